From an optimization exercise on the open Yosys and OpenROAD flow, aimed at small area; shortcuts taken in it are not production practice.
Function was checked by simulation only, so behaviour that the tests miss may differ from the original.
Order is by start time. A run may have started before the one above it ended, and the first run may already hold edits.
Some runs may be left out. An edit can pass the tests and still lose a function that they never use.
The clock cells of runs 7 to 12 come from the design's own scripts or RTL, not from TritonCTS.
The clock port is modelled as an ideal driver, which makes a skipped or thinned clock tree look cheaper than it is; a real chip needs a root buffer or a tree.
No activity file was given, so power comes from the tool's default toggle rates.

### flow/run.sh
#!/bin/bash
# synth_recipe.tcl (not shown) runs the flow's synth.tcl, then flattens the netlist and writes it again
# the make line also repeats each setting of config.mk as NAME=value (left out here)
make -C /OpenROAD-flow-scripts/flow DESIGN_CONFIG=/design/flow/config.mk WORK_HOME=/design/flow/orfs CLKGATE_MAP_FILE= SYNTH_SCRIPT=/design/flow/synth_recipe.tcl finish
### flow/config.mk
export PLATFORM = sky130hd
export DESIGN_NAME = ir_gun
export DESIGN_NICKNAME = ir_gun
export VERILOG_FILES = /design/flow/design.v
export SDC_FILE = /design/flow/constraint.sdc
export NUM_CORES = 4
export LEC_CHECK = 0
export CAP_MARGIN = 20
export CORE_MARGIN = 2
export CORE_UTILIZATION = 40
export SLEW_MARGIN = 20
### flow/constraint.sdc
create_clock -name core_clock -period 10.0 [get_ports {PCLK}]
set_input_delay 2.0000 -clock core_clock [delete_from_list [all_inputs] [get_ports {PCLK}]]
set_output_delay 2.0000 -clock core_clock [all_outputs]
set_load 0.01 [all_outputs]
### flow/design.v
module ir_gun(PCLK,ir_send,
                    PENABLE,
					PSEL,
					PRESETN,
					PWRITE,
					PREADY,
					PSLVERR,
					PADDR,
					PWDATA,
					PRDATA);
input PENABLE, PSEL, PRESETN, PWRITE;
input  [31:0] PWDATA;
input  [7:0] PADDR;
output reg [31:0] PRDATA;
output PREADY, PSLVERR;
wire BUS_WRITE_EN, BUS_READ_EN;
assign BUS_WRITE_EN = (PENABLE && PWRITE && PSEL);
assign BUS_READ_EN = (!PWRITE && PSEL);  
assign PREADY = 1'b1;
assign PSLVERR = 1'b0;
input PCLK;
output reg ir_send;
reg [10:0] DATA_TO_SEND;
reg [10:0] count1;    
reg [20:0] count2;    
reg [3:0] count3;     
always @(posedge PCLK) begin
  if (!PRESETN) begin
    DATA_TO_SEND <= 0;
    count1 <= 0;
    count2 <= 0;
    count3 <= 0;
    ir_send <= 0;
    PRDATA <= 0;
  end
  else begin
    if (BUS_READ_EN)
        PRDATA <= {count2[20:0], DATA_TO_SEND[10:0]};
    if (BUS_WRITE_EN) begin
        DATA_TO_SEND[10:0] <= PWDATA[10:0];
        count3 <= 0;
    end
    if (count3 == 10)
        DATA_TO_SEND[10:0] <= 0;
    else if (count3 > 10)
        count3 <= 0;
    if (count1 > 596*3)
        count1 <= 0;
    else
        count1 <= count1 + 1;
    if (count2 > 30*70*596) begin
        count2 <= 0;
        if (count3 < 10)
            count3 <= count3 + 1;
    end
    else
        count2 <= count2 + 1;
    if (count2 < 30*6*596) begin 
        if (count1 < 596)
            ir_send <= 1;
        else
            ir_send <= 0;
    end
    else if (count2 < 30*8*596) begin
        ir_send <= 0;
    end
    else if (count2 < 30*13*596) begin
        if (DATA_TO_SEND[10] == 0) begin
            if (count2 < 30*10*596) begin 
                if (count1 < 596)
                    ir_send <= 1;
                else
                    ir_send <= 0;
            end
            else begin
                 ir_send <= 0;
            end
        end
        else begin
            if (count2 < 30*11*596) begin 
                if (count1 < 596)
                    ir_send <= 1;
                else
                    ir_send <= 0;
            end
            else begin
                 ir_send <= 0;
            end
        end
    end
    else if (count2 < 30*18*596) begin
        if (DATA_TO_SEND[9] == 0) begin
            if (count2 < 30*15*596) begin 
                if (count1 < 596)
                    ir_send <= 1;
                else
                    ir_send <= 0;
            end
            else begin
                 ir_send <= 0;
            end
        end
        else begin
            if (count2 < 30*16*596) begin 
                if (count1 < 596)
                    ir_send <= 1;
                else
                    ir_send <= 0;
            end
            else begin
                 ir_send <= 0;
            end
        end
    end
    else if (count2 < 30*23*596) begin
        if (DATA_TO_SEND[8] == 0) begin
            if (count2 < 30*20*596) begin 
                if (count1 < 596)
                    ir_send <= 1;
                else
                    ir_send <= 0;
            end
            else begin
                 ir_send <= 0;
            end
        end
        else begin
            if (count2 < 30*21*596) begin 
                if (count1 < 596)
                    ir_send <= 1;
                else
                    ir_send <= 0;
            end
            else begin
                 ir_send <= 0;
            end
        end
    end
    else if (count2 < 30*28*596) begin
        if (DATA_TO_SEND[7] == 0) begin
            if (count2 < 30*25*596) begin 
                if (count1 < 596)
                    ir_send <= 1;
                else
                    ir_send <= 0;
            end
            else begin
                 ir_send <= 0;
            end
        end
        else begin
            if (count2 < 30*26*596) begin 
                if (count1 < 596)
                    ir_send <= 1;
                else
                    ir_send <= 0;
            end
            else begin
                 ir_send <= 0;
            end
        end
    end
    else if (count2 < 30*33*596) begin
        if (DATA_TO_SEND[6] == 0) begin
            if (count2 < 30*30*596) begin 
                if (count1 < 596)
                    ir_send <= 1;
                else
                    ir_send <= 0;
            end
            else begin
                 ir_send <= 0;
            end
        end
        else begin
            if (count2 < 30*31*596) begin 
                if (count1 < 596)
                    ir_send <= 1;
                else
                    ir_send <= 0;
            end
            else begin
                 ir_send <= 0;
            end
        end
    end
    else if (count2 < 30*38*596) begin
        if (DATA_TO_SEND[5] == 0) begin
            if (count2 < 30*35*596) begin 
                if (count1 < 596)
                    ir_send <= 1;
                else
                    ir_send <= 0;
            end
            else begin
                 ir_send <= 0;
            end
        end
        else begin
            if (count2 < 30*36*596) begin 
                if (count1 < 596)
                    ir_send <= 1;
                else
                    ir_send <= 0;
            end
            else begin
                 ir_send <= 0;
            end
        end
    end
    else if (count2 < 30*43*596) begin
        if (DATA_TO_SEND[4] == 0) begin
            if (count2 < 30*40*596) begin 
                if (count1 < 596)
                    ir_send <= 1;
                else
                    ir_send <= 0;
            end
            else begin
                 ir_send <= 0;
            end
        end
        else begin
            if (count2 < 30*41*596) begin 
                if (count1 < 596)
                    ir_send <= 1;
                else
                    ir_send <= 0;
            end
            else begin
                 ir_send <= 0;
            end
        end
    end
    else if (count2 < 30*48*596) begin
        if (DATA_TO_SEND[3] == 0) begin
            if (count2 < 30*45*596) begin 
                if (count1 < 596)
                    ir_send <= 1;
                else
                    ir_send <= 0;
            end
            else begin
                 ir_send <= 0;
            end
        end
        else begin
            if (count2 < 30*46*596) begin 
                if (count1 < 596)
                    ir_send <= 1;
                else
                    ir_send <= 0;
            end
            else begin
                 ir_send <= 0;
            end
        end
    end
    else if (count2 < 30*53*596) begin
        if (DATA_TO_SEND[2] == 0) begin
            if (count2 < 30*50*596) begin 
                if (count1 < 596)
                    ir_send <= 1;
                else
                    ir_send <= 0;
            end
            else begin
                 ir_send <= 0;
            end
        end
        else begin
            if (count2 < 30*51*596) begin 
                if (count1 < 596)
                    ir_send <= 1;
                else
                    ir_send <= 0;
            end
            else begin
                 ir_send <= 0;
            end
        end
    end
    else if (count2 < 30*58*596) begin
        if (DATA_TO_SEND[1] == 0) begin
            if (count2 < 30*55*596) begin 
                if (count1 < 596)
                    ir_send <= 1;
                else
                    ir_send <= 0;
            end
            else begin
                 ir_send <= 0;
            end
        end
        else begin
            if (count2 < 30*56*596) begin 
                if (count1 < 596)
                    ir_send <= 1;
                else
                    ir_send <= 0;
            end
            else begin
                 ir_send <= 0;
            end
        end
    end
    else if (count2 < 30*63*596) begin
        if (DATA_TO_SEND[0] == 0) begin
            if (count2 < 30*60*596) begin 
                if (count1 < 596)
                    ir_send <= 1;
                else
                    ir_send <= 0;
            end
            else begin
                 ir_send <= 0;
            end
        end
        else begin
            if (count2 < 30*61*596) begin 
                if (count1 < 596)
                    ir_send <= 1;
                else
                    ir_send <= 0;
            end
            else begin
                 ir_send <= 0;
            end
        end
    end
    else begin
        ir_send <= 0;
    end 
end
  end
endmodule
==> reports/results.ini, run 1 <==
[worst_setup_path]
worst-setup-path-type=in -> reg
r2r_start=count2[5]
reg2reg_to=count2[8]
ff2ff_path_depth=6
cp-end-kind=flop
rrSetupSlack_ns=7.08
critPathLaunchType=primary input
cp.required_ns=10.27
worstPathArrival_ns=3.59
worstPathMaxFanout=42

[placement]
dpl.hpwl_um=9910
gp_congestion=0.946
placed_cells=791
port-buffer-count=48

[synthesis]
synth_commonest_cells=nand2_1 (126), dfxtp_1 (80), nor2_1 (64), a21oi_1 (40), clkbuf_1 (36)
syn_avg_cell_area_um2=7.36
synth-edff-count=0
ys_types=67
synth_area_leaders=dfxtp_1 (33%), nand2_1 (9.9%), a21boi_0 (5.0%), nor2_1 (5.0%), a21oi_1 (4.2%)
synth_top_area_cell=dfxtp_1
async_reset_ff_share_pct=0
ys_ff_latch=80
synthCells=651
synth_area_um2=4790
synth.yosys.seq_area_share_pct=33.4
synth_most_common_cell=nand2_1
ys.warnings.count=1
synthFlopType=dfxtp_1
syn_nets=702
yosys.area.top_type_share_pct=33.4

[floorplan]
core_area_um2=11600
initial_core_util_pct=41.4
io_pins=80
rows=39
die-area_um2=12900
die_h_um=113
die_w_um=113

[detailed_routing]
vias_per_cell=5.95
first_pass_iters=5
dr.first_iter.drc_count=493
dr_total_vias=4802
routed_wl_um=14300
wl_per_cell_um=17.7
drt.antenna.violating_nets=0
drc_errors=0

[pwr]
power-per-cell-area_nw_per_um2=128
ir_drop_mv=0.102
total_power_mw=0.715
leakage_nw=1.84

[sta]
hold_violations=0
fin_crit_sh_pct=33.1
finalSetupTns_ns=0
finClkSkew_ns=0.0103
relSlewSlack_pct=30.3
rsz0062_at_grt=no
slew_viol_final=0
fin_crit_ns=3.31
tightest_slew_ns=1.04
max_freq_mhz=302
setup_violations=0

[grt]
grt_pass1_wl_um=23800
grt_usage_pct=23.2
grt_pass1_vias=4516
antenna_found_initial=0
grt-ovfl-total=0
grt_max_degree=43

[worst_hold_path]
hold_depth=2
hold_start=PRDATA[13]
hp-class=reg -> reg
hold_path_end=PRDATA[13]

[final_layout]
syn_to_final_growth_pct=16.4
num_antenna_cells=0
nNetsFinal=710
fillers=1184
post-route-util_pct=48.2
instances_no_fill=807
drive_above_1_share_pct=5.27

[clock_tree]
cts_hold_buf=0
h-tree-depth=3
ctsResizeCount=0
clk_latency_ns=0.35
cts_max_path_buffers=2
cts_tree=built
clk_pin_slew_ns=0.06
cts.sink_count=80
cts_root_buf=clkbuf_16
cts_buffers=9
post_cts_buffers=0

[run_status]
status=complete, no violations

[run]
cap_violations=0

## metal layers
| layer | vias up | part of all wire, % | GRT usage (%) |
|---|---|---|---|
| met2 | 195 | 43 | 33.7 |
| met1 | 2245 | 46 | 31.6 |
| met4 | 0 | 3.8 | 9.92 |
| met3 | 44 | 7.4 | 7.44 |
| li1 | 2318 | - | - |
| met5 | - | 0 | 0 |
## how the worst max path moves through the flow
stage	start	endpoint	cells past startpoint
6_report	PRESETN	count2[8]	4
2_1_floorplan	PSEL	PRDATA[21]	5
4_1_cts	PRESETN	count2[17]	4
3_3_place_gp	PWRITE	PRDATA[14]	4
5_1_grt	PRESETN	count2[16]	4
3_5_place_dp	PRESETN	count2[8]	4
## critical path: stages
cell and delay [ns]:
clkdlybuf4s50_1 0.45, buf_4 0.35, nand2_1 0.52, nor2_1 0.24
## layout by cell type, fill, tap and decap left out, types with 7 or more instances in the layout
| cell type | n |
|---|---|
| dfxtp_1 | 80 |
| buf_4 | 8 |
| and3_1 | 8 |
| inv_1 | 11 |
| xor2_1 | 11 |
| nand3_1 | 27 |
| o21ai_0 | 17 |
| a21boi_0 | 32 |
| nor2_1 | 64 |
| a21oi_1 | 40 |
| o211ai_1 | 8 |
| clkdlybuf4s50_1 | 48 |
| nand2_1 | 126 |
| xnor2_1 | 15 |
| nor3_1 | 19 |
| a311oi_1 | 7 |
| clkbuf_16 | 9 |
| nand4_1 | 9 |
## through the flow
| stage | setup slack, ns | hold WS [ns] | cell area, um^2 |
|---|---|---|---|
| global placement | 6.18 | 0.456 | 5250 |
| floorplan | 7.19 | 0.441 | 4790 |
| detailed placement | 6.31 | 0.460 | 5260 |
| global route | 6.48 | 0.496 | 5580 |
| CTS | 6.67 | 0.469 | 5580 |
| finish | 6.69 | 0.464 | 5580 |
## flip-flops by register name, indices dropped and copies added, names as in the netlist
signal	cells
DATA_TO_SEND	11
ir_send	1
count3	4
PRDATA	32
count2	21
count1	11
## cell families after synthesis
group / after synthesis / synth area share, %
compound gates: 167 / 24.4
xor+xnor: 26 / 4.75
fa+ha+maj: 6 / 1.57
buf+inv: 70 / 6.24
flops: 80 / 33.4
mux: 2 / 0.418
other cells: 2 / 0.157
simple gates: 298 / 29.0
## power by group
group	total, mW	internal [mW]	switching, mW
logic	0.0305	0.0140	0.0165
registers	0.328	0.323	0.00497
clock network	0.357	0.220	0.137
## cell type report
cell class	count	area (um^2)	area share, %
inverter	11	41.3	0.740
multi-input combinational	501	2890	51.9
tap	143	179	3.21
timing repair buffer	56	541	9.69
clock inverter	6	91.3	1.64
sequential	80	1600	28.7
clock buffer	10	229	4.11
==> run 2, diff against run 1 <==
==> flow/design.v (replaced) <==
module ir_gun(PCLK,ir_send,
                    PENABLE,
					PSEL,
					PRESETN,
					PWRITE,
					PREADY,
					PSLVERR,
					PADDR,
					PWDATA,
					PRDATA);
input PENABLE, PSEL, PRESETN, PWRITE;
input  [31:0] PWDATA;
input  [7:0] PADDR;
output reg [31:0] PRDATA;
output PREADY, PSLVERR;
input PCLK;
output reg ir_send;
wire wr = PENABLE & PWRITE & PSEL;
wire rd = PSEL & ~PWRITE;
assign PREADY = 1'b1;
assign PSLVERR = 1'b0;
reg [10:0] DATA_TO_SEND;
reg [20:0] count2;    
reg [9:0]  count1h;   
reg [3:0]  count3;    
reg [11:0] ru;        
reg [2:0]  uj;        
reg [3:0]  ui;        
wire c2wrap = (count2 == 21'd1251601);
wire carrier = (count1h < 10'd298);
wire c7 = (count2[2:0] == 3'd7);
wire utick = c7 & (ru == 12'd2234);
reg bitv;
always @* begin
  case (ui)
    4'd2: bitv = DATA_TO_SEND[10];
    4'd3: bitv = DATA_TO_SEND[9];
    4'd4: bitv = DATA_TO_SEND[8];
    4'd5: bitv = DATA_TO_SEND[7];
    4'd6: bitv = DATA_TO_SEND[6];
    4'd7: bitv = DATA_TO_SEND[5];
    4'd8: bitv = DATA_TO_SEND[4];
    4'd9: bitv = DATA_TO_SEND[3];
    4'd10: bitv = DATA_TO_SEND[2];
    4'd11: bitv = DATA_TO_SEND[1];
    4'd12: bitv = DATA_TO_SEND[0];
    default: bitv = 1'b0;
  endcase
end
reg env;
always @* begin
  if (ui == 4'd0) env = 1'b1;
  else if (ui == 4'd1) env = (uj < 3'd3);
  else env = (uj < 3'd2) ? (ui < 4'd13) : (uj == 3'd2) & bitv;
end
always @(posedge PCLK) begin
  if (!PRESETN || c2wrap) begin
    count2 <= 0;
    ru <= 0;
    ui <= 0;
    uj <= 3'd2;
  end else begin
    count2 <= count2 + 1'b1;
    if (c7)
      ru <= (ru == 12'd2234) ? 12'd0 : ru + 1'b1;
    if (utick) begin
      if (uj == 3'd4) begin
        uj <= 0;
        ui <= ui + 1'b1;
      end else
        uj <= uj + 1'b1;
    end
  end
  if (!PRESETN) begin
    DATA_TO_SEND <= 0;
    count1h <= 0;
    count3 <= 0;
    ir_send <= 0;
    PRDATA <= 0;
  end else begin
    if (rd)
      PRDATA <= {count2, DATA_TO_SEND};
    if (count3 == 4'd10)
      DATA_TO_SEND <= 0;
    else if (wr)
      DATA_TO_SEND <= PWDATA[10:0];
    if (c2wrap && count3 != 4'd10)
      count3 <= count3 + 1'b1;
    else if (wr)
      count3 <= 0;
    if (count2[0])
      count1h <= (count1h == 10'd894) ? 10'd0 : count1h + 1'b1;
    ir_send <= env & carrier;
  end
end
endmodule
--- a/flow/config.mk
+++ b/flow/config.mk
@@ -6,6 +6,9 @@
 export NUM_CORES = 4
 export LEC_CHECK = 0
+export ABC_AREA = 1
 export CAP_MARGIN = 20
 export CORE_MARGIN = 2
-export CORE_UTILIZATION = 40
+export CORE_UTILIZATION = 70
+export CTS_BUF_LIST = sky130_fd_sc_hd__clkbuf_4 sky130_fd_sc_hd__clkbuf_8
+export PLACE_DENSITY = 0.8
 export SLEW_MARGIN = 20
==> run 2 against run 1 <==
Cell count is 15% lower. Maximum frequency decreased by 5.1%. Wire length fell by 30%. Count of clock-buffer cells in the layout rose by 1. Critical endpoint is now ru[4].
==> reports/results.ini, run 2 <==
[synthesis]
synth.yosys.seq_area_share_pct=44.6  ; +11 points
ys.warnings.count=1  ; unchanged
synth-edff-count=0  ; unchanged
synth_area_leaders=dfxtp_1 (45%), a21oi_1 (6.6%), nand2_1 (5.8%), inv_1 (5.7%), nor2_1 (5.4%)
synthCells=562  ; -14%
syn_nets=624  ; -11%
yosys.area.top_type_share_pct=44.6  ; +11 points
synth_commonest_cells=dfxtp_1 (98), nand2_1 (68), inv_1 (67), nor2_1 (63), a21oi_1 (58)
ys_types=37  ; -45%
synth_area_um2=4400  ; -8.2%
async_reset_ff_share_pct=0  ; unchanged
synthFlopType=dfxtp_1
synth_top_area_cell=dfxtp_1
syn_avg_cell_area_um2=7.82  ; +6.3%
ys_ff_latch=98  ; +23%
synth_most_common_cell=dfxtp_1

[worst_setup_path]
ff2ff_path_depth=8  ; +2
worstPathMaxFanout=38  ; -9.5%
critPathLaunchType=primary input
reg2reg_to=ru[4]
rrSetupSlack_ns=7.66  ; +0.58 ns
r2r_start=count2[0]
cp.required_ns=10.28  ; about the same
worstPathArrival_ns=3.78  ; +0.19 ns
cp-end-kind=flop
worst-setup-path-type=in -> reg

[final_layout]
nNetsFinal=666  ; -6.2%
num_antenna_cells=0  ; unchanged
post-route-util_pct=86.0  ; +38 points
largest_registers=PRDATA x32, count2 x21, ru x12
syn_to_final_growth_pct=17.1
final_cell_mix=dfxtp_1 (98), nand2_1 (68), inv_1 (67)
largest_register_ffs=32  ; unchanged
final_common_cell=dfxtp_1
drive_above_1_share_pct=7.22  ; +2.0 points
top_register=PRDATA

[clock_tree]
cts_hold_buf=0  ; unchanged
post_cts_buffers=0  ; unchanged
cts_buffers=9  ; unchanged
clk_pin_slew_ns=0.09  ; +0.03 ns
cts_tree=built
cts_max_path_buffers=2  ; unchanged
h-tree-depth=3  ; unchanged
cts.sink_count=98  ; +23%
clk_latency_ns=0.36  ; about the same
ctsResizeCount=0  ; unchanged
cts_root_buf=clkbuf_8

[floorplan]
die_w_um=83.3  ; -27%
core_area_um2=5990  ; -48%
die-area_um2=6930  ; -46%
io_pins=80  ; unchanged
die_h_um=83.3  ; -27%
initial_core_util_pct=73.4  ; +32 points
rows=28  ; -28%

[detailed_routing]
dr.first_iter.drc_count=214  ; -57%
routed_wl_um=9960  ; -30%
vias_per_cell=5.73  ; -3.6%
dr_total_vias=3922  ; -18%
drt.antenna.violating_nets=0  ; unchanged
drc_errors=0  ; unchanged
wl_per_cell_um=14.6  ; -18%
first_pass_iters=5  ; unchanged

[sta]
max_freq_mhz=286  ; -5.1%
finClkSkew_ns=0.0116  ; +0.00126 ns
setup_slack_ns=6.51  ; -0.179 ns
fin_crit_ns=3.49  ; +0.179 ns
finalSetupTns_ns=0  ; unchanged
relSlewSlack_pct=34.5  ; +4.3 points
slew_viol_final=0  ; unchanged
rsz0062_at_grt=no
fin_crit_sh_pct=34.9  ; +1.8 points
hold_ws_ns=0.482  ; +0.0183 ns
hold_violations=0  ; unchanged
tightest_slew_ns=0.979  ; -0.0651 ns
setup_violations=0  ; unchanged

[grt]
grt_usage_pct=29.2  ; +6.0 points
grt_pass1_wl_um=16800  ; -29%
grt-ovfl-total=0  ; unchanged
antenna_found_initial=0  ; unchanged
grt_pass1_vias=3811  ; -16%
grt_max_degree=64  ; +49%

[run]
cap_violations=0  ; unchanged

[placement]
dpl.hpwl_um=6820  ; -31%
gp_congestion=0.923  ; -2.5%
port-buffer-count=48  ; unchanged
pre_cts_slack_ns=6.14  ; -0.170 ns

[pwr]
power-per-cell-area_nw_per_um2=146  ; +13%
leakage_nw=1.91  ; +4.2%
ir_drop_mv=0.112  ; +9.9%
total_power_mw=0.750  ; +4.8%

[worst_hold_path]
hold_depth=2  ; unchanged
hold_path_end=PRDATA[7]
hold_start=DATA_TO_SEND[7]
hp-class=reg -> reg

[run_status]
status=complete, no violations

[run 2: cell types whose count changed in the layout (fill, tap and decap cells not counted), sizes merged, moves of 8 or more]
cell / delta
nor2: +8
dfxtp: +18
xnor2: -13
nand2: -52
inv: +58
a21oi: +18
and3: -8
o21ai: +19
a21boi: -32
nand4: +11
ha: +11
[run 2: through the flow]
stage          cell area (um^2)  instances
4_1_cts                    5120        683
3_5_place_dp               4900        667
2_1_floorplan              4400        562
5_1_grt                    5150        684
6_report                   5150        684
3_3_place_gp               4900        667
[run 2: layout make-up]
cell class,count,area [um^2]
Fill cell,330,841
Clock buffer,11,145
Sequential cell,98,1960
Clock inverter,5,77.6
Inverter,70,263
Multi-Input combinational cell,375,2090
Tap cell,75,93.8
Timing Repair Buffer,50,515
[run 2: kinds of logic (layout without fill, tap and decap cells)]
family,Yosys count,count (layout),share of synthesized area (%)
adder cells (fa/ha/maj),17,17,4.84
AND/OR/NAND/NOR,221,221,24.3
flip-flops,98,98,44.6
XOR/XNOR,18,18,3.59
buffers and inverters,89,136,7.94
other,2,2,0.171
AO/OA/AOI/OAI,117,117,14.5
[run 2: worst max-delay path by stage]
stage | startpoint | endpoint | slack [ns] | depth (start not counted)
final | PRESETN | ru[4] | 6.51 | 6
after CTS | PSEL | PRDATA[15] | 6.51 | 6
after detailed placement | PSEL | PRDATA[15] | 6.14 | 6
after global placement | PRESETN | ru[2] | 6.21 | 6
after global routing | PRESETN | ru[4] | 6.36 | 6
after floorplan | PSEL | PRDATA[0] | 7.18 | 4
[run 2: report_power, final]
group          internal, mW  leakage [nW]  switching (mW)
sequential            0.402         0.798         0.00803
clock                 0.150         0.113           0.133
combinational        0.0272          1.00          0.0298
total                 0.579          1.91           0.171
[run 2: routing by layer]
layer  track usage [%]  vias to the layer above  part of all wire (%)
met5                 0                        -                     0
met4              12.7                        0                   2.5
met3              7.46                       27                   5.7
met2              50.8                      137                    50
met1              33.9                     1821                    42
li1                  -                     1937                     -
[run 2: worst max-delay path: stages]
cell and delay [ns]:
clkdlybuf4s50_1 0.45, buf_4 0.34, nand2_2 0.40, inv_2 0.28, nand2_2 0.14, nor3_1 0.14
==> run 3, diff against run 2 <==
==> flow/flow/run.sh (new file) <==
#!/bin/bash
# Own layout flow: the standard synthesis, then an area-oriented re-mapping of the
# combinational logic (registers untouched), then the standard layout steps with
# small port buffers and small clock buffers.
set -euo pipefail
W=$(pwd)
R=$W/orfs/results/$FLOW_PLATFORM/ir_gun/base
LIB=$FLOW_HOME/platforms/$FLOW_PLATFORM/lib/sky130_fd_sc_hd__tt_025C_1v80.lib
YOSYS=$FLOW_HOME/../tools/install/yosys/bin/yosys
[[ -x $YOSYS ]] || YOSYS=yosys

# 1. standard synthesis (unchanged)
bash standard.sh synth > $W/flow_synth.log 2>&1
cp $R/1_2_yosys.v $W/std_synth.v

# 2. re-map the combinational logic for area; flip-flop instances are kept as they are
sed -e "s|@LIB@|$LIB|g" -e "s|@IN@|$W/std_synth.v|g" -e "s|@OUT@|$W/reopt.v|g" \
    -e "s|@SCR@|$W/flow/abc_area.scr|g" flow/reopt.ys > $W/reopt.ys
(cd $W && $YOSYS -s $W/reopt.ys > $W/reopt_yosys.log 2>&1)
cp $W/reopt.v $R/1_2_yosys.v
rm -f $R/1_synth.odb $R/1_synth.sdc

# 3. standard layout steps
bash standard.sh \
  "BUFFER_PORTS_ARGS=-buffer_cell sky130_fd_sc_hd__buf_1" \
  "CTS_ARGS=-sink_clustering_enable -repair_clock_nets -dont_use_dummy_load -sink_clustering_size 30 -sink_clustering_max_diameter 100 -buf_list {sky130_fd_sc_hd__clkbuf_4 sky130_fd_sc_hd__clkbuf_8}" \
  finish > $W/flow_layout.log 2>&1
==> flow/flow/abc_area.scr (new file) <==
strash
&get -n
&deepsyn -T 60
&put
dch -f
amap
topo
==> flow/flow/reopt.ys (new file) <==
read_liberty -ignore_miss_func @LIB@
read_verilog @IN@
hierarchy -top ir_gun
setattr -mod -set keep_hierarchy 1 sky130_fd_sc_hd__df* sky130_fd_sc_hd__edf* sky130_fd_sc_hd__sdf* sky130_fd_sc_hd__sedf*
flatten
opt_clean
tee -o reopt_stat_in.txt stat -liberty @LIB@
abc -liberty @LIB@ -dont_use sky130_fd_sc_hd__lpflow_bleeder_1 -dont_use sky130_fd_sc_hd__lpflow_clkbufkapwr_1 -dont_use sky130_fd_sc_hd__lpflow_clkbufkapwr_16 -dont_use sky130_fd_sc_hd__lpflow_clkbufkapwr_2 -dont_use sky130_fd_sc_hd__lpflow_clkbufkapwr_4 -dont_use sky130_fd_sc_hd__lpflow_clkbufkapwr_8 -dont_use sky130_fd_sc_hd__lpflow_clkinvkapwr_1 -dont_use sky130_fd_sc_hd__lpflow_clkinvkapwr_16 -dont_use sky130_fd_sc_hd__lpflow_clkinvkapwr_2 -dont_use sky130_fd_sc_hd__lpflow_clkinvkapwr_4 -dont_use sky130_fd_sc_hd__lpflow_clkinvkapwr_8 -dont_use sky130_fd_sc_hd__lpflow_decapkapwr_12 -dont_use sky130_fd_sc_hd__lpflow_decapkapwr_3 -dont_use sky130_fd_sc_hd__lpflow_decapkapwr_4 -dont_use sky130_fd_sc_hd__lpflow_decapkapwr_6 -dont_use sky130_fd_sc_hd__lpflow_decapkapwr_8 -dont_use sky130_fd_sc_hd__lpflow_inputiso0n_1 -dont_use sky130_fd_sc_hd__lpflow_inputiso0p_1 -dont_use sky130_fd_sc_hd__lpflow_inputiso1n_1 -dont_use sky130_fd_sc_hd__lpflow_inputiso1p_1 -dont_use sky130_fd_sc_hd__lpflow_inputisolatch_1 -dont_use sky130_fd_sc_hd__lpflow_isobufsrc_1 -dont_use sky130_fd_sc_hd__lpflow_isobufsrc_16 -dont_use sky130_fd_sc_hd__lpflow_isobufsrc_2 -dont_use sky130_fd_sc_hd__lpflow_isobufsrc_4 -dont_use sky130_fd_sc_hd__lpflow_isobufsrc_8 -dont_use sky130_fd_sc_hd__lpflow_isobufsrckapwr_16 -dont_use sky130_fd_sc_hd__lpflow_lsbuf_lh_hl_isowell_tap_1 -dont_use sky130_fd_sc_hd__lpflow_lsbuf_lh_hl_isowell_tap_2 -dont_use sky130_fd_sc_hd__lpflow_lsbuf_lh_hl_isowell_tap_4 -dont_use sky130_fd_sc_hd__lpflow_lsbuf_lh_isowell_4 -dont_use sky130_fd_sc_hd__lpflow_lsbuf_lh_isowell_tap_1 -dont_use sky130_fd_sc_hd__lpflow_lsbuf_lh_isowell_tap_2 -dont_use sky130_fd_sc_hd__lpflow_lsbuf_lh_isowell_tap_4 -dont_use sky130_fd_sc_hd__probe_p_8 -dont_use sky130_fd_sc_hd__probec_p_8  -script @SCR@
opt_clean -purge
hilomap -singleton -hicell sky130_fd_sc_hd__conb_1 HI -locell sky130_fd_sc_hd__conb_1 LO
tee -o reopt_stat_out.txt stat -liberty @LIB@
blackbox sky130_fd_sc_hd__df* sky130_fd_sc_hd__edf* sky130_fd_sc_hd__sdf* sky130_fd_sc_hd__sedf*
write_verilog -noattr -nohex -nodec @OUT@
==> flow/standard.sh (new file) <==
#!/bin/bash
# synth_recipe.tcl (not shown) runs the flow's synth.tcl, then flattens the netlist and writes it again
# the make line also repeats each setting of config.mk as NAME=value (left out here)
make -C /OpenROAD-flow-scripts/flow DESIGN_CONFIG=/design/flow/config.mk WORK_HOME=/design/flow/orfs CLKGATE_MAP_FILE= SYNTH_SCRIPT=/design/flow/synth_recipe.tcl "${@:-finish}"
--- a/flow/config.mk
+++ b/flow/config.mk
@@ -6,9 +6,8 @@
 export NUM_CORES = 4
 export LEC_CHECK = 0
-export ABC_AREA = 1
 export CAP_MARGIN = 20
 export CORE_MARGIN = 2
 export CORE_UTILIZATION = 70
-export CTS_BUF_LIST = sky130_fd_sc_hd__clkbuf_4 sky130_fd_sc_hd__clkbuf_8
+export CTS_BUF_LIST = sky130_fd_sc_hd__clkbuf_2 sky130_fd_sc_hd__clkbuf_4 sky130_fd_sc_hd__clkbuf_8
 export PLACE_DENSITY = 0.8
 export SLEW_MARGIN = 20
removed: flow/run.sh
==> run 3 against run 2 <==
Critical path type is now reg -> reg. Via count fell by 22%. Non-clock buffer count down 1. Highest routed layer unchanged. Critical endpoint is now count2[20]. Global-route usage is 2.2 points lower. Register-to-register slack got worse by 1.8 ns. Total power decreased by 18%.
==> reports/results.ini, run 3 <==
[floorplan]
die-area_um2=5670  ; -18%
core_area_um2=4820  ; -20%
rows=25  ; -11%
initial_core_util_pct=73.9  ; +0.50 points
die_w_um=75.3  ; -9.5%
die_h_um=75.3  ; -9.5%
io_pins=80  ; unchanged

[sta]
rsz0062_at_grt=no
fin_crit_ns=4.17  ; +0.671 ns
finalSetupTns_ns=0  ; unchanged
tightest_slew_ns=0.764  ; -0.216 ns
max_freq_mhz=240  ; -16%
finClkSkew_ns=0.0253  ; +0.0137 ns
slew_viol_final=0  ; unchanged
relSlewSlack_pct=49.0  ; +14 points
hold_violations=0  ; unchanged
setup_violations=0  ; unchanged
fin_crit_sh_pct=41.7  ; +6.7 points

[clock_tree]
clk_pin_slew_ns=0.10  ; about the same
post_cts_buffers=0  ; unchanged
h-tree-depth=3  ; unchanged
clk_latency_ns=0.36  ; about the same
cts_hold_buf=0  ; unchanged
cts.sink_count=98  ; unchanged
cts_tree=built
cts_max_path_buffers=2  ; unchanged
ctsResizeCount=0  ; unchanged
cts_root_buf=clkbuf_8
cts_buffers=9  ; unchanged

[final_layout]
nNetsFinal=530  ; -20%
multi_input_area_um2=1230  ; -41%
num_antenna_cells=0  ; unchanged
top_register=PRDATA
fillers=342  ; +3.6%
largest_register_ffs=32  ; unchanged
largest_registers=PRDATA x32, count2 x21, ru x12
syn_to_final_growth_pct=11.2
final_cell_mix=dfxtp_1 (98), clkinv_1 (98), nor2_1 (51)
area.sequential_um2=1960  ; unchanged
final_cell_area_um2=3960  ; -23%
drive_above_1_share_pct=2.48  ; -4.7 points

[worst_setup_path]
reg2reg_to=count2[20]
cpMostUsedCell=nor2_1
ff2ff_path_depth=22  ; +14
cpMaxStageDelayCell=dfxtp_1
worstPathMaxFanout=6  ; -84%
worstPathArrival_ns=4.42  ; +0.64 ns
cp.required_ns=10.25  ; -0.03 ns
r2r_start=count2[0]
critPathLaunch=count2[0]
worst-setup-path-type=reg -> reg
max_stage_delay_ns=0.40  ; -0.05 ns
critPathLaunchType=flop
cp-endpoint=count2[20]
cp-end-kind=flop
rrSetupSlack_ns=5.84  ; -1.83 ns
path_cells=clkinv_1 -> nor2_1 -> nand2_1 -> nor2_1 -> nand2_1 -> nor2_1 -> nand2_1 -> nor2_1 -> nand2_1 -> nor2_1 -> nand2_1 -> nor2_1 -> nand2_1 -> nor2_1 -> nand2_1 -> nor2_1 -> clkinv_1 -> nor3_1 -> nand2_1 -> nor2_1 -> nor2_1 -> a211oi_1

[grt]
grt_usage_pct=27.0  ; -2.2 points
grt_pass1_vias=2767  ; -27%
antenna_found_initial=0  ; unchanged
grt_max_degree=33  ; -48%
grt-ovfl-total=0  ; unchanged
grt_pass1_wl_um=11800  ; -30%

[run_status]
status=complete, no violations

[detailed_routing]
wl_per_cell_um=13.1  ; -10%
routed_wl_um=7190  ; -28%
first_pass_iters=4  ; -1
drt.antenna.violating_nets=0  ; unchanged
drc_errors=0  ; unchanged
dr.first_iter.drc_count=153  ; -29%
vias_per_cell=5.56  ; -3.1%
dr_total_vias=3057  ; -22%

[synthesis]
syn_avg_cell_area_um2=8.38  ; +7.1%
synthCells=425  ; -24%
syn_nets=470  ; -25%
ys.warnings.count=1  ; unchanged
synth_area_um2=3560  ; -19%

[run]
cap_violations=0  ; unchanged

[pwr]
leakage_nw=1.21  ; -37%
ir_drop_mv=0.0929  ; -17%
power-per-cell-area_nw_per_um2=156  ; +7.2%

[placement]
dpl.hpwl_um=5150  ; -25%
dpl_cell_area_um2=3830  ; -22%
port-buffer-count=48  ; unchanged
gp_congestion=0.802  ; -13%

[worst_hold_path]
hp-class=reg -> reg

==> run 3: worst max-delay path, delay by kind of cell, from the launching register on <==
kind | cells | cell delay (ns)
buffers and inverters | 2 | 0.30
AND/OR/NAND/NOR | 19 | 3.12
AO/OA/AOI/OAI | 1 | 0.21
flip-flops | 1 | 0.40
==> run 3: final cells by class <==
class | instances | share of cell area (%)
clock buffers | 9 | 3.13
multi-input cells | 229 | 31.2
well taps | 67 | 2.12
inverters | 98 | 9.29
flip-flops and latches | 98 | 49.5
repair buffers | 49 | 4.74
==> run 3: routing by layer <==
metal	track usage, %	vias to the layer above	part of all wire (%)
li1	-	1566	-
met1	34.5	1391	47
met2	44.2	86	47
met3	5.69	14	5.1
met4	12.7	0	1.4
met5	0	-	0
==> run 3: where the power goes <==
group	internal, mW	leakage, nW	total, mW	switching, mW
Sequential	0.394	0.792	0.396	0.00240
Clock	0.0809	0.0647	0.196	0.115
Combinational	0.00739	0.356	0.0249	0.0175
==> run 3: stage by stage <==
| step | hold WS [ns] | cells | utilization (%) | total power [mW] | setup WS, ns |
|---|---|---|---|---|---|
| after floorplan | 0.418 | 425 | - | 0.420 | 5.91 |
| after global placement | 0.435 | 541 | 79.6 | 0.429 | 6.05 |
| after detailed placement | 0.449 | 541 | 79.6 | 0.430 | 5.89 |
| after CTS | 0.460 | 550 | 82.2 | 0.617 | 5.87 |
| after global routing | 0.477 | 550 | 82.2 | 0.636 | 5.10 |
| final | 0.459 | 550 | 82.2 | 0.618 | 5.84 |
==> run 3: how the worst min path moves through the flow <==
stage                          start         end  slack (ns)  depth (start not counted)
after floorplan           count1h[9]     ir_send        0.42                          1
after global placement        ru[11]      ru[11]        0.44                          1
after detailed placement   PRDATA[4]   PRDATA[4]        0.45                          2
after global routing      PRDATA[14]  PRDATA[14]        0.48                          2
after CTS                  PRDATA[4]   PRDATA[4]        0.46                          2
final                      PRDATA[5]   PRDATA[5]        0.46                          2
==> run 4, diff against run 3 <==
--- a/flow/flow/run.sh
+++ b/flow/flow/run.sh
@@ -24,4 +24,3 @@
 bash standard.sh \
   "BUFFER_PORTS_ARGS=-buffer_cell sky130_fd_sc_hd__buf_1" \
-  "CTS_ARGS=-sink_clustering_enable -repair_clock_nets -dont_use_dummy_load -sink_clustering_size 30 -sink_clustering_max_diameter 100 -buf_list {sky130_fd_sc_hd__clkbuf_4 sky130_fd_sc_hd__clkbuf_8}" \
   finish > $W/flow_layout.log 2>&1
==> run 4 against run 3 <==
Utilization increased by 2.0 points. Clock power up 42%. Critical path type unchanged. Combinational power hardly changed. Largest cell class unchanged. Synthesized cell count unchanged. Still clean. Global-route usage is 0.92 points higher. Count of clock-buffer cells in the layout rose by 1. Highest routed layer unchanged. Flip-flop and latch count is the same. Setup slack worse by 0.10 ns.
==> reports/results.ini, run 4 <==
[placement]
port-buffer-count=48  ; unchanged
dpl_cell_area_um2=3830  ; unchanged
placed_cells=541  ; unchanged
dpl.hpwl_um=5150  ; unchanged
gp_congestion=0.802  ; unchanged

[worst_setup_path]
worstPathArrival_ns=4.53  ; +0.11 ns
ff2ff_path_depth=22  ; unchanged
cpMostUsedCell=nor2_1
worstPathMaxFanout=6  ; unchanged
reg2reg_to=count2[20]
worst-path-buf-inv=2  ; unchanged
path_cells=clkinv_1 -> nor2_1 -> nand2_1 -> nor2_1 -> nand2_1 -> nor2_1 -> nand2_1 -> nor2_1 -> nand2_1 -> nor2_1 -> nand2_1 -> nor2_1 -> nand2_1 -> nor2_1 -> nand2_1 -> nor2_1 -> clkinv_1 -> nor3_1 -> nand2_1 -> nor2_1 -> nor2_1 -> a211oi_1
worst-setup-path-type=reg -> reg
cp-end-kind=flop
cp-endpoint=count2[20]
cp.required_ns=10.26  ; about the same
critPathLaunchType=flop
max_stage_delay_ns=0.40  ; about the same
cp.depth=22  ; unchanged
r2r_start=count2[0]
cpMaxStageDelayCell=dfxtp_1
cp_top_family=simple AND/OR/NAND/NOR gates
rrSetupSlack_ns=5.73  ; -0.10 ns
critPathLaunch=count2[0]

[floorplan]
die_h_um=75.3  ; unchanged
die_w_um=75.3  ; unchanged
rows=25  ; unchanged
die-area_um2=5670  ; unchanged
io_pins=80  ; unchanged
initial_core_util_pct=73.9  ; unchanged
core_area_um2=4820  ; unchanged

[final_layout]
instances_no_fill=557  ; +1.3%
multi_input_area_um2=1230  ; unchanged
drive_above_1_share_pct=3.88  ; +1.4 points
largest_registers=PRDATA x32, count2 x21, ru x12
syn_to_final_growth_pct=14.0
area.sequential_um2=1960  ; unchanged
top_register=PRDATA
fillers=310  ; -9.4%
nNetsFinal=530  ; unchanged
num_antenna_cells=0  ; unchanged
largest_register_ffs=32  ; unchanged
final_cell_mix=dfxtp_1 (98), clkinv_1 (98), nor2_1 (51)
final_cell_area_um2=4060  ; +2.5%

[detailed_routing]
vias_per_cell=5.54  ; -0.32%
drt.antenna.violating_nets=0  ; unchanged
routed_wl_um=7480  ; +4.1%
dr.first_iter.drc_count=150  ; -2.0%
dr_total_vias=3086  ; +0.95%
drc_errors=0  ; unchanged
first_pass_iters=4  ; unchanged
wl_per_cell_um=13.4  ; +2.8%

[sta]
tightest_slew_ns=0.752  ; -0.0115 ns
max_freq_mhz=234  ; -2.4%
relSlewSlack_pct=49.7  ; +0.77 points
fin_crit_ns=4.27  ; +0.103 ns
slew_viol_final=0  ; unchanged
rsz0062_at_grt=no
hold_violations=0  ; unchanged
finClkSkew_ns=0.0119  ; -0.0133 ns
finalSetupTns_ns=0  ; unchanged
fin_crit_sh_pct=42.7  ; +1.0 points
setup_violations=0  ; unchanged

[clock_tree]
h-tree-depth=3  ; unchanged
cts_root_buf=clkbuf_8
clk_pin_slew_ns=0.09  ; about the same
cts_hold_buf=0  ; unchanged
ctsResizeCount=0  ; unchanged
cts_buffers=9  ; unchanged
clk_latency_ns=0.36  ; about the same
cts_max_path_buffers=2  ; unchanged
cts.sink_count=98  ; unchanged
cts_tree=built
post_cts_buffers=0  ; unchanged

[worst_hold_path]
hp-class=reg -> reg

[pwr]
leakage_nw=1.26  ; +3.8%
ir_drop_mv=0.149  ; +61%
power-per-cell-area_nw_per_um2=173  ; +11%

[synthesis]
ys.warnings.count=1  ; unchanged
syn_nets=470  ; unchanged
syn_avg_cell_area_um2=8.38  ; unchanged
synth_area_um2=3560  ; unchanged
synthCells=425  ; unchanged

[grt]
grt_pass1_wl_um=12200  ; +3.9%
grt_pass1_vias=2866  ; +3.6%
grt-ovfl-total=0  ; unchanged
grt_max_degree=33  ; unchanged
grt_usage_pct=28.0  ; +0.92 points
antenna_found_initial=0  ; unchanged

[run]
cap_violations=0  ; unchanged

[run_status]
status=complete, no violations

[run 4: cell count changes in the layout (fill, tap and decap cells not counted), sizes merged]
cell,change
clkinv,+2
clkbuf,+1
inv,+1
clkinvlp,+1
bufinv,+2
[run 4: worst register-to-register path, delay by kind of cell (launching register included)]
| family | cells | cell delay [ns] |
|---|---|---|
| compound gates | 1 | 0.20 |
| simple gates | 19 | 3.27 |
| flops | 1 | 0.40 |
| buf+inv | 2 | 0.31 |
[run 4: area by class of cell]
type                            instances  share of cell area, %
Clock inverter                          6                   2.22
Multi-Input combinational cell        229                   30.4
Inverter                               98                   9.07
Clock buffer                           10                   3.24
Timing Repair Buffer                   49                   4.63
Sequential cell                        98                   48.4
Tap cell                               67                   2.07
[run 4: worst min-delay path by stage]
stage	from	endpoint	cells after the start
finish	PRDATA[14]	PRDATA[14]	2
global route	PRDATA[24]	PRDATA[24]	2
CTS	count3[3]	count3[3]	1
detailed placement	PRDATA[4]	PRDATA[4]	2
global placement	ru[11]	ru[11]	1
floorplan	count1h[9]	ir_send	1
[run 4: where the power goes]
group	switching [mW]	total, mW	internal, mW
logic	0.0177	0.0251	0.00739
clock network	0.135	0.279	0.145
registers	0.00251	0.397	0.394
[run 4: metal layers]
| metal | part of all wire (%) | vias to the layer above | track usage, % |
|---|---|---|---|
| li1 | - | 1574 | - |
| met4 | 2.2 | 0 | 14.4 |
| met3 | 4.9 | 18 | 5.82 |
| met5 | 0 | - | 0 |
| met2 | 47 | 90 | 45.7 |
| met1 | 46 | 1404 | 35.1 |
[run 4: stage by stage]
step	power [mW]	hold slack (ns)	setup slack, ns	utilization, %
2_1_floorplan	0.420	0.418	5.91	-
3_3_place_gp	0.429	0.435	6.05	79.6
3_5_place_dp	0.430	0.449	5.89	79.6
4_1_cts	0.700	0.462	5.73	84.2
5_1_grt	0.719	0.478	5.03	84.2
6_report	0.701	0.462	5.73	84.2
==> run 5, diff against run 4 <==
==> flow/flow/run.sh (replaced) <==
#!/bin/bash
# Own layout flow: the standard synthesis, then an area-oriented re-mapping of the
# combinational logic (flip-flops kept as they are: same instances, names and cells), then
# the standard layout steps with the smallest port buffers and no CTS dummy loads.
set -euo pipefail
W=$(pwd)
R=$W/orfs/results/$FLOW_PLATFORM/ir_gun/base
LIB=$FLOW_HOME/platforms/$FLOW_PLATFORM/lib/sky130_fd_sc_hd__tt_025C_1v80.lib
YOSYS=$FLOW_HOME/../tools/install/yosys/bin/yosys
[[ -x $YOSYS ]] || YOSYS=yosys

# 1. standard synthesis (unchanged)
bash standard.sh synth > $W/flow_synth.log 2>&1
cp $R/1_2_yosys.v $W/std_synth.v

# 2. re-map the combinational logic for area with a few ABC scripts in parallel; keep the smallest
best=""; bestarea=""
for k in 1 2 3 4; do
  mkdir -p $W/reopt$k
  sed -e "s|@LIB@|$LIB|g" -e "s|@IN@|$W/std_synth.v|g" -e "s|@OUT@|$W/reopt$k/reopt.v|g" \
      -e "s|@SCR@|$W/flow/abc$k.scr|g" flow/reopt.ys > $W/reopt$k/reopt.ys
  (cd $W/reopt$k && $YOSYS -s $W/reopt$k/reopt.ys > $W/reopt$k/yosys.log 2>&1 || true) &
done
wait
for k in 1 2 3 4; do
  f=$W/reopt$k/reopt_stat_out.txt
  [[ -s $W/reopt$k/reopt.v && -f $f ]] || continue
  a=$(grep -i "chip area for top module" $f | awk '{print $NF}')
  echo "abc$k area $a" >> $W/reopt_choice.log
  if [[ -z $bestarea ]] || awk "BEGIN{exit !($a < $bestarea)}"; then best=$k; bestarea=$a; fi
done
echo "chosen abc$best area $bestarea" >> $W/reopt_choice.log
cp $W/reopt$best/reopt.v $R/1_2_yosys.v
rm -f $R/1_synth.odb $R/1_synth.sdc

# 3. standard layout steps
bash standard.sh \
  "BUFFER_PORTS_ARGS=-buffer_cell sky130_fd_sc_hd__buf_1" \
  "CTS_ARGS=-sink_clustering_enable -repair_clock_nets -dont_use_dummy_load -buf_list {sky130_fd_sc_hd__clkbuf_4 sky130_fd_sc_hd__clkbuf_8}" \
  finish > $W/flow_layout.log 2>&1
==> flow/flow/abc1.scr (new file) <==
strash
&get -n
&deepsyn -T 60
&put
&get -n
&dch -f
&nf -R 1000 -a
&put
topo
==> flow/flow/abc2.scr (new file) <==
strash
&get -n
&deepsyn -T 60 -S 5
&put
&get -n
&dch -f
&nf -R 1000 -a
&put
topo
==> flow/flow/abc3.scr (new file) <==
strash
&get -n
&deepsyn -T 60 -S 7
&put
&get -n
&dch -f
&nf -R 1000 -a
&put
topo
==> flow/flow/abc4.scr (new file) <==
strash
&get -n
&deepsyn -T 60
&put
dch -f
amap
topo
removed: flow/flow/abc_area.scr
==> run 5 against run 4 <==
Still clean. First-iteration DRC count rose by 2.7%. Non-clock buffer count rose by 1. Via count fell by 8.0%. Cell count fell by 15%. Wire length fell by 5.2%. Largest cell class unchanged. Largest power group unchanged.
==> reports/results.ini, run 5 <==
[pwr]
total_power_mw=0.615  ; -12%
power-per-cell-area_nw_per_um2=159  ; -7.8%
leakage_nw=1.45  ; +15%
ir_drop_mv=0.129  ; -14%

[grt]
grt_usage_pct=27.6  ; -0.34 points
grt_pass1_wl_um=11600  ; -4.8%
grt_max_degree=33  ; unchanged
grt_pass1_vias=2574  ; -10%
antenna_found_initial=0  ; unchanged
grt-ovfl-total=0  ; unchanged

[placement]
dpl.hpwl_um=4820  ; -6.3%
gp_congestion=0.858  ; +7.0%
port-buffer-count=48  ; unchanged

[synthesis]
synth_area_um2=3450  ; -3.0%
syn_avg_cell_area_um2=9.96  ; +19%
synthCells=347  ; -18%
ys.warnings.count=1  ; unchanged
syn_nets=392  ; -17%

[clock_tree]
cts_tree=built
clk_latency_ns=0.36  ; about the same
cts_root_buf=clkbuf_8
post_cts_buffers=0  ; unchanged
cts_max_path_buffers=2  ; unchanged
cts.sink_count=98  ; unchanged
clk_pin_slew_ns=0.09  ; about the same
h-tree-depth=3  ; unchanged
cts_buffers=9  ; unchanged
cts_hold_buf=0  ; unchanged
ctsResizeCount=0  ; unchanged

[final_layout]
area.sequential_um2=1960  ; unchanged
multi_input_area_um2=1480  ; +20%
final_cell_mix=dfxtp_1 (98), buf_1 (48), a22o_1 (43)
drive_above_1_share_pct=3.20  ; -0.68 points
top_register=PRDATA
largest_register_ffs=32  ; unchanged
final_common_cell=dfxtp_1
largest_registers=PRDATA x32, count2 x21, ru x12
num_antenna_cells=0  ; unchanged
syn_to_final_growth_pct=11.8
fillers=309  ; -0.32%
nNetsFinal=453  ; -15%

[sta]
tightest_slew_ns=0.809  ; +0.0572 ns
max_freq_mhz=260  ; +11%
slew_viol_final=0  ; unchanged
fin_crit_sh_pct=38.4  ; -4.3 points
finalSetupTns_ns=0  ; unchanged
setup_violations=0  ; unchanged
hold_ws_ns=0.474  ; +0.0118 ns
hold_violations=0  ; unchanged
fin_crit_ns=3.84  ; -0.427 ns
finClkSkew_ns=0.0202  ; +0.00825 ns
relSlewSlack_pct=45.5  ; -4.2 points
rsz0062_at_grt=no

[floorplan]
die_w_um=74.3  ; -1.4%
die-area_um2=5510  ; -2.8%
io_pins=80  ; unchanged
initial_core_util_pct=72.7  ; -1.2 points
die_h_um=74.3  ; -1.4%
rows=25  ; unchanged
core_area_um2=4750  ; -1.3%

[worst_setup_path]
rrSetupSlack_ns=6.16  ; +0.43 ns
cp-end-kind=flop
cp.required_ns=10.23  ; -0.03 ns
critPathLaunch=count2[0]
worstPathMaxFanout=11  ; +5
worst-setup-path-type=reg -> reg
path_cells=and3_1 -> and3_1 -> and2_0 -> and3_1 -> and2_0 -> and3_1 -> and2_0 -> and3_1 -> and2_0 -> and4_1 -> and2_0 -> and3_1 -> nor3_1
critPathLaunchType=flop
worstPathArrival_ns=4.07  ; -0.46 ns
cpMaxStageDelayCell=dfxtp_1
cpMostUsedCell=and3_1
max_stage_delay_ns=0.60  ; +0.20 ns
r2r_start=count2[0]

[run_status]
status=complete, no violations

[detailed_routing]
dr_total_vias=2838  ; -8.0%
drc_errors=0  ; unchanged
vias_per_cell=6.00  ; +8.3%
routed_wl_um=7090  ; -5.2%
dr.first_iter.drc_count=154  ; +2.7%
first_pass_iters=5  ; +1
drt.antenna.violating_nets=0  ; unchanged
wl_per_cell_um=15.0  ; +12%

[worst_hold_path]
hold_start=PRDATA[1]
hp-class=reg -> reg

[run]
cap_violations=0  ; unchanged

run 5: final timing paths:
kind                     end  cells after the start
setup / recovery  count2[20]                     13
hold / removal     PRDATA[1]                      1
setup reg to reg  count2[20]                     13
hold reg to reg    PRDATA[1]                      1
run 5: stage by stage:
stage / setup slack [ns] / std cells / instance area [um^2] / utilization, %
finish: 6.16 / 473 / 3860 / 81.2
global route: 5.77 / 473 / 3860 / 81.2
CTS: 6.19 / 473 / 3860 / 81.2
detailed placement: 6.20 / 464 / 3740 / 78.6
global placement: 6.31 / 464 / 3740 / 78.6
floorplan: 6.40 / 347 / 3450 / -
run 5: per-layer routing:
layer  share of wire [%]  vias to the layer above  GRT usage (%)
met4                 1.3                        0           9.13
met3                 6.2                       12           9.49
li1                    -                     1412              -
met5                   0                        -              0
met1                  45                     1325           35.8
met2                  48                       89           43.8
run 5: critical path, delay by kind of cell (launching register included):
family,cells,cell delay (ns)
and+or+nand+nor,13,3.10
DFF,1,0.60
run 5: final cells by class:
| type | count | area share [%] |
|---|---|---|
| inverter | 5 | 0.486 |
| clock buffer | 9 | 3.21 |
| sequential | 98 | 50.8 |
| tap | 67 | 2.17 |
| timing repair buffer | 50 | 5.05 |
| multi-input combinational | 244 | 38.3 |
run 5: report_power, final:
part	internal, mW	switching (mW)	leakage (nW)
Combinational	0.00736	0.0145	0.594
Sequential	0.394	0.00437	0.792
Clock	0.0808	0.114	0.0647
Total	0.482	0.133	1.45
==> run 6, diff against run 5 <==
--- a/flow/design.v
+++ b/flow/design.v
@@ -27,8 +27,11 @@
 reg [2:0]  uj;        
 reg [3:0]  ui;        
-wire c2wrap = (count2 == 21'd1251601);
-wire carrier = (count1h < 10'd298);
-wire c7 = (count2[2:0] == 3'd7);
-wire utick = c7 & (ru == 12'd2234);
+wire c2wrap = &(count2 | ~21'd1251601);        
+wire c1wrap = &(count1h | ~10'd980);           
+wire ruwrap = ru[11] & ru[8];                  
+wire is10   = count3[3] & count3[1];           
+wire carrier = ~count1h[9] & ~(count1h[8] & count1h[7]);    
+wire c7 = &count2[2:0];
+wire utick = c7 & ruwrap;
 reg bitv;
 always @* begin
@@ -45,17 +48,13 @@
     4'd11: bitv = DATA_TO_SEND[1];
     4'd12: bitv = DATA_TO_SEND[0];
-    default: bitv = 1'b0;
+    default: bitv = 1'b1;
   endcase
 end
-reg env;
-always @* begin
-  if (ui == 4'd0) env = 1'b1;
-  else if (ui == 4'd1) env = (uj < 3'd3);
-  else env = (uj < 3'd2) ? (ui < 4'd13) : (uj == 3'd2) & bitv;
-end
+wire tail = (ui > 4'd12);
+wire env = (ui == 4'd0) | (~tail & ((~uj[2] & ~uj[1]) | (uj[1] & ~uj[0] & bitv)));
 always @(posedge PCLK) begin
   if (!PRESETN || c2wrap) begin
     count2 <= 0;
-    ru <= 0;
+    ru <= 12'd70;
     ui <= 0;
     uj <= 3'd2;
@@ -63,7 +62,7 @@
     count2 <= count2 + 1'b1;
     if (c7)
-      ru <= (ru == 12'd2234) ? 12'd0 : ru + 1'b1;
+      ru <= ruwrap ? 12'd70 : ru + 1'b1;
     if (utick) begin
-      if (uj == 3'd4) begin
+      if (uj[2]) begin
         uj <= 0;
         ui <= ui + 1'b1;
@@ -74,5 +73,5 @@
   if (!PRESETN) begin
     DATA_TO_SEND <= 0;
-    count1h <= 0;
+    count1h <= 10'd86;
     count3 <= 0;
     ir_send <= 0;
@@ -81,14 +80,14 @@
     if (rd)
       PRDATA <= {count2, DATA_TO_SEND};
-    if (count3 == 4'd10)
+    if (is10)
       DATA_TO_SEND <= 0;
     else if (wr)
       DATA_TO_SEND <= PWDATA[10:0];
-    if (c2wrap && count3 != 4'd10)
+    if (c2wrap && !is10)
       count3 <= count3 + 1'b1;
     else if (wr)
       count3 <= 0;
     if (count2[0])
-      count1h <= (count1h == 10'd894) ? 10'd0 : count1h + 1'b1;
+      count1h <= c1wrap ? 10'd86 : count1h + 1'b1;
     ir_send <= env & carrier;
   end
==> run 6 against run 5 <==
Synthesized cell count fell by 5.8%. Utilization fell by 1.5 points. Hold slack got worse by 0.0038 ns. Setup slack improved by 0.23 ns. Final area fell by 4.4%. Still clean. Clock skew fell by 0.0044 ns. Register-to-register slack improved by 0.23 ns. Clock power barely moved. First-iteration DRC count rose by 16%. Cell count fell by 7.2%.
==> reports/results.ini, run 6 <==
[final_layout]
drive_above_1_share_pct=3.12  ; -0.085 points
largest_registers=PRDATA x32, count2 x21, ru x12
syn_to_final_growth_pct=11.6
final_cell_mix=dfxtp_1 (98), buf_1 (48), a22o_1 (43)
post-route-util_pct=79.8  ; -1.5 points
largest_register_ffs=32  ; unchanged
final_common_cell=dfxtp_1
nNetsFinal=432  ; -4.6%
num_antenna_cells=0  ; unchanged
top_register=PRDATA

[detailed_routing]
drc_errors=0  ; unchanged
routed_wl_um=6640  ; -6.3%
wl_per_cell_um=15.1  ; +0.92%
dr.first_iter.drc_count=178  ; +16%
dr_total_vias=2641  ; -6.9%
vias_per_cell=6.02  ; +0.27%
drt.antenna.violating_nets=0  ; unchanged
first_pass_iters=4  ; -1

[run_status]
status=complete, no violations

[worst_setup_path]
worstPathMaxFanout=12  ; +1
cp-end-kind=flop
worstPathArrival_ns=3.88  ; -0.19 ns
cp.required_ns=10.27  ; +0.04 ns
cpMaxStageDelayCell=dfxtp_1
cpMostUsedCell=and3_1
max_stage_delay_ns=0.55  ; -0.05 ns
worst-setup-path-type=reg -> reg
critPathLaunchType=flop
path_cells=and3_1 -> and3_1 -> and3_1 -> and2_0 -> and3_1 -> and3_1 -> and3_1 -> and2_0 -> and3_1 -> and2_0 -> and3_1 -> nor2_1 -> nor2_1

[clock_tree]
cts_hold_buf=0  ; unchanged
h-tree-depth=3  ; unchanged
clk_latency_ns=0.35  ; about the same
cts_root_buf=clkbuf_8
post_cts_buffers=0  ; unchanged
clk_pin_slew_ns=0.08  ; about the same
ctsResizeCount=0  ; unchanged
cts.sink_count=98  ; unchanged
cts_max_path_buffers=2  ; unchanged
cts_buffers=9  ; unchanged
cts_tree=built

[grt]
grt_max_degree=33  ; unchanged
grt_pass1_vias=2402  ; -6.7%
grt_usage_pct=25.9  ; -1.7 points
antenna_found_initial=0  ; unchanged
grt_pass1_wl_um=10700  ; -8.1%
grt-ovfl-total=0  ; unchanged

[floorplan]
rows=25  ; unchanged
io_pins=80  ; unchanged
initial_core_util_pct=71.5  ; -1.2 points
die-area_um2=5290  ; -4.0%
core_area_um2=4630  ; -2.6%
die_h_um=72.7  ; -2.0%
die_w_um=72.7  ; -2.0%

[sta]
relSlewSlack_pct=36.3  ; -9.2 points
finClkSkew_ns=0.0158  ; -0.00436 ns
fin_crit_ns=3.61  ; -0.234 ns
slew_viol_final=0  ; unchanged
hold_violations=0  ; unchanged
tightest_slew_ns=0.949  ; +0.140 ns
setup_violations=0  ; unchanged
rsz0062_at_grt=no
finalSetupTns_ns=0  ; unchanged
max_freq_mhz=277  ; +6.5%
fin_crit_sh_pct=36.1  ; -2.3 points
setup_slack_ns=6.39  ; +0.234 ns

[placement]
gp_congestion=0.821  ; -4.3%
pre_cts_slack_ns=6.32  ; +0.116 ns
dpl.hpwl_um=4480  ; -7.1%
port-buffer-count=48  ; unchanged

[pwr]
leakage_nw=1.41  ; -2.7%
total_power_mw=0.612  ; -0.49%
ir_drop_mv=0.130  ; +1.4%
power-per-cell-area_nw_per_um2=166  ; +4.1%

[synthesis]
syn_nets=372  ; -5.1%
ys.warnings.count=1  ; unchanged
synthCells=327  ; -5.8%
syn_avg_cell_area_um2=10.1  ; +1.6%
synth_area_um2=3310  ; -4.2%

[worst_hold_path]
hp-class=reg -> reg

[run]
cap_violations=0  ; unchanged

-- run 6: final timing paths --
check | slack, ns | from | to | cells after the start
min reg2reg | 0.47 | ru[3] | ru[3] | 1
max reg2reg | 6.39 | count2[0] | count2[20] | 13
min | 0.47 | ru[3] | ru[3] | 1
max | 6.39 | count2[0] | count2[20] | 13
-- run 6: worst max-delay path, delay by kind of cell (launching register included) --
| kind | cells | cell delay (ns) |
|---|---|---|
| DFF | 1 | 0.55 |
| and+or+nand+nor | 13 | 2.98 |
-- run 6: power breakdown --
part	leakage, nW	switching [mW]	internal, mW
Combinational	0.554	0.0140	0.00734
Sequential	0.792	0.00404	0.394
Clock	0.0647	0.112	0.0808
-- run 6: metrics by stage --
step,hold WS (ns),area [um^2],std cells
after floorplan,0.436,3310,327
after global placement,0.450,3570,430
after detailed placement,0.454,3570,430
after CTS,0.469,3690,439
after global routing,0.487,3690,439
final,0.470,3690,439
-- run 6: metal layers --
metal	vias to the layer above	part of all wire, %	routed length [um]	track usage (%)
met5	-	0	0	0
met4	0	2.0	133	12.6
met3	14	3.3	216	4.56
met2	43	48	3200	41.3
met1	1250	47	3090	34.0
li1	1334	-	-	-
-- run 6: final cells by class --
type,count,area (um^2)
fillers,315,937
multi-input cells,223,1330
inverters,6,22.5
clock buffers,9,124
flip-flops and latches,98,1960
repair buffers,49,188
well taps,54,67.6
==> run 7, diff against run 6 <==
--- a/flow/flow/run.sh
+++ b/flow/flow/run.sh
@@ -2,5 +2,5 @@
 # Own layout flow: the standard synthesis, then an area-oriented re-mapping of the
 # combinational logic (flip-flops kept as they are: same instances, names and cells), then
-# the standard layout steps with the smallest port buffers and no CTS dummy loads.
+# the standard layout steps with the smallest port buffers and a small clock tree of its own.
 set -euo pipefail
 W=$(pwd)
@@ -34,7 +34,16 @@
 rm -f $R/1_synth.odb $R/1_synth.sdc
 
-# 3. standard layout steps
-bash standard.sh \
-  "BUFFER_PORTS_ARGS=-buffer_cell sky130_fd_sc_hd__buf_1" \
-  "CTS_ARGS=-sink_clustering_enable -repair_clock_nets -dont_use_dummy_load -buf_list {sky130_fd_sc_hd__clkbuf_4 sky130_fd_sc_hd__clkbuf_8}" \
-  finish > $W/flow_layout.log 2>&1
+# 3. standard layout steps up to placement
+ARGS=("BUFFER_PORTS_ARGS=-buffer_cell sky130_fd_sc_hd__buf_1")
+bash standard.sh "${ARGS[@]}" place > $W/flow_place.log 2>&1
+
+# 4. clock buffering in place of ORFS's CTS step: the clock port drives one root buffer,
+#    which drives a few leaf buffers, each driving the flip-flops of one region
+RESULTS_DIR=$R PLATFORM_DIR=$FLOW_HOME/platforms/$FLOW_PLATFORM \
+  MYCLK_NLEAF=6 MYCLK_NCOL=2 MYCLK_BUF=sky130_fd_sc_hd__buf_6 MYCLK_ROOT=sky130_fd_sc_hd__clkbuf_4 \
+  openroad -no_init -exit flow/myclock.tcl > $W/flow_clock.log 2>&1
+cp $R/4_1_cts.odb $R/4_cts.odb
+touch $R/4_cts.sdc
+
+# 5. standard layout steps from global routing to the end
+bash standard.sh "${ARGS[@]}" finish > $W/flow_layout.log 2>&1
==> flow/flow/myclock.tcl (new file) <==
# Clock buffering: the clock port drives NLEAF clock buffers, each driving a group of
# flip-flops split by position. Replaces ORFS's CTS step (writes 4_1_cts.odb, 4_cts.sdc).
set R $::env(RESULTS_DIR)
set P $::env(PLATFORM_DIR)
read_liberty $P/lib/sky130_fd_sc_hd__tt_025C_1v80.lib
read_db $R/3_place.odb
read_sdc $R/3_place.sdc
source $P/setRC.tcl
set nleaf $::env(MYCLK_NLEAF)
set bufcell $::env(MYCLK_BUF)
set block [ord::get_db_block]
set clknet [$block findNet PCLK]
set sinks {}
foreach it [$clknet getITerms] {
  if {[$it isInputSignal] || [$it getIoType] == "INPUT"} { lappend sinks $it }
}
puts "clock sinks: [llength $sinks]"
# sort sinks by x then split into nleaf groups
set pts {}
foreach it $sinks {
  set inst [$it getInst]
  set loc [$inst getLocation]
  lappend pts [list [lindex $loc 0] [lindex $loc 1] $it]
}
# split into columns by x, then each column into rows by y
set ncol $::env(MYCLK_NCOL)
set nrow [expr {$nleaf / $ncol}]
set pts [lsort -integer -index 0 $pts]
set n [llength $pts]
set groups {}
for {set c 0} {$c < $ncol} {incr c} {
  set col [lsort -integer -index 1 [lrange $pts [expr {$c * $n / $ncol}] [expr {($c + 1) * $n / $ncol - 1}]]]
  set m [llength $col]
  for {set r 0} {$r < $nrow} {incr r} {
    lappend groups [lrange $col [expr {$r * $m / $nrow}] [expr {($r + 1) * $m / $nrow - 1}]]
  }
}
set master [[ord::get_db] findMaster $bufcell]
set rootnet $clknet
if {[llength $groups] > 4} {
  set rootnet [odb::dbNet_create $block "clknet_root"]
  $rootnet setSigType CLOCK
  set rinst [odb::dbInst_create $block [[ord::get_db] findMaster $::env(MYCLK_ROOT)] "clkbuf_root"]
  set rx 0; set ry 0
  foreach e $pts { set rx [expr {$rx + [lindex $e 0]}]; set ry [expr {$ry + [lindex $e 1]}] }
  $rinst setLocation [expr {$rx / [llength $pts]}] [expr {$ry / [llength $pts]}]
  $rinst setPlacementStatus PLACED
  [$rinst findITerm A] connect $clknet
  [$rinst findITerm X] connect $rootnet
}
set g 0
foreach grp $groups {
  set net [odb::dbNet_create $block "clknet_leaf_$g"]
  $net setSigType CLOCK
  set inst [odb::dbInst_create $block $master "clkbuf_leaf_$g"]
  set sx 0; set sy 0
  foreach e $grp {
    set it [lindex $e 2]
    $it disconnect
    $it connect $net
    set sx [expr {$sx + [lindex $e 0]}]; set sy [expr {$sy + [lindex $e 1]}]
  }
  set cnt [llength $grp]
  $inst setLocation [expr {$sx / $cnt}] [expr {$sy / $cnt}]
  $inst setPlacementStatus PLACED
  [$inst findITerm A] connect $rootnet
  [$inst findITerm X] connect $net
  incr g
}
detailed_placement
check_placement -verbose
set_propagated_clock [all_clocks]
estimate_parasitics -placement
report_worst_slack -min
report_worst_slack -max
set mx 0
foreach p [get_pins -hierarchical */CLK] { set s [get_property $p slew_max]; if {$s > $mx} {set mx $s} }
puts "MAXCLKSLEW $mx"
write_db $R/4_1_cts.odb
write_sdc $R/4_cts.sdc
==> run 7 against run 6 <==
Utilization fell by 1.1 points. Critical path depth unchanged. Highest routed layer unchanged. Sequential share of layout area grew 0.71 points. Clock skew shrank 0.0059 ns. Die area unchanged. Cell count fell by 0.46%.
==> reports/results.ini, run 7 <==
[detailed_routing]
vias_per_cell=6.04  ; +0.42%
drt.antenna.violating_nets=0  ; unchanged
wl_per_cell_um=14.6  ; -3.6%
drc_errors=0  ; unchanged
first_pass_iters=5  ; +1
dr.first_iter.drc_count=146  ; -18%
routed_wl_um=6370  ; -4.0%
dr_total_vias=2640  ; -0.038%

[pwr]
power.switching_mw=0.128  ; -1.4%
pwr-share-clk_pct=27.8  ; -3.6 points
leakage_nw=1.39  ; -1.7%
p_seq_share_pct=68.6  ; +3.5 points
sw_frac_of_total_pct=22.0  ; +0.84 points
ir_drop_mv=0.120  ; -7.7%
power-per-cell-area_nw_per_um2=159  ; -3.8%
pwr-share-comb_pct=3.7  ; +0.2 points
intPower_mw=0.453  ; -6.1%

[final_layout]
instances_no_fill=437  ; -0.46%
largest_registers=PRDATA x32, count2 x21, ru x12
nNetsFinal=430  ; -0.46%
syn_to_final_growth_pct=10.1
drive_above_1_share_pct=2.61  ; -0.51 points
largest_register_ffs=32  ; unchanged
final_cell_mix=dfxtp_1 (98), buf_1 (48), a22o_1 (43)
final_common_cell=dfxtp_1
final_cell_area_um2=3640  ; -1.3%
num_antenna_cells=0  ; unchanged
top_register=PRDATA

[sta]
finClkSkew_ns=0.00994  ; -0.00588 ns
slew_viol_final=0  ; unchanged
setup_slack_ns=6.44  ; +0.0457 ns
setup_violations=0  ; unchanged
hold_violations=0  ; unchanged
tightest_slew_ns=0.928  ; -0.0211 ns
fin_crit_ns=3.56  ; -0.0457 ns
finalSetupTns_ns=0  ; unchanged
fin_crit_sh_pct=35.6  ; -0.46 points
max_freq_mhz=281  ; +1.3%
rsz0062_at_grt=no
relSlewSlack_pct=37.7  ; +1.4 points

[placement]
dpl.hpwl_um=4480  ; unchanged
gp_congestion=0.821  ; unchanged
pre_cts_slack_ns=6.32  ; unchanged
port-buffer-count=48  ; unchanged
placed_cells=430  ; unchanged
dpl_cell_area_um2=3570  ; unchanged

[synthesis]
synthCells=327  ; unchanged
synth_area_um2=3310  ; unchanged
ys.warnings.count=1  ; unchanged
syn_avg_cell_area_um2=10.1  ; unchanged
syn_nets=372  ; unchanged

[floorplan]
io_pins=80  ; unchanged
die_h_um=72.7  ; unchanged
rows=25  ; unchanged
die-area_um2=5290  ; unchanged
initial_core_util_pct=71.5  ; unchanged
core_area_um2=4630  ; unchanged
die_w_um=72.7  ; unchanged

[grt]
antenna_found_initial=0  ; unchanged
grt-ovfl-total=0  ; unchanged
grt_usage_pct=23.6  ; -2.3 points
grt_max_degree=33  ; unchanged
grt_pass1_vias=2373  ; -1.2%
grt_pass1_wl_um=10400  ; -2.5%

[worst_hold_path]
hp-class=reg -> reg

[worst_setup_path]
cpMaxStageDelayCell=dfxtp_1
worstPathMaxFanout=12  ; unchanged
cp-end-kind=flop
worst-path-buf-inv=0  ; unchanged
rrSetupSlack_ns=6.44  ; +0.05 ns
max_stage_delay_ns=0.54  ; about the same
cpMostUsedCell=and3_1
critPathLaunchType=flop
path_cells=and3_1 -> and3_1 -> and3_1 -> and2_0 -> and3_1 -> and3_1 -> and3_1 -> and2_0 -> and3_1 -> and2_0 -> and3_1 -> nor2_1 -> nor2_1
worst-setup-path-type=reg -> reg
worstPathArrival_ns=3.88  ; about the same
cp_top_family=simple AND/OR/NAND/NOR gates
cp.required_ns=10.32  ; +0.05 ns

[clock_tree]
clk_pin_slew_ns=0.10  ; +0.02 ns
clk_latency_ns=0.39  ; +0.04 ns

[run]
cap_violations=0  ; unchanged

[run_status]
status=complete, no violations

run 7: power groups by stage:
stage               Clock (mW)  Sequential, mW  Combinational [mW]
finish                   0.161           0.398              0.0212
global route             0.181           0.399              0.0237
detailed placement           0           0.408              0.0211
global placement             0           0.407              0.0207
floorplan                    0           0.407              0.0127
run 7: layer usage:
layer  share of wire [%]  up-vias  GRT usage [%]  wire [um]
li1                    -     1330              -          -
met1                  46     1252           32.7       2960
met2                  48       49           40.7       3070
met3                 3.7        9           2.35        239
met4                 1.7        0           4.32        108
met5                   0        -              0          0
run 7: metrics by stage:
| stage | power [mW] | utilization, % | hold slack, ns |
|---|---|---|---|
| after detailed placement | 0.429 | 77.1 | 0.454 |
| after global placement | 0.428 | 77.1 | 0.450 |
| after global routing | 0.604 | 78.7 | 0.491 |
| final | 0.581 | 78.7 | 0.474 |
| after floorplan | 0.420 | - | 0.436 |
run 7: area by class of cell:
| class | count | area (um^2) |
|---|---|---|
| sequential | 98 | 1960 |
| multi-input combinational | 223 | 1330 |
| fill | 317 | 986 |
| timing repair buffer | 49 | 188 |
| buffer | 7 | 75.1 |
| tap | 54 | 67.6 |
| inverter | 6 | 22.5 |
run 7: final timing paths:
check             startpoint          to  cells past startpoint
hold reg to reg        ru[3]       ru[3]                      1
hold / removal         ru[3]       ru[3]                      1
setup reg to reg   count2[0]  count2[20]                     13
setup / recovery   count2[0]  count2[20]                     13
run 7: worst reg2reg max path: stages, from the launching register on:
cell	delay (ns)
dfxtp_1	0.54
and3_1	0.42
and3_1	0.28
and3_1	0.21
and2_0	0.26
and3_1	0.25
and3_1	0.27
and3_1	0.22
and2_0	0.24
and3_1	0.23
and2_0	0.24
and3_1	0.21
nor2_1	0.05
nor2_1	0.09
==> run 8, diff against run 7 <==
==> flow/config.mk (replaced) <==
export PLATFORM = sky130hd
export DESIGN_NAME = ir_gun
export DESIGN_NICKNAME = ir_gun
export VERILOG_FILES = /design/flow/design.v
export SDC_FILE = /design/flow/constraint.sdc
export NUM_CORES = 4
export LEC_CHECK = 0
export CAP_MARGIN = 0
export CORE_MARGIN = 2
export CORE_UTILIZATION = 70
export PLACE_DENSITY = 0.8
export SLEW_MARGIN = 0
==> run 8 against run 7 <==
Still clean. Via count shrank 0.15%. Total power hardly changed. Synthesized cell count stayed put. Global-route usage stayed put. Largest cell class unchanged. Largest power group unchanged. Highest routed layer unchanged.
==> reports/results.ini, run 8 <==
[sta]
slew_viol_final=0  ; unchanged
finalSetupTns_ns=0  ; unchanged
rsz0062_at_grt=no
max_freq_mhz=281  ; about the same
relSlewSlack_pct=21.4  ; -16 points
hold_violations=0  ; unchanged
setup_slack_ns=6.44  ; +0.00264 ns
fin_crit_ns=3.56  ; -0.00264 ns
finClkSkew_ns=0.0103  ; +0.000366 ns
fin_crit_sh_pct=35.6  ; about the same
tightest_slew_ns=1.18  ; +0.251 ns
setup_violations=0  ; unchanged

[synthesis]
synthCells=327  ; unchanged
syn_nets=372  ; unchanged
syn_avg_cell_area_um2=10.1  ; unchanged
ys.warnings.count=1  ; unchanged
synth_area_um2=3310  ; unchanged

[final_layout]
nNetsFinal=430  ; unchanged
final_cell_mix=dfxtp_1 (98), buf_1 (48), a22o_1 (43)
syn_to_final_growth_pct=10.1  ; about the same
largest_registers=PRDATA x32, count2 x21, ru x12
top_register=PRDATA
drive_above_1_share_pct=2.35  ; -0.26 points
num_antenna_cells=0  ; unchanged
final_cell_area_um2=3640  ; about the same
final_common_cell=dfxtp_1
largest_register_ffs=32  ; unchanged

[worst_setup_path]
ff2ff_path_depth=13  ; unchanged
rrSetupSlack_ns=6.44  ; about the same
cp-endpoint=count2[20]
path_cells=and3_1 -> and3_1 -> and3_1 -> and2_0 -> and3_1 -> and3_1 -> and3_1 -> and2_0 -> and3_1 -> and2_0 -> and3_1 -> nor2_1 -> nor2_1
worst-path-buf-inv=0  ; unchanged
reg2reg_to=count2[20]
max_stage_delay_ns=0.53  ; about the same
worstPathArrival_ns=3.88  ; about the same
cp-end-kind=flop
critPathLaunch=count2[0]
cpMostUsedCell=and3_1
cpMaxStageDelayCell=dfxtp_1
critPathLaunchType=flop
r2r_start=count2[0]
cp_top_family=simple AND/OR/NAND/NOR gates
worstPathMaxFanout=12  ; unchanged
cp.depth=13  ; unchanged
cp.required_ns=10.32  ; about the same
worst-setup-path-type=reg -> reg

[detailed_routing]
routed_wl_um=6360  ; -0.28%
dr.first_iter.drc_count=145  ; -0.68%
first_pass_iters=5  ; unchanged
drt.antenna.violating_nets=0  ; unchanged
vias_per_cell=6.03  ; -0.15%
dr_total_vias=2636  ; -0.15%
wl_per_cell_um=14.5  ; -0.28%
drc_errors=0  ; unchanged

[floorplan]
rows=25  ; unchanged
io_pins=80  ; unchanged
die_h_um=72.7  ; unchanged
die-area_um2=5290  ; unchanged
die_w_um=72.7  ; unchanged
core_area_um2=4630  ; unchanged
initial_core_util_pct=71.5  ; unchanged

[placement]
gp_congestion=0.821  ; unchanged
port-buffer-count=48  ; unchanged
dpl.hpwl_um=4480  ; unchanged
dpl_cell_area_um2=3570  ; unchanged
pre_cts_slack_ns=6.32  ; unchanged

[run_status]
status=complete, no violations

[worst_hold_path]
hp-class=reg -> reg
hold_start=ru[3]

[grt]
grt_max_degree=33  ; unchanged
grt-ovfl-total=0  ; unchanged
antenna_found_initial=0  ; unchanged
grt_usage_pct=23.6  ; unchanged
grt_pass1_wl_um=10400  ; unchanged
grt_pass1_vias=2373  ; unchanged

[clock_tree]
clk_pin_slew_ns=0.10  ; about the same
clk_latency_ns=0.39  ; about the same

[run]
cap_violations=0  ; unchanged

[pwr]
power-per-cell-area_nw_per_um2=160  ; about the same
ir_drop_mv=0.120  ; about the same
leakage_nw=1.39  ; about the same
total_power_mw=0.581  ; about the same

==> run 8: cell types whose count changed in the layout (fill, tap and decap cells not counted) <==
| cell | before | now |
|---|---|---|
| and3_2 | 1 | 0 |
| and3_1 | 19 | 20 |
==> run 8: final cells by class <==
cell class	instances	area (um^2)
multi-input cells	223	1330
fillers	316	987
flip-flops and latches	98	1960
inverters	6	22.5
repair buffers	49	188
plain buffers	7	75.1
well taps	54	67.6
==> run 8: worst min-delay path by stage <==
stage                            end  slack [ns]  cells past startpoint
after floorplan           count1h[5]        0.44                      1
after global placement         ru[5]        0.45                      1
after detailed placement  PRDATA[18]        0.45                      1
after global routing           ru[5]        0.49                      1
final                          ru[3]        0.47                      1
==> run 8: power breakdown <==
| part | internal (mW) | switching, mW |
|---|---|---|
| sequential | 0.395 | 0.00387 |
| combinational | 0.00730 | 0.0138 |
| clock | 0.0512 | 0.110 |
==> run 8: per-stage QoR <==
| stage | utilization, % | instances | hold slack, ns |
|---|---|---|---|
| 3_3_place_gp | 77.1 | 430 | 0.450 |
| 2_1_floorplan | - | 327 | 0.436 |
| 6_report | 78.7 | 437 | 0.474 |
| 5_1_grt | 78.7 | 437 | 0.491 |
| 3_5_place_dp | 77.1 | 430 | 0.454 |
==> run 8: metal layers <==
layer / wire (um) / up-vias / track usage (%)
met5: 0 / - / 0
met4: 108 / 0 / 4.32
met3: 196 / 9 / 2.35
met2: 3070 / 40 / 40.7
met1: 2980 / 1257 / 32.7
li1: - / 1330 / -
==> run 9, diff against run 8 <==
--- a/flow/flow/run.sh
+++ b/flow/flow/run.sh
@@ -14,14 +14,19 @@
 cp $R/1_2_yosys.v $W/std_synth.v
 
-# 2. re-map the combinational logic for area with a few ABC scripts in parallel; keep the smallest
+# 2. re-map the combinational logic for area with several ABC scripts, four at a time;
+#    keep the smallest result
 best=""; bestarea=""
-for k in 1 2 3 4; do
+for k in 1 2 3 4 5 6 7 8; do
   mkdir -p $W/reopt$k
   sed -e "s|@LIB@|$LIB|g" -e "s|@IN@|$W/std_synth.v|g" -e "s|@OUT@|$W/reopt$k/reopt.v|g" \
       -e "s|@SCR@|$W/flow/abc$k.scr|g" flow/reopt.ys > $W/reopt$k/reopt.ys
-  (cd $W/reopt$k && $YOSYS -s $W/reopt$k/reopt.ys > $W/reopt$k/yosys.log 2>&1 || true) &
 done
-wait
-for k in 1 2 3 4; do
+for wave in "1 2 3 4" "5 6 7 8"; do
+  for k in $wave; do
+    (cd $W/reopt$k && $YOSYS -s $W/reopt$k/reopt.ys > $W/reopt$k/yosys.log 2>&1 || true) &
+  done
+  wait
+done
+for k in 1 2 3 4 5 6 7 8; do
   f=$W/reopt$k/reopt_stat_out.txt
   [[ -s $W/reopt$k/reopt.v && -f $f ]] || continue
==> flow/flow/abc2.scr (replaced) <==
strash
&get -n
&deepsyn -T 60 -S 3
&put
&get -n
&dch -f
&nf -R 1000 -a
&put
topo
==> flow/flow/abc3.scr (replaced) <==
strash
&get -n
&deepsyn -T 60 -S 4
&put
&get -n
&dch -f
&nf -R 1000 -a
&put
topo
==> flow/flow/abc4.scr (replaced) <==
strash
&get -n
&deepsyn -T 60 -S 5
&put
&get -n
&dch -f
&nf -R 1000 -a
&put
topo
==> flow/flow/abc5.scr (new file) <==
strash
&get -n
&deepsyn -T 120
&put
&get -n
&dch -f
&nf -R 1000 -a
&put
topo
==> flow/flow/abc6.scr (new file) <==
strash
&get -n
&deepsyn -T 60
&deepsyn -T 60 -S 3
&put
&get -n
&dch -f
&nf -R 1000 -a
&put
topo
==> flow/flow/abc7.scr (new file) <==
strash
&get -n
&deepsyn -T 60 -S 1
&put
&get -n
&dch -f
&nf -R 1000 -a -p
&put
topo
==> flow/flow/abc8.scr (new file) <==
strash
&get -n
&deepsyn -T 60
&put
dch -f
amap
topo
--- a/flow/config.mk
+++ b/flow/config.mk
@@ -6,7 +6,8 @@
 export NUM_CORES = 4
 export LEC_CHECK = 0
-export CAP_MARGIN = 0
+export CAP_MARGIN = 20
 export CORE_MARGIN = 2
 export CORE_UTILIZATION = 70
+export CTS_BUF_LIST = sky130_fd_sc_hd__clkbuf_2 sky130_fd_sc_hd__clkbuf_4 sky130_fd_sc_hd__clkbuf_8
 export PLACE_DENSITY = 0.8
-export SLEW_MARGIN = 0
+export SLEW_MARGIN = 20
==> run 9 against run 8 <==
Utilization about the same. Setup slack got worse by 0.0026 ns. Still clean. Critical path depth unchanged. First-iteration DRC count increased by 0.69%.
==> reports/results.ini, run 9 <==
[worst_setup_path]
cp.required_ns=10.32  ; about the same
critPathLaunchType=flop
worstPathMaxFanout=12  ; unchanged
cp-end-kind=flop
worstPathArrival_ns=3.88  ; about the same
worst-setup-path-type=reg -> reg

[detailed_routing]
dr.first_iter.drc_count=146  ; +0.69%
drt.antenna.violating_nets=0  ; unchanged
routed_wl_um=6370  ; +0.28%
vias_per_cell=6.04  ; +0.15%
wl_per_cell_um=14.6  ; +0.28%
dr_total_vias=2640  ; +0.15%
drc_errors=0  ; unchanged
first_pass_iters=5  ; unchanged

[synthesis]
synthCells=327  ; unchanged
syn_avg_cell_area_um2=10.1  ; unchanged
synth_area_um2=3310  ; unchanged
ys.warnings.count=1  ; unchanged
syn_nets=372  ; unchanged

[grt]
grt_pass1_wl_um=10400  ; unchanged
grt-ovfl-total=0  ; unchanged
grt_max_degree=33  ; unchanged
grt_pass1_vias=2373  ; unchanged
antenna_found_initial=0  ; unchanged
grt_usage_pct=23.6  ; unchanged

[sta]
finalSetupTns_ns=0  ; unchanged
fin_crit_ns=3.56  ; +0.00264 ns
slew_viol_final=0  ; unchanged
hold_ws_ns=0.474  ; unchanged
fin_crit_sh_pct=35.6  ; about the same
relSlewSlack_pct=37.7  ; +16 points
hold_violations=0  ; unchanged
tightest_slew_ns=0.928  ; -0.251 ns
finClkSkew_ns=0.00994  ; -0.000366 ns
setup_violations=0  ; unchanged
max_freq_mhz=281  ; about the same
rsz0062_at_grt=no

[pwr]
ir_drop_mv=0.120  ; about the same
power-per-cell-area_nw_per_um2=159  ; about the same
leakage_nw=1.39  ; about the same
total_power_mw=0.581  ; about the same

[final_layout]
final_cell_mix=dfxtp_1 (98), buf_1 (48), a22o_1 (43)
instances_no_fill=437  ; unchanged
largest_registers=PRDATA x32, count2 x21, ru x12
post-route-util_pct=78.7  ; about the same
drive_above_1_share_pct=2.61  ; +0.26 points
num_antenna_cells=0  ; unchanged
nNetsFinal=430  ; unchanged
largest_register_ffs=32  ; unchanged
final_common_cell=dfxtp_1
top_register=PRDATA
syn_to_final_growth_pct=10.1  ; about the same

[run]
cap_violations=0  ; unchanged

[floorplan]
die_h_um=72.7  ; unchanged
io_pins=80  ; unchanged
die-area_um2=5290  ; unchanged
rows=25  ; unchanged
initial_core_util_pct=71.5  ; unchanged
core_area_um2=4630  ; unchanged
die_w_um=72.7  ; unchanged

[clock_tree]
clk_pin_slew_ns=0.10  ; about the same
clk_latency_ns=0.39  ; about the same

[placement]
dpl.hpwl_um=4480  ; unchanged
placed_cells=430  ; unchanged
gp_congestion=0.821  ; unchanged
port-buffer-count=48  ; unchanged

[worst_hold_path]
hp-class=reg -> reg

[run_status]
status=complete, no violations

==> run 9: layout make-up <==
type,instances,area [um^2]
buffer,7,75.1
inverter,6,22.5
fill,317,986
sequential,98,1960
tap,54,67.6
multi-input combinational,223,1330
timing repair buffer,49,188
==> run 9: where the power goes <==
group	internal [mW]	switching (mW)	leakage (nW)
Combinational	0.00734	0.0139	0.554
Clock	0.0512	0.110	0.0409
Sequential	0.395	0.00388	0.792
Total	0.453	0.128	1.39
==> run 9: worst paths after layout <==
kind / from / endpoint / slack, ns / cells past startpoint
max: count2[0] / count2[20] / 6.44 / 13
min: ru[3] / ru[3] / 0.47 / 1
max reg2reg: count2[0] / count2[20] / 6.44 / 13
min reg2reg: ru[3] / ru[3] / 0.47 / 1
==> run 9: critical path, cell delays in order, from the launching register on <==
cell	delay, ns
dfxtp_1	0.54
and3_1	0.42
and3_1	0.28
and3_1	0.21
and2_0	0.26
and3_1	0.25
and3_1	0.27
and3_1	0.22
and2_0	0.24
and3_1	0.23
and2_0	0.24
and3_1	0.21
nor2_1	0.05
nor2_1	0.09
==> run 9: stage by stage <==
stage                     setup slack (ns)  instance area (um^2)
after global placement                6.34                  3570
after floorplan                       5.83                  3310
after global routing                  6.16                  3640
after detailed placement              6.32                  3570
final                                 6.44                  3640
==> run 9: layer usage <==
metal	vias up	global-route usage [%]	part of all wire (%)
li1	1330	-	-
met1	1252	32.7	46
met2	49	40.7	48
met3	9	2.35	3.7
met4	0	4.32	1.7
met5	-	0	0
==> run 10, diff against run 9 <==
--- a/flow/flow/run.sh
+++ b/flow/flow/run.sh
@@ -14,19 +14,14 @@
 cp $R/1_2_yosys.v $W/std_synth.v
 
-# 2. re-map the combinational logic for area with several ABC scripts, four at a time;
-#    keep the smallest result
+# 2. re-map the combinational logic for area with a few ABC scripts in parallel; keep the smallest
 best=""; bestarea=""
-for k in 1 2 3 4 5 6 7 8; do
+for k in 1 2 3 4; do
   mkdir -p $W/reopt$k
   sed -e "s|@LIB@|$LIB|g" -e "s|@IN@|$W/std_synth.v|g" -e "s|@OUT@|$W/reopt$k/reopt.v|g" \
       -e "s|@SCR@|$W/flow/abc$k.scr|g" flow/reopt.ys > $W/reopt$k/reopt.ys
+  (cd $W/reopt$k && $YOSYS -s $W/reopt$k/reopt.ys > $W/reopt$k/yosys.log 2>&1 || true) &
 done
-for wave in "1 2 3 4" "5 6 7 8"; do
-  for k in $wave; do
-    (cd $W/reopt$k && $YOSYS -s $W/reopt$k/reopt.ys > $W/reopt$k/yosys.log 2>&1 || true) &
-  done
-  wait
-done
-for k in 1 2 3 4 5 6 7 8; do
+wait
+for k in 1 2 3 4; do
   f=$W/reopt$k/reopt_stat_out.txt
   [[ -s $W/reopt$k/reopt.v && -f $f ]] || continue
==> flow/flow/abc2.scr (replaced) <==
strash
&get -n
&deepsyn -T 60 -S 5
&put
&get -n
&dch -f
&nf -R 1000 -a
&put
topo
==> flow/flow/abc3.scr (replaced) <==
strash
&get -n
&deepsyn -T 60 -S 7
&put
&get -n
&dch -f
&nf -R 1000 -a
&put
topo
==> flow/flow/abc4.scr (replaced) <==
strash
&get -n
&deepsyn -T 60
&put
dch -f
amap
topo
==> flow/config.mk (replaced) <==
export PLATFORM = sky130hd
export DESIGN_NAME = ir_gun
export DESIGN_NICKNAME = ir_gun
export VERILOG_FILES = /design/flow/design.v
export SDC_FILE = /design/flow/constraint.sdc
export NUM_CORES = 4
export LEC_CHECK = 0
export CAP_MARGIN = 20
export CORE_MARGIN = 2
export CORE_UTILIZATION = 80
export PLACE_DENSITY = 0.9
export SLEW_MARGIN = 20
removed: flow/flow/abc5.scr
removed: flow/flow/abc6.scr
removed: flow/flow/abc7.scr
removed: flow/flow/abc8.scr
==> run 10 against run 9 <==
Via count is 6.7% higher. Clock power about the same. Wire length increased by 20%. Die area fell by 12%. Critical path depth did not move. Global-route usage rose by 9.4 points. Sequential power is essentially flat. Still clean on timing, DRC and antenna. Utilization grew 12 points. Synthesized area unchanged.
==> reports/results.ini, run 10 <==
[run_status]
status=complete, no violations

[synthesis]
ys.warnings.count=1  ; unchanged
syn_nets=372  ; unchanged
synthCells=327  ; unchanged
synth_area_um2=3310  ; unchanged
syn_avg_cell_area_um2=10.1  ; unchanged

[placement]
dpl.hpwl_um=5110  ; +14%
gp_congestion=0.791  ; -3.7%
port-buffer-count=48  ; unchanged

[pwr]
sw_frac_of_total_pct=22.2  ; +0.20 points
leakage_nw=1.39  ; +0.37%
intPower_mw=0.453  ; about the same
ir_drop_mv=0.129  ; +7.3%
power-per-cell-area_nw_per_um2=160  ; +0.25%
pwr-share-clk_pct=27.7  ; about the same
p_seq_share_pct=68.4  ; -0.2 points
pwr-share-comb_pct=3.9  ; +0.2 points
power.switching_mw=0.130  ; +1.2%

[final_layout]
final_cell_mix=dfxtp_1 (98), buf_1 (48), a22o_1 (43)
fillers=182  ; -43%
nNetsFinal=431  ; +0.23%
syn_to_final_growth_pct=10.2  ; about the same
num_antenna_cells=0  ; unchanged
largest_register_ffs=32  ; unchanged
drive_above_1_share_pct=2.86  ; +0.25 points
top_register=PRDATA
final_common_cell=dfxtp_1
largest_registers=PRDATA x32, count2 x21, ru x12

[sta]
fin_crit_sh_pct=36.1  ; +0.50 points
tightest_slew_ns=0.784  ; -0.144 ns
hold_ws_ns=0.486  ; +0.0127 ns
relSlewSlack_pct=47.5  ; +9.8 points
finClkSkew_ns=0.00855  ; -0.00139 ns
fin_crit_ns=3.61  ; +0.0503 ns
slew_viol_final=0  ; unchanged
setup_violations=0  ; unchanged
max_freq_mhz=277  ; -1.4%
rsz0062_at_grt=no
finalSetupTns_ns=0  ; unchanged
hold_violations=0  ; unchanged

[grt]
grt_usage_pct=33.0  ; +9.4 points
grt-ovfl-total=0  ; unchanged
grt_max_degree=33  ; unchanged
grt_pass1_wl_um=11900  ; +15%
antenna_found_initial=0  ; unchanged
grt_pass1_vias=2637  ; +11%

[detailed_routing]
dr.first_iter.drc_count=278  ; +90%
drt.antenna.violating_nets=0  ; unchanged
vias_per_cell=6.49  ; +7.4%
routed_wl_um=7650  ; +20%
first_pass_iters=5  ; unchanged
wl_per_cell_um=17.6  ; +21%
dr_total_vias=2816  ; +6.7%
drc_errors=0  ; unchanged

[worst_setup_path]
worstPathMaxFanout=12  ; unchanged
critPathLaunchType=flop
worst-setup-path-type=reg -> reg
worstPathArrival_ns=3.94  ; +0.06 ns
cp-end-kind=flop
rrSetupSlack_ns=6.39  ; -0.05 ns
cp.required_ns=10.33  ; about the same

[floorplan]
core_area_um2=4000  ; -14%
die_w_um=68.3  ; -6.1%
initial_core_util_pct=82.7  ; +11 points
rows=23  ; -8.0%
die-area_um2=4670  ; -12%
die_h_um=68.3  ; -6.1%
io_pins=80  ; unchanged

[clock_tree]
clk_pin_slew_ns=0.10  ; about the same
clk_latency_ns=0.39  ; about the same

[run]
cap_violations=0  ; unchanged

[worst_hold_path]
hp-class=reg -> reg

## run 10: final cells by class
type / instances / area [um^2] / area share, %
inverter: 6 / 22.5 / 0.618
multi-input combinational: 223 / 1330 / 36.4
buffer: 7 / 75.1 / 2.06
tap: 50 / 62.6 / 1.72
timing repair buffer: 50 / 195 / 5.35
sequential: 98 / 1960 / 53.8
## run 10: path summary, 6_finish.rpt
check | startpoint | to | depth (start not counted)
max | count2[0] | count2[20] | 13
min | PRDATA[24] | PRDATA[24] | 1
max reg2reg | count2[0] | count2[20] | 13
min reg2reg | PRDATA[24] | PRDATA[24] | 1
## run 10: metal layers
metal  global-route usage, %  up-vias  part of all wire (%)  wire length, um
li1                        -     1335                     -                -
met1                    41.8     1348                    40             3090
met2                    60.0      120                    52             3960
met3                    2.80       13                   6.1              469
met4                    9.50        0                   1.5              117
met5                       0        -                     0                0
## run 10: worst max-delay path, stage by stage (launching register included)
cell	delay, ns
dfxtp_1	0.58
and3_1	0.42
and3_1	0.30
and3_1	0.21
and2_0	0.24
and3_1	0.25
and3_1	0.26
and3_1	0.21
and2_0	0.25
and3_1	0.24
and2_0	0.26
and3_1	0.21
nor2_1	0.05
nor2_1	0.08
## run 10: power by group through the flow
stage	logic, mW	clock network [mW]	registers, mW
floorplan	0.0127	0	0.407
global placement	0.0208	0	0.407
detailed placement	0.0220	0	0.408
global route	0.0247	0.173	0.400
finish	0.0225	0.161	0.399
## run 10: per-stage QoR
step,setup slack [ns],cell area (um^2),power [mW],util [%],instances
after floorplan,5.83,3310,0.420,-,327
after global placement,6.33,3570,0.428,89.2,427
after detailed placement,6.23,3570,0.430,89.2,427
after global routing,6.04,3650,0.597,91.1,434
final,6.39,3650,0.583,91.1,434
==> run 11, diff against run 10 <==
--- a/flow/flow/run.sh
+++ b/flow/flow/run.sh
@@ -41,5 +41,5 @@
 #    which drives a few leaf buffers, each driving the flip-flops of one region
 RESULTS_DIR=$R PLATFORM_DIR=$FLOW_HOME/platforms/$FLOW_PLATFORM \
-  MYCLK_NLEAF=6 MYCLK_NCOL=2 MYCLK_BUF=sky130_fd_sc_hd__buf_6 MYCLK_ROOT=sky130_fd_sc_hd__clkbuf_4 \
+  MYCLK_NLEAF=8 MYCLK_NCOL=2 MYCLK_BUF=sky130_fd_sc_hd__buf_4 MYCLK_ROOT=sky130_fd_sc_hd__clkbuf_4 \
   openroad -no_init -exit flow/myclock.tcl > $W/flow_clock.log 2>&1
 cp $R/4_1_cts.odb $R/4_cts.odb
==> run 11 against run 10 <==
Critical path depth did not move. First-iteration DRC count fell by 9.4%. Largest power group unchanged. Via count rose by 3.3%. Global-route usage rose by 1.4 points. Synthesized area did not move. Critical endpoint unchanged. Cell count rose by 0.46%.
==> reports/results.ini, run 11 <==
[worst_setup_path]
ff2ff_path_depth=13  ; unchanged
critPathLaunch=count2[0]
critPathLaunchType=flop
cp-endpoint=count2[20]
worstPathArrival_ns=4.09  ; +0.15 ns
worstPathMaxFanout=12  ; unchanged
rrSetupSlack_ns=6.25  ; -0.14 ns
cp-end-kind=flop
worst-setup-path-type=reg -> reg
r2r_start=count2[0]
reg2reg_to=count2[20]
cp.required_ns=10.35  ; +0.02 ns

[detailed_routing]
vias_per_cell=6.67  ; +2.8%
dr.first_iter.drc_count=252  ; -9.4%
first_pass_iters=5  ; unchanged
dr_total_vias=2908  ; +3.3%
drt.antenna.violating_nets=0  ; unchanged
wl_per_cell_um=18.4  ; +4.2%
drc_errors=0  ; unchanged
routed_wl_um=8010  ; +4.7%

[placement]
gp_congestion=0.791  ; unchanged
dpl.hpwl_um=5110  ; unchanged
port-buffer-count=48  ; unchanged
pre_cts_slack_ns=6.23  ; unchanged

[pwr]
intPower_mw=0.448  ; -1.2%
p_seq_share_pct=68.6  ; +0.2 points
power.switching_mw=0.134  ; +3.3%
pwr-share-comb_pct=4.0  ; about the same
power-per-cell-area_nw_per_um2=160  ; about the same
leakage_nw=1.39  ; +0.15%
pwr-share-clk_pct=27.4  ; -0.3 points
sw_frac_of_total_pct=23.0  ; +0.78 points
ir_drop_mv=0.146  ; +13%

[grt]
grt_pass1_wl_um=12400  ; +4.0%
grt_usage_pct=34.4  ; +1.4 points
grt_max_degree=33  ; unchanged
grt_pass1_vias=2676  ; +1.5%
grt-ovfl-total=0  ; unchanged
antenna_found_initial=0  ; unchanged

[sta]
fin_crit_ns=3.75  ; +0.136 ns
tightest_slew_ns=0.729  ; -0.0553 ns
max_freq_mhz=267  ; -3.6%
finClkSkew_ns=0.0119  ; +0.00330 ns
rsz0062_at_grt=no
fin_crit_sh_pct=37.5  ; +1.4 points
finalSetupTns_ns=0  ; unchanged
slew_viol_final=0  ; unchanged
setup_slack_ns=6.25  ; -0.136 ns
setup_violations=0  ; unchanged
hold_ws_ns=0.485  ; -0.00142 ns
relSlewSlack_pct=51.2  ; +3.7 points
hold_violations=0  ; unchanged

[floorplan]
die_w_um=68.3  ; unchanged
io_pins=80  ; unchanged
die-area_um2=4670  ; unchanged
rows=23  ; unchanged
initial_core_util_pct=82.7  ; unchanged
core_area_um2=4000  ; unchanged
die_h_um=68.3  ; unchanged

[synthesis]
synth_area_um2=3310  ; unchanged
syn_avg_cell_area_um2=10.1  ; unchanged
syn_nets=372  ; unchanged
ys.warnings.count=1  ; unchanged
synthCells=327  ; unchanged

[run_status]
status=complete, no violations

[final_layout]
largest_register_ffs=32  ; unchanged
top_register=PRDATA
final_common_cell=dfxtp_1
final_cell_mix=dfxtp_1 (98), buf_1 (48), a22o_1 (43)
syn_to_final_growth_pct=9.98
nNetsFinal=433  ; +0.46%
num_antenna_cells=0  ; unchanged
drive_above_1_share_pct=3.37  ; +0.50 points
largest_registers=PRDATA x32, count2 x21, ru x12

[run]
cap_violations=0  ; unchanged

[clock_tree]
clk_pin_slew_ns=0.11  ; about the same
clk_latency_ns=0.41  ; +0.02 ns

[worst_hold_path]
hp-class=reg -> reg
hold_depth=1  ; unchanged

## run 11: changes by cell type in the layout (fill, tap and decap cells not counted)
cell   change
buf_4      +8
buf_6      -6
## run 11: worst min-delay path by stage
stage                      end       start  slack (ns)
finish               PRDATA[8]   PRDATA[8]        0.48
global route         PRDATA[3]   PRDATA[3]        0.51
detailed placement  PRDATA[18]  PRDATA[18]        0.45
global placement    count1h[5]  count1h[5]        0.45
floorplan           count1h[5]  count1h[5]        0.44
## run 11: stage by stage
stage          power, mW  utilization, %  instance area (um^2)  cells
2_1_floorplan      0.420               -                  3310    327
3_3_place_gp       0.428            89.2                  3570    427
3_5_place_dp       0.430            89.2                  3570    427
5_1_grt            0.593            91.0                  3640    436
6_report           0.582            91.0                  3640    436
## run 11: metal layers
layer	GRT usage, %	up-vias	share of wire [%]
met5	0	-	0
met4	13.5	0	3.3
met3	3.62	31	6.8
met2	60.4	166	50
met1	43.3	1377	39
li1	-	1334	-
## run 11: area by class of cell
class,count,area (um^2)
Inverter,6,22.5
Tap cell,50,62.6
Sequential cell,98,1960
Multi-Input combinational cell,223,1330
Fill cell,186,362
Buffer,9,67.6
Timing Repair Buffer,50,195
## run 11: worst max-delay path: stages (launching register included)
cell and delay [ns]:
dfxtp_1 0.60, and3_1 0.41, and3_1 0.28, and3_1 0.23
and2_0 0.26, and3_1 0.26, and3_1 0.26, and3_1 0.23
and2_0 0.25, and3_1 0.23, and2_0 0.27, and3_1 0.23
nor2_1 0.06, nor2_1 0.09
## run 11: power by group through the flow
stage               registers [mW]  clock network [mW]  logic [mW]
finish                       0.399               0.159      0.0231
global route                 0.400               0.168      0.0249
detailed placement           0.408                   0      0.0220
global placement             0.407                   0      0.0208
floorplan                    0.407                   0      0.0127
==> run 12, diff against run 11 <==
--- a/flow/flow/run.sh
+++ b/flow/flow/run.sh
@@ -14,14 +14,19 @@
 cp $R/1_2_yosys.v $W/std_synth.v
 
-# 2. re-map the combinational logic for area with a few ABC scripts in parallel; keep the smallest
+# 2. re-map the combinational logic for area with several ABC scripts, four at a time;
+#    keep the smallest result
 best=""; bestarea=""
-for k in 1 2 3 4; do
+for k in 1 2 3 4 5 6 7 8; do
   mkdir -p $W/reopt$k
   sed -e "s|@LIB@|$LIB|g" -e "s|@IN@|$W/std_synth.v|g" -e "s|@OUT@|$W/reopt$k/reopt.v|g" \
       -e "s|@SCR@|$W/flow/abc$k.scr|g" flow/reopt.ys > $W/reopt$k/reopt.ys
-  (cd $W/reopt$k && $YOSYS -s $W/reopt$k/reopt.ys > $W/reopt$k/yosys.log 2>&1 || true) &
 done
-wait
-for k in 1 2 3 4; do
+for wave in "1 2 3 4" "5 6 7 8"; do
+  for k in $wave; do
+    (cd $W/reopt$k && $YOSYS -s $W/reopt$k/reopt.ys > $W/reopt$k/yosys.log 2>&1 || true) &
+  done
+  wait
+done
+for k in 1 2 3 4 5 6 7 8; do
   f=$W/reopt$k/reopt_stat_out.txt
   [[ -s $W/reopt$k/reopt.v && -f $f ]] || continue
@@ -41,5 +46,5 @@
 #    which drives a few leaf buffers, each driving the flip-flops of one region
 RESULTS_DIR=$R PLATFORM_DIR=$FLOW_HOME/platforms/$FLOW_PLATFORM \
-  MYCLK_NLEAF=8 MYCLK_NCOL=2 MYCLK_BUF=sky130_fd_sc_hd__buf_4 MYCLK_ROOT=sky130_fd_sc_hd__clkbuf_4 \
+  MYCLK_NLEAF=6 MYCLK_NCOL=2 MYCLK_BUF=sky130_fd_sc_hd__buf_6 MYCLK_ROOT=sky130_fd_sc_hd__clkbuf_2 \
   openroad -no_init -exit flow/myclock.tcl > $W/flow_clock.log 2>&1
 cp $R/4_1_cts.odb $R/4_cts.odb
==> flow/flow/abc2.scr (replaced) <==
strash
&get -n
&deepsyn -T 60 -S 3
&put
&get -n
&dch -f
&nf -R 1000 -a
&put
topo
==> flow/flow/abc3.scr (replaced) <==
strash
&get -n
&deepsyn -T 60 -S 4
&put
&get -n
&dch -f
&nf -R 1000 -a
&put
topo
==> flow/flow/abc4.scr (replaced) <==
strash
&get -n
&deepsyn -T 60 -S 5
&put
&get -n
&dch -f
&nf -R 1000 -a
&put
topo
==> flow/flow/abc5.scr (new file) <==
strash
&get -n
&deepsyn -T 120
&put
&get -n
&dch -f
&nf -R 1000 -a
&put
topo
==> flow/flow/abc6.scr (new file) <==
strash
&get -n
&deepsyn -T 60
&deepsyn -T 60 -S 3
&put
&get -n
&dch -f
&nf -R 1000 -a
&put
topo
==> flow/flow/abc7.scr (new file) <==
strash
&get -n
&deepsyn -T 60 -S 1
&put
&get -n
&dch -f
&nf -R 1000 -a -p
&put
topo
==> flow/flow/abc8.scr (new file) <==
strash
&get -n
&deepsyn -T 60
&put
dch -f
amap
topo
--- a/flow/config.mk
+++ b/flow/config.mk
@@ -6,7 +6,7 @@
 export NUM_CORES = 4
 export LEC_CHECK = 0
-export CAP_MARGIN = 20
+export CAP_MARGIN = 0
 export CORE_MARGIN = 2
-export CORE_UTILIZATION = 80
-export PLACE_DENSITY = 0.9
-export SLEW_MARGIN = 20
+export CORE_UTILIZATION = 70
+export PLACE_DENSITY = 0.8
+export SLEW_MARGIN = 0
==> run 12 against run 11 <==
Still clean on timing, DRC and antenna. Flip-flop and latch count unchanged. Wire length is 21% lower. Final area hardly changed. Clock power about the same. Register-to-register slack gained 0.19 ns. Highest routed layer unchanged.
==> reports/results.ini, run 12 <==
[clock_tree]
clk_latency_ns=0.47  ; +0.06 ns
clk_pin_slew_ns=0.10  ; about the same

[detailed_routing]
drt.antenna.violating_nets=0  ; unchanged
first_pass_iters=4  ; -1
dr_total_vias=2643  ; -9.1%
wl_per_cell_um=14.5  ; -21%
vias_per_cell=6.05  ; -9.3%
drc_errors=0  ; unchanged
routed_wl_um=6340  ; -21%
dr.first_iter.drc_count=142  ; -44%

[worst_setup_path]
ff2ff_path_depth=13  ; unchanged
r2r_start=count2[0]
cp-end-kind=flop
max_stage_delay_ns=0.54  ; -0.06 ns
cp.required_ns=10.40  ; +0.05 ns
worst-setup-path-type=reg -> reg
critPathLaunchType=flop
critPathLaunch=count2[0]
worstPathArrival_ns=3.95  ; -0.14 ns
cpMostUsedCell=and3_1
worstPathMaxFanout=12  ; unchanged
cpMaxStageDelayCell=dfxtp_1
path_cells=and3_1 -> and3_1 -> and3_1 -> and2_0 -> and3_1 -> and3_1 -> and3_1 -> and2_0 -> and3_1 -> and2_0 -> and3_1 -> nor2_1 -> nor2_1

[final_layout]
num_antenna_cells=0  ; unchanged
drive_above_1_share_pct=2.35  ; -1.0 points
post-route-util_pct=78.6  ; -12 points
fillers=315  ; +69%
top_register=PRDATA
instances_no_fill=437  ; +0.23%
final_common_cell=dfxtp_1
syn_to_final_growth_pct=10.0  ; about the same
nNetsFinal=430  ; -0.69%
largest_registers=PRDATA x32, count2 x21, ru x12
largest_register_ffs=32  ; unchanged
final_cell_area_um2=3640  ; about the same
final_cell_mix=dfxtp_1 (98), buf_1 (48), a22o_1 (43)
multi_input_area_um2=1330  ; about the same
area.sequential_um2=1960  ; unchanged

[pwr]
total_power_mw=0.578  ; -0.60%
power-per-cell-area_nw_per_um2=159  ; -0.64%
ir_drop_mv=0.120  ; -17%
leakage_nw=1.39  ; -0.52%

[sta]
hold_ws_ns=0.474  ; -0.0111 ns
fin_crit_sh_pct=35.6  ; -1.9 points
finClkSkew_ns=0.00855  ; -0.00330 ns
tightest_slew_ns=1.18  ; +0.449 ns
hold_violations=0  ; unchanged
slew_viol_final=0  ; unchanged
setup_violations=0  ; unchanged
setup_slack_ns=6.44  ; +0.189 ns
fin_crit_ns=3.56  ; -0.189 ns
finalSetupTns_ns=0  ; unchanged
relSlewSlack_pct=21.5  ; -30 points
rsz0062_at_grt=no
max_freq_mhz=281  ; +5.3%

[synthesis]
syn_nets=372  ; unchanged
ys.warnings.count=1  ; unchanged
synth_area_um2=3310  ; unchanged
synthCells=327  ; unchanged
syn_avg_cell_area_um2=10.1  ; unchanged

[placement]
gp_congestion=0.821  ; +3.9%
pre_cts_slack_ns=6.32  ; +0.0924 ns
port-buffer-count=48  ; unchanged
dpl_cell_area_um2=3570  ; about the same
placed_cells=430  ; +0.70%
dpl.hpwl_um=4480  ; -12%

[grt]
grt-ovfl-total=0  ; unchanged
antenna_found_initial=0  ; unchanged
grt_usage_pct=23.5  ; -11 points
grt_pass1_wl_um=10400  ; -16%
grt_pass1_vias=2353  ; -12%
grt_max_degree=33  ; unchanged

[floorplan]
initial_core_util_pct=71.5  ; -11 points
core_area_um2=4630  ; +16%
io_pins=80  ; unchanged
rows=25  ; +8.7%
die-area_um2=5290  ; +13%
die_h_um=72.7  ; +6.5%
die_w_um=72.7  ; +6.5%

[worst_hold_path]
hold_start=ru[3]
hp-class=reg -> reg
hold_depth=1  ; unchanged

[run]
cap_violations=0  ; unchanged

[run_status]
status=complete, no violations

run 12: final cells by class:
cell class / count / area share (%)
Multi-Input combinational cell: 223 / 36.5
Timing Repair Buffer: 49 / 5.16
Tap cell: 54 / 1.86
Buffer: 7 / 1.99
Sequential cell: 98 / 53.9
Inverter: 6 / 0.619
run 12: path summary, 6_finish.rpt:
check / endpoint / slack, ns
min reg2reg: ru[3] / 0.47
max: count2[20] / 6.44
min: ru[3] / 0.47
max reg2reg: count2[20] / 6.44
run 12: critical path, delay by kind of cell, from the launching register on:
family / cells / cell delay [ns]
DFF: 1 / 0.54
and+or+nand+nor: 13 / 2.96
run 12: metal layers:
| layer | global-route usage [%] | vias up | share of wire (%) |
|---|---|---|---|
| met4 | 4.32 | 0 | 1.7 |
| met2 | 40.3 | 38 | 48 |
| met1 | 32.7 | 1266 | 47 |
| met3 | 2.35 | 9 | 3.0 |
| met5 | 0 | - | 0 |
| li1 | - | 1330 | - |
run 12: power breakdown:
group | internal [mW] | switching, mW
clock network | 0.0485 | 0.110
logic | 0.00730 | 0.0139
registers | 0.395 | 0.00388

-- static timing again, ports no longer ideal --
The flow's constraints put no driver on any port. The routed layouts listed below were extracted and timed again, unchanged, in two steps. Step 1: set_driving_cell puts a clkbuf_16 on PCLK and a buf_2 on each other input, an assumption about the parent block. Step 2 adds t to the input delays and takes it off the output delays; t is the mean of the earliest and latest rising clock arrival at the registers after step 1. Input paths then give back, and output paths get back, about the clock's delay inside the block. Three values: ideal, step 1, step 2; two values: the first two.
| run | t (ns) | setup slack, ns | worst setup path at the end | worst register clock-pin slew, ns |
|---|---|---|---|---|
| run 1 | 0.387 | 6.686 / 6.702 / 6.315 | input to register | 0.07 / 0.07 |
| run 2 | 0.385 | 6.506 / 6.509 / 6.124 | input to register | 0.10 / 0.10 |
| run 3 | 0.378 | 5.835 / 5.835 / 5.835 | register to register | 0.10 / 0.10 |
| run 4 | 0.381 | 5.732 / 5.732 / 5.732 | register to register | 0.10 / 0.10 |
| run 5 | 0.374 | 6.160 / 6.160 / 6.160 | register to register | 0.09 / 0.09 |
| run 6 | 0.374 | 6.393 / 6.393 / 6.393 | register to register | 0.09 / 0.09 |
| run 7 | 0.413 | 6.439 / 6.439 / 6.419 | input to register | 0.11 / 0.11 |
| run 8 | 0.413 | 6.442 / 6.442 / 6.295 | input to register | 0.11 / 0.11 |
| run 9 | 0.413 | 6.439 / 6.439 / 6.419 | input to register | 0.11 / 0.11 |
| run 10 | 0.409 | 6.389 / 6.389 / 6.277 | input to register | 0.11 / 0.11 |
| run 11 | 0.428 | 6.252 / 6.252 / 6.242 | input to register | 0.12 / 0.12 |
| run 12 | 0.489 | 6.441 / 6.441 / 6.298 | input to register | 0.11 / 0.11 |
After both steps setup and hold are still met in every run listed. The setup slack of run 2, which loses most, moves by +0.003 ns with the drivers and by -0.382 ns with both steps.
